Source: an optimization exercise on an open RTL-to-GDS flow (aim: small area and a short achievable clock period). Production flows keep margins and buffers that such runs may drop. Function was checked by simulation only, so behaviour that the tests miss may differ from the original. The runs stand in the order in which they began. Some may have run side by side, so a run need not build on the results above it, and the first need not be the original design. The series may have gaps, and a smaller design here may also do less where the tests do not look. Power is estimated from default activity; no workload was simulated.

File: design/flow/run.sh
#!/bin/bash
# synth_recipe.tcl (not shown) runs the flow's synth.tcl, then flattens the netlist and writes it again
# the make line also repeats each setting of config.mk as NAME=value (left out here)
make -C /OpenROAD-flow-scripts/flow DESIGN_CONFIG=/design/flow/config.mk WORK_HOME=/design/flow/orfs CLKGATE_MAP_FILE= SYNTH_SCRIPT=/design/flow/synth_recipe.tcl finish
File: design/flow/config.mk
export PLATFORM = sky130hd
export DESIGN_NAME = cpu
export DESIGN_NICKNAME = cpu
export VERILOG_FILES = /design/flow/design.v
export SDC_FILE = /design/flow/constraint.sdc
export NUM_CORES = 4
export LEC_CHECK = 0
export CAP_MARGIN = 20
export CORE_MARGIN = 2
export CORE_UTILIZATION = 25
export SLEW_MARGIN = 20
File: design/flow/constraint.sdc
create_clock -name core_clock -period 14.0 [get_ports {clk}]
set_input_delay 2.8000 -clock core_clock [delete_from_list [all_inputs] [get_ports {clk}]]
set_output_delay 2.8000 -clock core_clock [all_outputs]
set_load 0.01 [all_outputs]
File: design/flow/design.v
module pc #(
    parameter COUNTER_WIDTH = 32,
    parameter CMD_WIDTH     = 32'h4,
    parameter START_ADDRESS = 32'h0
) (
    input   bit clk,
    input   bit a_reset_n,
    input   bit [COUNTER_WIDTH -1 : 0] cmd_address_next,
    output  bit [COUNTER_WIDTH -1 : 0] cmd_address_current
);
    always_ff @(posedge clk, negedge a_reset_n) begin
        if (~a_reset_n) cmd_address_current <= START_ADDRESS;
        else            cmd_address_current <= cmd_address_next;
    end
endmodule
module id #(
    parameter INSTRUCTON_WIDTH = 32
) (
    input   bit [INSTRUCTON_WIDTH -1 : 0] input_instruction,
    output  bit [6 : 0]     opcode,
    output  bit [4 : 0]     rd,
    output  bit [4 : 0]     rs1,
    output  bit [4 : 0]     rs2,
    output  bit [2 : 0]     func3,
    output  bit [31 : 0]    imm,
    output  bit [6 : 0]     func7
);
    localparam R_TYPE = 3'd0;
    localparam I_TYPE = 3'd1;
    localparam S_TYPE = 3'd2;
    localparam B_TYPE = 3'd3;
    localparam U_TYPE = 3'd4;
    localparam J_TYPE = 3'd5;
    bit [2 : 0] op_type;
    always_comb begin
        case (input_instruction[6:0])
            7'b0110011 : op_type = R_TYPE;
            7'b0010011 : op_type = I_TYPE;
            7'b0000011 : op_type = I_TYPE;
            7'b0100011 : op_type = S_TYPE;
            7'b1100011 : op_type = B_TYPE;
            7'b1101111 : op_type = J_TYPE;
            7'b1100111 : op_type = I_TYPE;
            7'b0010111 : op_type = U_TYPE;
            7'b0110111 : op_type = U_TYPE;
            7'b1110011 : op_type = I_TYPE;
            7'b0101111 : op_type = R_TYPE;
            default    : op_type = R_TYPE;
        endcase
    end
    assign  opcode   = input_instruction[6:0];
    always_comb begin
        rd      = input_instruction[11 : 7];
        func3   = input_instruction[14 : 12];
        rs1     = input_instruction[19 : 15];
        rs2     = input_instruction[24 : 20];
        imm     = '0;
        func7   = input_instruction[31 : 25];
        case (op_type)
            R_TYPE : begin    
                  rd      = input_instruction[11 : 7];
                  func3   = input_instruction[14 : 12];
                  rs1     = input_instruction[19 : 15];
                  rs2     = input_instruction[24 : 20];
                  imm     = '0;
                  func7   = input_instruction[31 : 25];
            end
            I_TYPE : begin    
                  rd      = input_instruction[11 : 7];
                  func3   = input_instruction[14 : 12];
                  rs1     = input_instruction[19 : 15];
                  rs2     = '0;
                  imm     = {{20{input_instruction[31]}}, input_instruction[31 : 20]};
                  func7   = (opcode == 7'b0010011 & (func3 == 3'h1 | func3 == 3'h5)) ? imm [11:5] : '0;
            end
            S_TYPE : begin    
                  rd      = '0;
                  func3   = input_instruction[14 : 12];
                  rs1     = input_instruction[19 : 15];
                  rs2     = input_instruction[24 : 20];
                  imm     = {{20{input_instruction[31]}}, input_instruction[31 : 25], input_instruction[11 : 7]};
                  func7   = '0;
            end
            B_TYPE : begin    
                  rd      = '0;
                  func3   = input_instruction[14 : 12];
                  rs1     = input_instruction[19 : 15];
                  rs2     = input_instruction[24 : 20];
                  imm     = { {19{input_instruction[31]}},
                                input_instruction[31], 
                                input_instruction[7],
                                input_instruction[30 : 25], 
                                input_instruction[11 : 8], 
                                1'b0};
                  func7   = '0;
            end
            U_TYPE : begin    
                  rd      = input_instruction[11 : 7];
                  func3   = '0;
                  rs1     = '0;
                  rs2     = '0;
                  imm     = {input_instruction[31 : 12], 12'b0};
                  func7   = '0;
            end
            J_TYPE : begin    
                  rd      = input_instruction[11 : 7];
                  func3   = '0;
                  rs1     = '0;
                  rs2     = '0;
                  imm     = { {11{input_instruction[31]}},
                                input_instruction[31], 
                                input_instruction[19 : 12], 
                                input_instruction[20], 
                                input_instruction[30 : 21], 
                                1'b0};
                  func7   = '0;
            end
            default : ;
        endcase
    end
endmodule
module rf #(
    parameter REGISTER_ADDRESS_WIDTH    = 5,
    parameter REGISTER_ADDRESS_DEPTH    = 32,
    parameter DATA_WIDTH                = 32
) (
    input   bit clk,
    input   bit a_reset_n,
    input   bit we,
    input   bit [REGISTER_ADDRESS_WIDTH - 1 : 0] address1,
    input   bit [REGISTER_ADDRESS_WIDTH - 1 : 0] address2,
    input   bit [REGISTER_ADDRESS_WIDTH - 1 : 0] address3,
    output  bit [DATA_WIDTH - 1 : 0] read_data_1,
    output  bit [DATA_WIDTH - 1 : 0] read_data_2,
    input   bit [DATA_WIDTH - 1 : 0] write_data
);
    bit [REGISTER_ADDRESS_DEPTH - 1 : 0] [DATA_WIDTH - 1: 0] RF_DATA ;    
    always_comb begin
        read_data_1 = RF_DATA[address1];
        read_data_2 = RF_DATA[address2];
    end
    always_ff @(posedge clk, negedge a_reset_n) begin
        if (~a_reset_n)  begin
            RF_DATA <= 'b0;
        end
        else begin
            if (we & address3 != 0 ) RF_DATA[address3] <= write_data;
        end 
    end
endmodule
module alu #(
    parameter DATA_WIDTH = 32,
    parameter RAM_WIDTH = 31,
    parameter FW_LENGTH = 8,
    parameter COUNTER_WIDTH = 12
) (
    input bit [2:0] func3,
    input bit [6:0] func7,
    input bit [6:0] opcode,
    input bit [DATA_WIDTH - 1:0]    rs1_data,
    input bit [DATA_WIDTH - 1:0]    rs2_data,
    output bit [DATA_WIDTH - 1:0]   rd_data,
    output bit                      rf_we,
    input bit [DATA_WIDTH - 1:0]    imm,
    input  bit clk,
    input  bit [DATA_WIDTH - 1:0]   ram_rdata,
    output bit [DATA_WIDTH - 1:0]   ram_wdata,
    output bit                      ram_we,
    output bit [RAM_WIDTH-1:0]      ram_address,
    input bit [COUNTER_WIDTH - 1:0]    pc_current_address,
    output bit [COUNTER_WIDTH - 1:0]   pc_next_address
);
    localparam FW_VOLUME = FW_LENGTH << 2;
    bit [DATA_WIDTH - 1:0] slt_calc_data;
    bit [DATA_WIDTH - 1:0] sltu_calc_data;
    bit [DATA_WIDTH - 1:0] slti_calc_data;
    bit [DATA_WIDTH - 1:0] sltiu_calc_data;
    bit [DATA_WIDTH - 1:0] jalr_target;
    assign slt_calc_data   = slt_calc(rs1_data, rs2_data);
    assign sltu_calc_data  = sltu_calc(rs1_data, rs2_data);
    assign slti_calc_data  = slt_calc(rs1_data, imm);
    assign sltiu_calc_data = sltu_calc(rs1_data, imm);
    assign jalr_target     = rs1_data + imm;
    function bit [DATA_WIDTH - 1:0] slt_calc (  input bit [DATA_WIDTH - 1:0] rs1_data,
                                                input bit [DATA_WIDTH - 1:0] rs2_data) ;
        case ({rs1_data[DATA_WIDTH - 1], rs2_data[DATA_WIDTH - 1]})
            2'b00:      slt_calc = rs1_data[DATA_WIDTH - 2:0] < rs2_data[DATA_WIDTH - 2:0] ? 1 : 0;
            2'b01:    slt_calc = 0;
            2'b10:    slt_calc = 1;
            2'b11:      slt_calc = rs1_data[DATA_WIDTH - 2:0] < rs2_data[DATA_WIDTH - 2:0] ? 1 : 0;
        endcase
    endfunction   
    function bit [DATA_WIDTH - 1:0] sltu_calc ( input bit [DATA_WIDTH - 1:0] rs1_data,
                                                input bit [DATA_WIDTH - 1:0] rs2_data) ;
        sltu_calc = rs1_data < rs2_data ? 1 : 0;
    endfunction   
    function bit [DATA_WIDTH - 1:0] sra_calc (  input bit [DATA_WIDTH - 1:0] rs1_data,
                                                input bit [4:0] shamt) ;
        reg [DATA_WIDTH - 1:0] output_data;
        output_data = rs1_data;
        for (int i = 0; i < DATA_WIDTH; i = i + 1) begin
            if (i < shamt) begin
                output_data = output_data >> 1;
                output_data[DATA_WIDTH - 1] = rs1_data[DATA_WIDTH - 1];
            end
        end
        sra_calc = output_data;
    endfunction  
    always_comb begin
        rd_data             = '0;
        ram_wdata           = 'b0;
        ram_we              = 1'b0;
        ram_address         = 'b0;
        pc_next_address     = (pc_current_address >= FW_VOLUME) ? 0 : pc_current_address + 4;
        rf_we               = 1'b1;
        case (opcode)
            7'b0110011 : begin
                case ({func7, func3})
                    10'b0000000000     :   rd_data = rs1_data + rs2_data;
                    10'b0100000000     :   rd_data = rs1_data - rs2_data;
                    10'b0000000100     :   rd_data = rs1_data ^ rs2_data;
                    10'b0000000110      :   rd_data = rs1_data | rs2_data;
                    10'b0000000111     :   rd_data = rs1_data & rs2_data;
                    10'b0000000001     :   rd_data = rs1_data << rs2_data[4:0];
                    10'b0000000101     :   rd_data = rs1_data >> rs2_data[4:0];
                    10'b0100000101     :   rd_data = sra_calc (rs1_data, rs2_data[4:0]);
                    10'b0000000010     :   rd_data = slt_calc_data;
                    10'b0000000011    :   rd_data = sltu_calc_data;
                    default  :   rd_data = '0;
                endcase
            end
            7'b0010011 : begin
                case ({func7, func3})
                    10'b0000000000     :   rd_data = rs1_data + imm;
                    10'b0000000100     :   rd_data = rs1_data ^ imm;
                    10'b0000000110      :   rd_data = rs1_data | imm;
                    10'b0000000111     :   rd_data = rs1_data & imm;
                    10'b0000000001     :   rd_data = rs1_data << imm[4:0];
                    10'b0000000101     :   rd_data = rs1_data >> imm[4:0];
                    10'b0100000101     :   rd_data = sra_calc (rs1_data, imm[4:0]);
                    10'b0000000010     :   rd_data = slti_calc_data;
                    10'b0000000011    :   rd_data = sltiu_calc_data;
                    default  :   rd_data = '0;  
                endcase          
            end
            7'b1100011 : begin    
                rf_we       = 1'b0;
                case ({func7, func3})
                    10'b0000000000     :   if (rs1_data == rs2_data)   pc_next_address = pc_current_address + imm;
                    10'b0000000001     :   if (rs1_data != rs2_data)   pc_next_address = pc_current_address + imm;
                    10'b0000000100     :   if (slt_calc_data[0])       pc_next_address = pc_current_address + imm;
                    10'b0000000101    :   if (sltu_calc_data[0])      pc_next_address = pc_current_address + imm;
                    10'b0000000110     :   if (~slt_calc_data[0])      pc_next_address = pc_current_address + imm;
                    10'b0000000111    :   if (~sltu_calc_data[0])     pc_next_address = pc_current_address + imm;
                    default  :   pc_next_address = (pc_current_address >= FW_VOLUME) ? 0 : pc_current_address + 4;
                endcase
            end
            7'b0000011 : begin
                ram_address = rs1_data + imm;      
                case ({func7, func3})
                    10'b0000000000     : rd_data = {{24{ram_rdata[7]}},  ram_rdata[7:0]};
                    10'b0000000001     : rd_data = {{16{ram_rdata[15]}}, ram_rdata[15:0]};
                    10'b0000000010     : rd_data = ram_rdata;
                    10'b0000000100    : rd_data = {24'b0, ram_rdata[7:0]};
                    10'b0000000101    : rd_data = {16'b0, ram_rdata[15:0]};
                endcase
            end
            7'b0100011 : begin
                ram_we      = 1'b1;        
                rf_we       = 1'b0;
                ram_address = rs1_data + imm;
                case ({func7, func3})
                    10'b0000000000 : ram_wdata = {24'b0, rs2_data[7:0]};
                    10'b0000000001 : ram_wdata = {16'b0, rs2_data[15:0]};
                    10'b0000000010 : ram_wdata = rs2_data;
                endcase         
            end
            7'b0110111 : begin  
                case ({func7, func3})
                    10'b0000000000 : rd_data = imm;
                endcase
            end
            7'b0010111  : begin                
                case ({func7, func3})
                    10'b0000000000  : rd_data = pc_current_address + imm;
                endcase
            end
            7'b1101111 : begin
                case ({func7, func3})
                    10'b0000000000    : begin
                        rd_data = pc_current_address + 4;
                        pc_next_address = pc_current_address + imm;
                    end
                endcase
            end
            7'b1100111 : begin                
                case ({func7, func3})
                    10'b0000000000   : begin
                        rd_data = pc_current_address + 4;
                        pc_next_address = {jalr_target[COUNTER_WIDTH - 1:1], 1'b0};
                    end
                endcase
            end
        endcase
    end
endmodule
module cpu #(   parameter CPU_WIDTH = 32, 
                parameter RAM_WIDTH = 31,
                parameter FW_LENGTH = 1024,
                parameter COUNTER_WIDTH = 12) (   
    input bit clk, 
    input bit a_reset_n,
    output bit [COUNTER_WIDTH - 1 : 0]  imem_addr,
    input  bit [CPU_WIDTH - 1 : 0]      imem_rdata,
    output bit [RAM_WIDTH - 1 : 0]      dmem_addr,
    output bit                          dmem_we,
    output bit [CPU_WIDTH - 1 : 0]      dmem_wdata,
    input  bit [CPU_WIDTH - 1 : 0]      dmem_rdata);
    localparam CMD_WIDTH        = 32'h4;
    localparam START_ADDRESS    = 32'h0;
    localparam DATA_WIDTH       = CPU_WIDTH;
    localparam INSTRUCTON_WIDTH = CPU_WIDTH;
    localparam REGISTER_ADDRESS_WIDTH = 5;
    localparam REGISTER_ADDRESS_DEPTH = 32;
    bit [COUNTER_WIDTH -1 : 0] cmd_address_next;
    bit [COUNTER_WIDTH -1 : 0] cmd_address_current;
    bit [CPU_WIDTH - 1:0] current_instruction; 
    bit [RAM_WIDTH - 1 :0]          ram_address;
    bit                             ram_we;
    bit [DATA_WIDTH - 1:0]          ram_wdata;
    bit [6 : 0]     id_opcode;
    bit [4 : 0]     id_rd;
    bit [4 : 0]     id_rs1;
    bit [4 : 0]     id_rs2;
    bit [2 : 0]     id_func3;
    bit [31 : 0]    id_imm;
    bit [6 : 0]     id_func7;
    bit[DATA_WIDTH - 1 : 0] rf_rd_data;
    bit[DATA_WIDTH - 1 : 0] rf_rs1_data;
    bit[DATA_WIDTH - 1 : 0] rf_rs2_data;
    bit                     rf_we;
    pc #(.COUNTER_WIDTH(COUNTER_WIDTH), 
         .CMD_WIDTH(CMD_WIDTH),
         .START_ADDRESS(START_ADDRESS)) 
        program_counter (
            .cmd_address_next(cmd_address_next),
            .cmd_address_current(cmd_address_current),
            .clk(clk),
            .a_reset_n(a_reset_n));
    assign imem_addr           = cmd_address_current;
    assign current_instruction = imem_rdata;
    id #( .INSTRUCTON_WIDTH(INSTRUCTON_WIDTH)
        ) instruction_decoder(
            .input_instruction(current_instruction),
            .opcode(id_opcode),
            .rd(id_rd),
            .rs1(id_rs1),
            .rs2(id_rs2),
            .func3(id_func3),
            .imm(id_imm),
            .func7(id_func7)
            );
    rf #(
        .REGISTER_ADDRESS_WIDTH(REGISTER_ADDRESS_WIDTH),
        .REGISTER_ADDRESS_DEPTH(REGISTER_ADDRESS_DEPTH),
        .DATA_WIDTH(DATA_WIDTH)
    ) register_file (
        .clk(clk),
        .a_reset_n(a_reset_n),
        .we(rf_we),
        .address1(id_rs1),
        .address2(id_rs2),
        .address3(id_rd),
        .read_data_1(rf_rs1_data),
        .read_data_2(rf_rs2_data),
        .write_data(rf_rd_data)
    );
    assign dmem_addr  = ram_address;
    assign dmem_we    = ram_we;
    assign dmem_wdata = ram_wdata;
    alu #(
        .RAM_WIDTH(RAM_WIDTH),
        .DATA_WIDTH(DATA_WIDTH),
        .FW_LENGTH(FW_LENGTH),
        .COUNTER_WIDTH(COUNTER_WIDTH)
        ) alu (
        .clk(clk),
        .func3(id_func3),
        .func7(id_func7),
        .opcode(id_opcode),
        .imm(id_imm),
        .rs1_data(rf_rs1_data),
        .rs2_data(rf_rs2_data),
        .rd_data(rf_rd_data),
        .rf_we(rf_we),
        .ram_rdata(dmem_rdata),
        .ram_wdata(ram_wdata),
        .ram_address(ram_address),
        .ram_we(ram_we),
        .pc_current_address(cmd_address_current),
        .pc_next_address(cmd_address_next)
        );
endmodule
==> results of run 1 <==
## logic make-up (layout without fill, tap and decap cells)
group | Yosys count | in the layout | share of synthesized area, %
mux | 738 | 738 | 10.1
other cells | 0 | 23 | 0
fa+ha+maj | 215 | 215 | 3.19
buf+inv | 1317 | 1233 | 6.24
simple gates | 3569 | 3570 | 18.6
flops | 1036 | 1036 | 30.4
compound gates | 3932 | 3932 | 30.6
xor+xnor | 82 | 82 | 0.850
## critical path, delay by kind of cell
kind | cells | cell delay [ns]
AOI/OAI and AO/OA | 15 | 3.16
buffers and inverters | 10 | 2.69
and+or+nand+nor | 7 | 1.71
adders and majority gates | 1 | 0.31
xor gates and xnor gates | 1 | 0.30
## metrics by stage
stage	cells	hold slack (ns)	setup slack [ns]	total power, mW
floorplan	10900	0.429	1.28	7.02
global placement	15100	0.365	-0.119	9.27
detailed placement	15100	0.366	-0.210	9.27
CTS	15300	0.381	0.0250	12.7
global route	15300	0.391	0.00990	13.4
finish	15400	0.378	0.209	12.9
## area by class of cell
class | count | area, um2 | area share, %
multi-input combinational | 8537 | 55100 | 56.0
clock buffer | 164 | 3380 | 3.44
clock inverter | 48 | 774 | 0.786
antenna | 23 | 57.6 | 0.0584
tap | 4536 | 5680 | 5.76
inverter | 231 | 872 | 0.885
timing repair buffer | 790 | 6710 | 6.81
sequential | 1036 | 25900 | 26.3
## cells in the final DEF (no fill, tap or decap), types with 48 or more instances in the layout
master           count
a211oi_1           227
a21o_1              55
a21oi_1           1161
a221o_1             55
a221oi_1           338
a22oi_1             83
a31oi_1            250
and3_1              88
buf_4              617
clkbuf_16          117
clkdlybuf4s50_1    132
dfrtp_1           1036
ha_1               210
inv_1              210
mux2_2             458
mux2i_1            226
mux4_2              53
nand2_1           1211
nand2b_1            65
nand3_1            248
nand4_1             57
nor2_1            1162
nor3_1             357
nor4_1              68
o211ai_1           145
o21ai_0            630
o21ai_1             55
o221ai_1           101
o22ai_1            146
o31ai_1             48
xnor2_1             68
## how the worst max path moves through the flow
stage	endpoint	slack [ns]	cells past startpoint
after floorplan	dmem_addr[29]	1.28	34
after global placement	dmem_addr[27]	-0.12	28
after detailed placement	register_file.RF_DATA[288]	-0.21	43
after CTS	dmem_addr[27]	0.02	29
after global routing	dmem_addr[29]	0.01	34
final	dmem_addr[29]	0.21	34
## sequential cells by signal, summed over array words and instances (netlist names), named ones only
register,cells
program_counter.cmd_address_current,10
register_file.RF_DATA,1024
## power by group through the flow
stage / registers (mW) / clock network, mW / logic, mW
floorplan: 3.90 / 0 / 3.12
global placement: 4.07 / 0 / 5.20
detailed placement: 4.07 / 0 / 5.20
CTS: 4.02 / 3.42 / 5.22
global route: 4.10 / 3.55 / 5.72
finish: 4.05 / 3.41 / 5.47
## routing by layer
| layer | wire (um) | share of wire [%] |
|---|---|---|
| met1 | 197000 | 37 |
| met2 | 216000 | 41 |
| met3 | 67100 | 13 |
| met4 | 47800 | 9.1 |
| met5 | 109 | 0.021 |
## what timing repair did
item	CTS	global route
gates resized for setup	1	6
endpoints found under the setup margin	1	5
pin swaps	2	2
gates cloned	0	1
setup buffers	1	1
==> results.yml, run 1 <==
cells_and_area:
  final_cell_area_um2: 98500
  final_nets: 11000
  nFillCells: 36700
  fin_util_pct: 29.0
  area_growth_pct: 15.4
  layout-drive-gt1-share_pct: 15.4
floorplan:
  num_rows: 214
  core_area_um2: 340000
  fp.dieArea_um2: 346000
  ios: 142
  die_x_um: 588
  initial_utilization_pct: 25.1
  fp.dieH_um: 588
yosys:
  yosysSeqAreaShare_pct: 30.4
  avgSynthCellArea_um2: 7.84
  synth_area_leader_cell: "dfrtp_1"
  synthCells: 10900
  ys.flop_type: "dfrtp_1"
  synth_top_area_share_pct: 30.4
  synth_cell_types: 127
  async_flop_share_pct: 100
  synth_common_cells: "nand2_1, nor2_1, a21oi_1, dfrtp_1, clkbuf_1"
  synth-seq-cells: 1036
  yosysMostFrequentCell: "nand2_1"
  synth_nets: 11200
  synth.area.top_cells: "dfrtp_1, a21oi_1, mux2_2"
  ys_warn_count: 4
  synth_area_um2: 85400
  synth_edf_count: 0
pwr:
  p_sw_mw: 5.66
  internal-power_mw: 7.27
  cellLeakagePower_nw: 39.4
  switching_share_pct: 43.8
  combPwrFrac_pct: 42.3
  p_clk_share_pct: 26.4
  powerDensity_nw_per_um2: 131
  pwr-share-seq_pct: 31.3
  ir_worst_vdd_uv: 119
grt:
  grt_pass1_vias: 90500
  track_usage_pct: 29.1
  grt_antenna_before_repair: 36
  grt.overflow.total: 0
  use_met1_pct: 36.4
  use_met2_pct: 41.8
  grt_pass1_wl_um: 729000
  busiest_layer: "met2"
  grt_max_degree: 148
  use_met3_pct: 9.06
worst_setup_path:
  critPathSlowestCell: "clkdlybuf4s50_1"
  crit_fanout: 25
  crit_arrival_ns: 10.99
  startpoint_type: "input pin"
  reg2reg_slack_ns: 4.62
  cp-startpoint: "imem_rdata[6]"
  reg2reg_to: "register_file.RF_DATA[303]"
  cp_common_cell: "buf_4"
  max_stage_delay_ns: 0.60
  cp-end-kind: "primary output"
  path_class: "in2out"
  ff2ff_path_depth: 23
  cp.required_ns: 11.20
  reg2reg_from: "register_file.RF_DATA[834]"
min_path:
  hold_path_depth: 0
  hold_end: "register_file.RF_DATA[14]"
  min_from: "register_file.RF_DATA[14]"
  hold_path.class: "reg2reg"
sta:
  slew_headroom_pct: 15.0
  finalClockSkew_ns: 0.0818
  fin_crit_sh_pct: 98.5
  slew_violations: 0
  rsz0062_at_grt: "no"
  final-hold-violation-count: 0
  tightest_slew_ns: 1.26
  period_minus_slack_ns: 13.79
  setup_tns_ns: 0
  setup_viol: 0
  fmax_mhz: 72.5
clocking:
  clkSinkCount: 1036
  cts_tree: "built"
  clkLatencyLatePin_ns: 0.81
  cts_root_buffer: "clkbuf_16"
  cts_buffers: 116
  h-tree-depth: 3
  clk_path_buf_depth: 3
  clk_pin_slew_ns: 0.06
  hold_buffers: 0
placed_design:
  port_buffers: 141
  place_congestion: 1.07
  place_area_um2: 94200
  hpwlAfterDp_um: 372000
detailed_routing:
  ant_nets: 0
  drtIter0Drc: 16300
  firstDrtPassIters: 10
  drc: 0
  routed_wl_um: 528000
  num_vias: 98000
  wire_per_inst_um: 34.3
  via_per_inst: 6.38
run:
  max_cap_violations: 0
status:
  status: "complete, no violations"
==> run 2: changes to the inputs <==
==> design/flow/design.v (replaced) <==
module cpu (
    input  logic        clk,
    input  logic        a_reset_n,
    output logic [11:0] imem_addr,
    input  logic [31:0] imem_rdata,
    output logic [30:0] dmem_addr,
    output logic        dmem_we,
    output logic [31:0] dmem_wdata,
    input  logic [31:0] dmem_rdata
);
    logic [31:0] ins;
    assign ins = imem_rdata;
    logic [6:0] opc;
    logic [2:0] f3;
    logic [4:0] rd, rs1, rs2;
    assign opc = ins[6:0];
    assign f3  = ins[14:12];
    assign rd  = ins[11:7];
    assign rs1 = ins[19:15];
    assign rs2 = ins[24:20];
    logic is_lui, is_auipc, is_jal, is_jalr, is_br, is_load, is_store, is_opimm, is_op;
    assign is_lui   = (opc == 7'b0110111);
    assign is_auipc = (opc == 7'b0010111);
    assign is_jal   = (opc == 7'b1101111);
    assign is_jalr  = (opc == 7'b1100111);
    assign is_br    = (opc == 7'b1100011);
    assign is_load  = (opc == 7'b0000011);
    assign is_store = (opc == 7'b0100011);
    assign is_opimm = (opc == 7'b0010011);
    assign is_op    = (opc == 7'b0110011);
    logic [31:0] imm_i, imm_s, imm_u;
    logic [11:0] imm_b, imm_j;           
    assign imm_i = {{20{ins[31]}}, ins[31:20]};
    assign imm_s = {{20{ins[31]}}, ins[31:25], ins[11:7]};
    assign imm_u = {ins[31:12], 12'b0};
    assign imm_b = {ins[7],  ins[30:25], ins[11:8], 1'b0};
    assign imm_j = {ins[20], ins[30:21], 1'b0};
    logic [31:0] regs [1:31];
    logic [31:1] valid;
    logic [31:1] wsel;
    logic [31:0] wdata;
    logic        rf_we;
    assign rf_we = ~(is_br | is_store);
    always_comb begin
        for (int k = 1; k < 32; k++)
            wsel[k] = rf_we & (rd == k[4:0]);
    end
    always_ff @(posedge clk, negedge a_reset_n) begin
        if (~a_reset_n) valid <= '0;
        else            valid <= valid | wsel;
    end
    for (genvar k = 1; k < 32; k++) begin : g_reg
        always_ff @(posedge clk) begin
            if (wsel[k]) regs[k] <= wdata;
        end
    end
    logic [31:0] a, b;
    always_comb begin
        a = '0;
        b = '0;
        for (int k = 1; k < 32; k++) begin
            a = a | ({32{valid[k] & (rs1 == k[4:0])}} & regs[k]);
            b = b | ({32{valid[k] & (rs2 == k[4:0])}} & regs[k]);
        end
    end
    logic [11:0] pc, pc_next;
    logic [12:0] pc4;
    logic [11:0] pc_tgt;
    always_ff @(posedge clk, negedge a_reset_n) begin
        if (~a_reset_n) pc <= '0;
        else            pc <= pc_next;
    end
    assign imem_addr = pc;
    assign pc4    = {1'b0, pc} + 13'd4;
    assign pc_tgt = pc + (is_jal ? imm_j : imm_b);
    logic [31:0] asum;
    assign asum = a + (is_store ? imm_s : imm_i);
    assign dmem_addr  = asum[30:0];
    assign dmem_we    = is_store;
    assign dmem_wdata = {f3[1] ? b[31:16] : 16'b0,
                         (f3[1] | f3[0]) ? b[15:8] : 8'b0,
                         b[7:0]};
    logic [31:0] opb;
    assign opb = ins[5] ? b : imm_i;           
    logic        sub;
    assign sub = ~(is_op & (f3 == 3'b000) & ~ins[30]);
    logic [32:0] dsum;
    assign dsum = {1'b0, a} + {1'b0, opb ^ {32{sub}}} + {32'b0, sub};
    logic ltu, lt, eq;
    assign ltu = ~dsum[32];
    assign lt  = (a[31] ^ opb[31]) ? a[31] : dsum[31];
    assign eq  = (a == b);
    logic taken;
    assign taken = f3[2] ? ((f3[0] ? ltu : lt) ^ f3[1]) : (eq ^ f3[0]);
    logic [4:0]  shamt;
    logic [31:0] sh_in, sh_out, sh_rev;
    logic [31:0] sh_ext;
    logic        sh_fill;
    logic        sh_left;
    assign shamt   = ins[5] ? b[4:0] : ins[24:20];
    assign sh_left = ~f3[2];
    for (genvar k = 0; k < 32; k++) begin : g_rev
        assign sh_rev[k] = a[31 - k];
        assign sh_out[k] = sh_left ? sh_ext[31 - k] : sh_ext[k];
    end
    assign sh_in  = sh_left ? sh_rev : a;
    assign sh_fill = ins[30] & ~sh_left & a[31];
    logic [31:0] sh1, sh2, sh4, sh8;
    assign sh1    = shamt[0] ? {{1{sh_fill}},  sh_in[31:1]}  : sh_in;
    assign sh2    = shamt[1] ? {{2{sh_fill}},  sh1[31:2]}    : sh1;
    assign sh4    = shamt[2] ? {{4{sh_fill}},  sh2[31:4]}    : sh2;
    assign sh8    = shamt[3] ? {{8{sh_fill}},  sh4[31:8]}    : sh4;
    assign sh_ext = shamt[4] ? {{16{sh_fill}}, sh8[31:16]}   : sh8;
    logic [31:0] alu;
    always_comb begin
        case (f3)
            3'b000:  alu = is_opimm ? asum : dsum[31:0];
            3'b001:  alu = sh_out;
            3'b010:  alu = {31'b0, lt};
            3'b011:  alu = {31'b0, ltu};
            3'b100:  alu = a ^ opb;
            3'b101:  alu = sh_out;
            3'b110:  alu = a | opb;
            default: alu = a & opb;
        endcase
    end
    logic [31:0] ld;
    always_comb begin
        case (f3[1:0])
            2'b00:   ld = {{24{~f3[2] & dmem_rdata[7]}},  dmem_rdata[7:0]};
            2'b01:   ld = {{16{~f3[2] & dmem_rdata[15]}}, dmem_rdata[15:0]};
            default: ld = dmem_rdata;
        endcase
    end
    always_comb begin
        if (is_load)                wdata = ld;
        else if (is_lui)            wdata = imm_u;
        else if (is_auipc)          wdata = {ins[31:12], pc};
        else if (is_jal | is_jalr)  wdata = {19'b0, pc4};
        else                        wdata = alu;
    end
    always_comb begin
        if (is_jalr)                          pc_next = {asum[11:1], 1'b0};
        else if (is_jal | (is_br & taken))    pc_next = pc_tgt;
        else                                  pc_next = pc4[11:0];
    end
endmodule
==> run 2 against run 1 <==
Synthesized cell count down 46%. Still clean. Fmax up 3.5%. Combinational power down about 40%. Clock skew up 0.034 ns. Non-clock buffer count down 182. First-iteration DRC count down 22%. Sequential power down 6.9%. Die area down 31%. Critical path type unchanged. Worst setup slack better by 0.47 ns. Sequential share of layout area up 18 points.
==> results.yml, run 2 <==
yosys:
  synth_area_um2: 58600
  synthCells: 5858
  yosysSeqAreaShare_pct: 52.6
  synth_area_leader_cell: "edfxtp_1"
  ys_warn_count: 2
  synth_common_cells: "nand2_1, edfxtp_1, o22ai_1, nor2_1, clkbuf_1"
  synth_nets: 6064
  yosysMostFrequentCell: "nand2_1"
  avgSynthCellArea_um2: 10.0
  synth_edf_count: 992
  ys.flop_type: "edfxtp_1"
  synth-seq-cells: 1034
  async_flop_share_pct: 4.06
  synth_cell_types: 94
  synth.area.top_cells: "edfxtp_1, nand2_1, o22ai_1"
  synth_top_area_share_pct: 50.8
grt:
  grt_antenna_before_repair: 47
  grt_max_degree: 46
  grt_pass1_wl_um: 576000
  grt_pass1_vias: 58600
  track_usage_pct: 36.3
  grt.overflow.total: 0
clocking:
  clk_path_buf_depth: 3
  cts_buffers: 116
  cts_resized: 0
  post-cts-setup-buffer-count: 0
  cts_tree: "built"
  h-tree-depth: 3
  clkLatencyLatePin_ns: 0.87
  clkSinkCount: 1034
  hold_buffers: 0
  cts_root_buffer: "clkbuf_16"
  clk_pin_slew_ns: 0.06
worst_setup_path:
  cp.required_ns: 11.20
  crit_arrival_ns: 10.52
  crit_fanout: 16
  startpoint_type: "input pin"
  reg2reg_from: "valid[10]"
  path_class: "in2out"
  critPathSlowestCell: "a211oi_1"
  cp_common_cell: "buf_4"
  cp-startpoint: "imem_rdata[17]"
  max_stage_delay_ns: 0.89
  path_cells: "clkdlybuf4s50_1 -> buf_4 -> and3b_2 -> nand2_1 -> buf_4 -> o22ai_1 -> nor4_1 -> and4_1 -> inv_1 -> ha_1 -> o21ai_0 -> a21oi_1 -> nor2_1 -> a211oi_1 -> buf_4 -> a31o_2 -> o21ai_0 -> nand2b_1 -> a21o_1 -> a21oi_1 -> xnor2_1 -> clkdlybuf4s50_1"
  cp-end-kind: "primary output"
detailed_routing:
  drtIter0Drc: 12700
  wire_per_inst_um: 47.9
  firstDrtPassIters: 7
  drc: 0
  via_per_inst: 6.82
  ant_nets: 0
  routed_wl_um: 448000
  num_vias: 63900
placed_design:
  place_congestion: 1.10
  dp_slack_ns: 0.780
  dp_cells: 9115
  hpwlAfterDp_um: 308000
  port_buffers: 140
cells_and_area:
  nFillCells: 24300
  largest_reg_flops: 992
  final_cell_mix: "nand2_1, edfxtp_1, o22ai_1"
  final_nets: 6308
  layout-drive-gt1-share_pct: 14.2
  regMostFlops: "regs"
  area_growth_pct: 20.2
  layout_commonest_cell: "nand2_1"
  largest_registers: "regs: 992 flops, valid: 31 flops, pc: 11 flops"
  layout.cells.non_filler: 9366
  multiInputGateArea_um2: 25900
  seq_area_um2: 30900
sta:
  fin_crit_sh_pct: 95.2
  period_minus_slack_ns: 13.32
  slew_headroom_pct: 7.17
  setup_tns_ns: 0
  rsz0062_at_grt: "no"
  fmax_mhz: 75.1
  slew_violations: 0
  setup_viol: 0
  finalClockSkew_ns: 0.116
  tightest_slew_ns: 1.39
  finalWorstSetupSlack_ns: 0.677
  final-hold-violation-count: 0
floorplan:
  fp.dieArea_um2: 238000
  initial_utilization_pct: 25.2
  num_rows: 177
  core_area_um2: 233000
  die_x_um: 488
  ios: 142
  fp.dieH_um: 488
pwr:
  p_sw_mw: 4.03
  internal-power_mw: 6.38
  powerDensity_nw_per_um2: 148
  fin_total_pwr_mw: 10.4
  cellLeakagePower_nw: 24.7
  pwr-share-seq_pct: 36.2
  p_clk_share_pct: 32.5
  switching_share_pct: 38.7
  combPwrFrac_pct: 31.3
  ir_worst_vdd_uv: 115
min_path:
  hold_path.class: "reg2reg"
  min_from: "valid[14]"
status:
  status: "complete, no violations"
run:
  max_cap_violations: 0
## run 2: cell types whose count changed after synthesis, moves of 444 or more
| cell | delta |
|---|---|
| a21oi_1 | -985 |
| nor2_1 | -875 |
| o21ai_0 | -497 |
| o22ai_1 | +444 |
| dfrtp_1 | -994 |
| clkbuf_1 | -485 |
| edfxtp_1 | +992 |
## run 2: final timing paths
path	depth (start not counted)	slack, ns	to
max	22	0.68	dmem_addr[16]
min	1	0.48	valid[14]
max reg2reg	23	5.88	regs[31][30]
min reg2reg	1	0.48	valid[14]
max in group asynchronous	2	11.11	valid[2]
min in group asynchronous	2	2.18	valid[23]
## run 2: final cells by class
type | instances | share of cell area (%)
flip-flops and latches | 1034 | 43.8
multi-input cells | 4234 | 36.8
repair buffers | 608 | 7.29
well taps | 3132 | 5.56
clock buffers | 146 | 4.34
clock inverters | 74 | 1.52
inverters | 108 | 0.575
diodes | 30 | 0.107
## run 2: routing by layer
metal / global-route usage (%) / wire (um) / vias to the layer above
met5: 0 / 281 / -
met3: 15.8 / 68200 / 2119
met4: 26.7 / 42400 / 32
met2: 51.0 / 178000 / 6844
li1: - / - / 23100
met1: 43.7 / 159000 / 31700
## run 2: critical path, delay by kind of cell
kind | cells | cell delay (ns)
AOI/OAI and AO/OA | 8 | 1.75
and+or+nand+nor | 6 | 2.42
xor gates and xnor gates | 1 | 0.68
adders and majority gates | 1 | 0.33
buffers and inverters | 6 | 2.50
## run 2: stage by stage
| step | instance area (um2) | utilization (%) | hold slack (ns) |
|---|---|---|---|
| 2_1_floorplan | 58600 | - | 0.636 |
| 3_3_place_gp | 66200 | 28.4 | 0.459 |
| 3_5_place_dp | 66200 | 28.4 | 0.462 |
| 4_1_cts | 70400 | 30.2 | 0.477 |
| 5_1_grt | 70400 | 30.2 | 0.488 |
| 6_report | 70500 | 30.2 | 0.476 |
## run 2: kinds of logic (layout without fill, tap and decap cells)
logic type      after synthesis  after routing  share of synthesized area [%]
other cells                   1             31                        0.00640
fa+ha+maj                   140            140                           3.03
mux                          80             80                           1.62
simple gates               2473           2473                           20.5
xor+xnor                    136            136                           2.03
flops                      1034           1034                           52.6
buf+inv                     590            936                           4.19
compound gates             1404           1404                           16.0
## run 2: power by group through the flow
stage,sequential (mW),combinational (mW),clock [mW]
after global placement,3.81,3.08,0
after detailed placement,3.81,3.06,0
final,3.77,3.26,3.39
after global routing,3.76,3.25,3.49
after floorplan,3.73,1.40,0
after CTS,3.75,3.07,3.38
==> run 3: changes to the inputs <==
--- a/design/flow/design.v
+++ b/design/flow/design.v
@@ -1,2 +1,52 @@
+module rf_dec (
+    input  logic [4:0]  rs,
+    input  logic [31:1] valid,
+    output logic [31:1] sel
+);
+    always_comb
+        for (int k = 1; k < 32; k++) sel[k] = valid[k] & (rs == k[4:0]);
+endmodule
+module rf_ao3n (
+    input  logic [2:0] s,
+    input  logic [2:0] d,
+    output logic       y
+);
+    assign y = ~((s[0] & d[0]) | (s[1] & d[1]) | (s[2] & d[2]));
+endmodule
+module rf_mux (
+    input  logic [31:1] sel,
+    input  logic [31:1] d,
+    output logic        y
+);
+    logic [10:0] t;
+    for (genvar g = 0; g < 10; g++) begin : g_ao
+        rf_ao3n u (.s(sel[3*g+3:3*g+1]), .d(d[3*g+3:3*g+1]), .y(t[g]));
+    end
+    assign t[10] = ~(sel[31] & d[31]);
+    assign y = ~&t;
+endmodule
+module add_ks #(parameter N = 32) (
+    input  logic [N-1:0] x,
+    input  logic [N-1:0] y,
+    output logic [N-1:0] s
+);
+    localparam L = 5;    
+    logic [N-1:0] g [0:L];
+    logic [N-1:0] p [0:L];
+    assign g[0] = x & y;
+    assign p[0] = x ^ y;
+    for (genvar l = 0; l < L; l++) begin : g_lvl
+        for (genvar i = 0; i < N; i++) begin : g_bit
+            if (i >= (1 << l)) begin : g_op
+                assign g[l+1][i] = g[l][i] | (p[l][i] & g[l][i - (1 << l)]);
+                assign p[l+1][i] = p[l][i] & p[l][i - (1 << l)];
+            end else begin : g_pass
+                assign g[l+1][i] = g[l][i];
+                assign p[l+1][i] = p[l][i];
+            end
+        end
+    end
+    assign s = p[0] ^ {g[L][N-2:0], 1'b0};
+endmodule
 module cpu (
     input  logic        clk,
@@ -56,11 +106,14 @@
     end
     logic [31:0] a, b;
-    always_comb begin
-        a = '0;
-        b = '0;
-        for (int k = 1; k < 32; k++) begin
-            a = a | ({32{valid[k] & (rs1 == k[4:0])}} & regs[k]);
-            b = b | ({32{valid[k] & (rs2 == k[4:0])}} & regs[k]);
+    logic [31:1] sel_a, sel_b;
+    rf_dec dec_a (.rs(rs1), .valid(valid), .sel(sel_a));
+    rf_dec dec_b (.rs(rs2), .valid(valid), .sel(sel_b));
+    for (genvar i = 0; i < 32; i++) begin : g_bit
+        logic [31:1] col;
+        for (genvar k = 1; k < 32; k++) begin : g_col
+            assign col[k] = regs[k][i];
         end
+        rf_mux mux_a (.sel(sel_a), .d(col), .y(a[i]));
+        rf_mux mux_b (.sel(sel_b), .d(col), .y(b[i]));
     end
     logic [11:0] pc, pc_next;
@@ -75,5 +128,5 @@
     assign pc_tgt = pc + (is_jal ? imm_j : imm_b);
     logic [31:0] asum;
-    assign asum = a + (is_store ? imm_s : imm_i);
+    add_ks #(.N(32)) addr_add (.x(a), .y(is_store ? imm_s : imm_i), .s(asum));
     assign dmem_addr  = asum[30:0];
     assign dmem_we    = is_store;
--- a/design/flow/config.mk
+++ b/design/flow/config.mk
@@ -8,4 +8,7 @@
 export CAP_MARGIN = 20
 export CORE_MARGIN = 2
-export CORE_UTILIZATION = 25
+export CORE_UTILIZATION = 45
+export SETUP_SLACK_MARGIN = 5
 export SLEW_MARGIN = 20
+export SYNTH_HIERARCHICAL = 1
+export SYNTH_MINIMUM_KEEP_SIZE = 0
==> run 3 against run 2 <==
Largest power group unchanged. Sequential power is 1% lower. Worst setup slack better by 3.4 ns. Highest routed layer unchanged. Largest cell class unchanged. Total power is 11% lower. Register-to-register slack better by 1.5 ns. Synthesized cell count is 35% lower. Critical path type unchanged. Global-route usage is 4.8 points higher.
==> results.yml, run 3 <==
status:
  status: "complete, no violations"
floorplan:
  fp.dieH_um: 343
  num_rows: 124
  fp.dieArea_um2: 118000
  die_x_um: 343
  initial_utilization_pct: 45.3
  core_area_um2: 114000
  ios: 142
yosys:
  synth_cell_types: 104
  synth_area_leader_cell: "edfxtp_1"
  synth_edf_count: 992
  avgSynthCellArea_um2: 13.6
  synth.area.top_cells: "edfxtp_1, a222oi_1, ha_1"
  ys_warn_count: 12
  ys.flop_type: "edfxtp_1"
  async_flop_share_pct: 4.06
  synth_top_area_share_pct: 57.6
  synth_area_um2: 51700
  yosysSeqAreaShare_pct: 59.7
  synthCells: 3800
  synth_nets: 4008
  yosysMostFrequentCell: "edfxtp_1"
  synth-seq-cells: 1034
  synth_common_cells: "edfxtp_1, a222oi_1, a21oi_1, nand2_1, nor2_1"
sta:
  rsz0062_at_grt: "yes"
  setup_tns_ns: 0
  slew_violations: 0
  slew_headroom_pct: 4.89
  finalClockSkew_ns: 0.0566
  fin_crit_sh_pct: 71.0
  finalWorstSetupSlack_ns: 4.06
  setup_viol: 0
  final-hold-violation-count: 0
  tightest_slew_ns: 1.43
  period_minus_slack_ns: 9.94
  fmax_mhz: 101
cells_and_area:
  layout-drive-gt1-share_pct: 24.3
  largest_reg_flops: 992
  final_nets: 4580
  final_cell_area_um2: 64400
  area_growth_pct: 24.5
  regMostFlops: "regs"
  nFillCells: 9345
  largest_registers: "regs: 992 flops, valid: 31 flops, pc: 11 flops"
  final_cell_mix: "edfxtp_1, a222oi_1, buf_4"
  layout_commonest_cell: "edfxtp_1"
  fin_util_pct: 56.4
worst_setup_path:
  path_class: "in2out"
  path_cells: "buf_12 -> and3b_2 -> and3_4 -> buf_12 -> a222oi_1 -> nand4_1 -> a2111o_1 -> ha_4 -> fa_2 -> a21oi_2 -> nand4b_1 -> a21oi_4 -> buf_4 -> nor3_4 -> o21ai_2 -> a21oi_2 -> xnor2_2 -> buf_2"
  cp.required_ns: 11.20
  cp-end-kind: "primary output"
  crit_fanout: 8
  ff2ff_path_depth: 21
  reg2reg_from: "valid[1]"
  cp_num_buf_inv: 4
  crit_family: "compound AO/OA/AOI/OAI gates"
  max_stage_delay_ns: 0.66
  cp_num_cells: 18
  crit_arrival_ns: 7.14
  critPathSlowestCell: "a2111o_1"
  reg2reg_to: "pc[11]"
  reg2reg_slack_ns: 7.36
  startpoint_type: "input pin"
detailed_routing:
  firstDrtPassIters: 15
  num_vias: 46500
  drtIter0Drc: 11300
  wire_per_inst_um: 42.2
  via_per_inst: 7.77
  routed_wl_um: 253000
  drc: 0
  ant_nets: 0
clocking:
  cts_buffers: 106
  h-tree-depth: 3
  clkSinkCount: 1034
  cts_tree: "built"
  hold_buffers: 0
  clkLatencyLatePin_ns: 0.74
  clk_pin_slew_ns: 0.06
  clk_path_buf_depth: 3
  cts_root_buffer: "clkbuf_16"
grt:
  grt_antenna_before_repair: 17
  track_usage_pct: 41.0
  grt_pass1_vias: 42900
  grt_max_degree: 60
  grt.overflow.total: 0
  grt_pass1_wl_um: 337000
pwr:
  cellLeakagePower_nw: 22.6
  powerDensity_nw_per_um2: 143
  fin_total_pwr_mw: 9.22
  ir_worst_vdd_uv: 140
min_path:
  hold_path.class: "reg2reg"
  hold_end: "valid[24]"
  min_from: "valid[24]"
  hold_path_depth: 1
placed_design:
  dp_slack_ns: 2.49
  place_area_um2: 56000
  hpwlAfterDp_um: 144000
  place_congestion: 1.03
  port_buffers: 140
run:
  max_cap_violations: 0
[run 3: cell count changes in the layout (fill, tap and decap cells not counted), sizes merged, moves of 86 or more]
cell / delta
a222oi: +640
and3: +86
nand2: -858
nand4: -99
nor2: -156
nor3: -158
nor4: -102
o2111ai: -114
o22ai: -581
or3: -188
[run 3: layer usage]
layer,track usage [%],vias up,wire length [um]
met2,60.3,4655,105000
met5,2.36,-,696
met4,27.3,28,23400
li1,-,18100,-
met3,17.5,1156,41500
met1,48.9,22500,81600
[run 3: stage by stage]
stage	instances	hold WS, ns
after floorplan	3800	0.445
after global placement	5462	0.468
after detailed placement	5462	0.467
after CTS	5895	0.501
after global routing	5971	0.538
final	5979	0.516
[run 3: area by class of cell]
type	count	area, um2	area share, %
Antenna cell	9	22.5	0.0350
Clock buffer	132	2790	4.34
Clock inverter	62	498	0.774
Inverter	83	319	0.496
Multi-Input combinational cell	2601	22800	35.4
Sequential cell	1034	30800	47.9
Tap cell	1512	1890	2.94
Timing Repair Buffer	546	5210	8.10
[run 3: cells by family after synthesis]
family | after synthesis | share of synthesized area [%]
mux | 101 | 2.90
simple gates | 830 | 8.25
other cells | 1 | 0.00726
buf+inv | 209 | 1.72
flops | 1034 | 59.7
fa+ha+maj | 142 | 3.48
xor+xnor | 138 | 2.34
compound gates | 1345 | 21.6
[run 3: worst max-delay path by stage]
stage,startpoint,endpoint
finish,imem_rdata[17],dmem_addr[18]
global route,imem_rdata[17],dmem_addr[18]
CTS,imem_rdata[18],dmem_addr[28]
detailed placement,imem_rdata[15],dmem_addr[26]
global placement,imem_rdata[15],dmem_addr[28]
floorplan,imem_rdata[19],dmem_addr[10]
[run 3: report_power, final]
| part | switching [mW] | internal [mW] |
|---|---|---|
| clock network | 1.22 | 1.52 |
| registers | 0.104 | 3.63 |
| logic | 1.74 | 1.02 |
| total | 3.06 | 6.17 |
[run 3: per-module statistics from Yosys, one instance, submodules excluded, a selection]
| module | cells inside | area (um2) |
|---|---|---|
| rf_mux | 4 | 27.5 |
| cpu | 2565 | 41100 |
| rf_dec | 47 | 318 |
| rf_ao3n | 1 | 10.0 |
[run 3: timing repair]
item | 4_1_cts | 5_1_grt
gates cloned | 39 | 13
setup endpoints to repair | 849 | 861
setup buffers | 200 | 62
gates resized for setup | 538 | 138
pin swaps | 252 | 173
==> run 4: changes to the inputs <==
==> design/flow/design.v (replaced) <==
module rf_dec (
    input  logic [4:0]  rs,
    input  logic [31:1] valid,
    output logic [31:1] sel
);
    always_comb
        for (int k = 1; k < 32; k++) sel[k] = valid[k] & (rs == k[4:0]);
endmodule
module rf_ao3n (
    input  logic [2:0] s,
    input  logic [2:0] d,
    output logic       y
);
    assign y = ~((s[0] & d[0]) | (s[1] & d[1]) | (s[2] & d[2]));
endmodule
module rf_nand4 (input logic [3:0] x, output logic y);  assign y = ~&x;  endmodule
module rf_and3  (input logic [2:0] x, output logic y);  assign y = &x;   endmodule
module rf_nor2  (input logic [1:0] x, output logic y);  assign y = ~|x;  endmodule
module rf_nand2 (input logic [1:0] x, output logic y);  assign y = ~&x;  endmodule
module rf_mux (
    input  logic [31:1] sel,
    input  logic [31:1] d,
    output logic        y
);
    logic [11:0] t;                  
    logic        u0, u1, u2, v0;
    for (genvar g = 0; g < 10; g++) begin : g_ao
        rf_ao3n u (.s(sel[3*g+3:3*g+1]), .d(d[3*g+3:3*g+1]), .y(t[g]));
    end
    rf_nand2 u_t10 (.x({sel[31], d[31]}), .y(t[10]));
    assign t[11] = 1'b1;
    rf_nand4 u_u0 (.x(t[3:0]), .y(u0));
    rf_nand4 u_u1 (.x(t[7:4]), .y(u1));
    rf_and3  u_u2 (.x(t[10:8]), .y(u2));           
    rf_nor2  u_v0 (.x({u1, u0}), .y(v0));          
    rf_nand2 u_y  (.x({u2, v0}), .y(y));
endmodule
module ks_g (input logic x, y, output logic g);  assign g = x & y;  endmodule
module ks_p (input logic x, y, output logic p);  assign p = x ^ y;  endmodule
module ks_inv (input logic x, output logic y);  assign y = ~x;  endmodule
module ks_node_n (
    input  logic gh, ph, gl, pl,
    output logic gn, pn
);
    assign gn = ~(gh | (ph & gl));
    assign pn = ~(ph & pl);
endmodule
module ks_node_p (
    input  logic gnh, pnh, gnl, pnl,
    output logic g, p
);
    assign g = ~(gnh & (pnh | gnl));
    assign p = ~(pnh | pnl);
endmodule
module ks_sum (input logic p, gn, output logic s);  assign s = ~(p ^ gn);  endmodule
module add_ks (
    input  logic [31:0] x,
    input  logic [31:0] y,
    output logic [31:0] s
);
    logic [31:0] g [0:5];
    logic [31:0] p [0:5];
    for (genvar i = 0; i < 32; i++) begin : g_in
        ks_g ug (.x(x[i]), .y(y[i]), .g(g[0][i]));
        ks_p up (.x(x[i]), .y(y[i]), .p(p[0][i]));
    end
    for (genvar l = 0; l < 5; l++) begin : g_lvl
        for (genvar i = 0; i < 32; i++) begin : g_bit
            if (i >= (1 << l)) begin : g_op
                if (l % 2 == 0) begin : g_n
                    ks_node_n u (.gh(g[l][i]), .ph(p[l][i]), .gl(g[l][i - (1 << l)]), .pl(p[l][i - (1 << l)]),
                                 .gn(g[l+1][i]), .pn(p[l+1][i]));
                end else begin : g_p
                    ks_node_p u (.gnh(g[l][i]), .pnh(p[l][i]), .gnl(g[l][i - (1 << l)]), .pnl(p[l][i - (1 << l)]),
                                 .g(g[l+1][i]), .p(p[l+1][i]));
                end
            end else begin : g_pass
                ks_inv ug (.x(g[l][i]), .y(g[l+1][i]));
                assign p[l+1][i] = 1'b0;     
            end
        end
    end
    assign s[0] = p[0][0];
    for (genvar i = 1; i < 32; i++) begin : g_sum
        ks_sum us (.p(p[0][i]), .gn(g[5][i - 1]), .s(s[i]));
    end
endmodule
module add_bk (
    input  logic [31:0] x,
    input  logic [31:0] y,
    input  logic        ci,
    output logic [31:0] s,
    output logic        co,
    output logic [31:0] p,
    output logic [31:0] g0
);
    logic [32:0] c;
    logic [31:0] gu [0:5];
    logic [31:0] pu [0:5];
    assign p  = x ^ y;
    assign g0 = x & y;
    assign gu[0] = {g0[31:1], g0[0] | (p[0] & ci)};
    assign pu[0] = p;
    for (genvar l = 0; l < 5; l++) begin : g_up
        for (genvar i = 0; i < 32; i++) begin : g_bit
            if ((i % (2 << l)) == (2 << l) - 1) begin : g_op
                assign gu[l+1][i] = gu[l][i] | (pu[l][i] & gu[l][i - (1 << l)]);
                assign pu[l+1][i] = pu[l][i] & pu[l][i - (1 << l)];
            end else begin : g_pass
                assign gu[l+1][i] = gu[l][i];
                assign pu[l+1][i] = pu[l][i];
            end
        end
    end
    logic [31:0] gd [0:5];
    assign gd[5] = gu[5];
    for (genvar l = 4; l >= 0; l--) begin : g_dn
        for (genvar i = 0; i < 32; i++) begin : g_bit
            if (((i + 1) % (2 << l)) == (1 << l) && (i + 1) >= (3 << l)) begin : g_op
                assign gd[l][i] = gd[l+1][i] | (pu[l][i] & gd[l+1][i - (1 << l)]);
            end else begin : g_pass
                assign gd[l][i] = gd[l+1][i];
            end
        end
    end
    assign c  = {gd[0], ci};
    assign s  = p ^ c[31:0];
    assign co = c[32];
endmodule
module sh_ao4 (
    input  logic [3:0] s,
    input  logic [3:0] d,
    output logic       y
);
    assign y = |(s & d);
endmodule
module sh_mux2i (
    input  logic s,
    input  logic d0,
    input  logic d1,
    output logic y
);
    assign y = ~(s ? d1 : d0);
endmodule
module shifter (
    input  logic [31:0] a,
    input  logic [4:0]  shamt,
    input  logic        left,
    input  logic        fill_in,
    output logic [31:0] y
);
    logic [31:0] x, s1, s2;
    logic [3:0]  d1, d2;
    logic        fill;
    assign fill = ~fill_in;
    assign d1 = 4'b0001 << shamt[1:0];
    assign d2 = 4'b0001 << shamt[3:2];
    for (genvar i = 0; i < 32; i++) begin : g_bit
        sh_mux2i u_in (.s(left), .d0(a[i]), .d1(a[31 - i]), .y(x[i]));
        sh_ao4 u_s1 (.s(d1), .y(s1[i]),
            .d({i + 3 < 32 ? x[(i + 3) % 32] : fill,
                i + 2 < 32 ? x[(i + 2) % 32] : fill,
                i + 1 < 32 ? x[(i + 1) % 32] : fill,
                x[i]}));
        sh_ao4 u_s2 (.s(d2), .y(s2[i]),
            .d({i + 12 < 32 ? s1[(i + 12) % 32] : fill,
                i + 8  < 32 ? s1[(i + 8) % 32]  : fill,
                i + 4  < 32 ? s1[(i + 4) % 32]  : fill,
                s1[i]}));
        sh_mux2i u_s3 (.s(shamt[4]), .d0(s2[i]), .d1(i + 16 < 32 ? s2[(i + 16) % 32] : fill), .y(y[i]));
    end
endmodule
module wb_bit (
    input  logic add, shr, shl, prop, gen, misc,
    input  logic v_add, v_shr, v_shl, v_prop, v_gen, v_misc,
    output logic y
);
    assign y = (add & v_add) | (shr & v_shr) | (shl & v_shl)
             | (prop & v_prop) | (gen & v_gen) | (misc & v_misc);
endmodule
module rf_wdec (
    input  logic        we,
    input  logic [4:0]  rd,
    output logic [31:1] wsel
);
    always_comb
        for (int k = 1; k < 32; k++) wsel[k] = we & (rd == k[4:0]);
endmodule
module cpu (
    input  logic        clk,
    input  logic        a_reset_n,
    output logic [11:0] imem_addr,
    input  logic [31:0] imem_rdata,
    output logic [30:0] dmem_addr,
    output logic        dmem_we,
    output logic [31:0] dmem_wdata,
    input  logic [31:0] dmem_rdata
);
    logic [31:0] ins;
    assign ins = imem_rdata;
    logic [6:0] opc;
    logic [2:0] f3;
    logic [4:0] rd, rs1, rs2;
    assign opc = ins[6:0];
    assign f3  = ins[14:12];
    assign rd  = ins[11:7];
    assign rs1 = ins[19:15];
    assign rs2 = ins[24:20];
    logic is_lui, is_auipc, is_jal, is_jalr, is_br, is_load, is_store, is_opimm, is_op;
    assign is_lui   = ins[5] & ins[4] & ins[2];
    assign is_auipc = ~ins[5] & ins[4] & ins[2];
    assign is_jal   = ins[6] & ins[3];
    assign is_jalr  = ins[6] & ~ins[3] & ins[2];
    assign is_br    = ins[6] & ~ins[2];
    assign is_load  = ~ins[6] & ~ins[5] & ~ins[4];
    assign is_store = ~ins[6] & ins[5] & ~ins[4];
    assign is_opimm = ~ins[5] & ins[4] & ~ins[2];
    assign is_op    = ins[5] & ins[4] & ~ins[2];
    logic [31:0] imm_i, imm_s, imm_u;
    logic [11:0] imm_b, imm_j;           
    assign imm_i = {{20{ins[31]}}, ins[31:20]};
    assign imm_s = {{20{ins[31]}}, ins[31:25], ins[11:7]};
    assign imm_u = {ins[31:12], 12'b0};
    assign imm_b = {ins[7],  ins[30:25], ins[11:8], 1'b0};
    assign imm_j = {ins[20], ins[30:21], 1'b0};
    logic [31:0] regs [1:31];
    logic [31:1] valid;
    logic [31:1] wsel;
    logic [31:0] wdata;
    logic        rf_we;
    assign rf_we = ~(is_br | is_store);        
    rf_wdec wdec (.we(rf_we), .rd(rd), .wsel(wsel));
    always_ff @(posedge clk, negedge a_reset_n) begin
        if (~a_reset_n) valid <= '0;
        else            valid <= valid | wsel;
    end
    for (genvar k = 1; k < 32; k++) begin : g_reg
        always_ff @(posedge clk) begin
            if (wsel[k]) regs[k] <= wdata;
        end
    end
    logic [31:0] a, b;
    logic [31:1] sel_a, sel_b;
    rf_dec dec_a (.rs(rs1), .valid(valid), .sel(sel_a));
    rf_dec dec_b (.rs(rs2), .valid(valid), .sel(sel_b));
    for (genvar i = 0; i < 32; i++) begin : g_bit
        logic [31:1] col;
        for (genvar k = 1; k < 32; k++) begin : g_col
            assign col[k] = regs[k][i];
        end
        rf_mux mux_a (.sel(sel_a), .d(col), .y(a[i]));
        rf_mux mux_b (.sel(sel_b), .d(col), .y(b[i]));
    end
    logic [11:0] pc, pc_next;
    logic [12:0] pc4;
    logic [11:0] pc_tgt;
    always_ff @(posedge clk, negedge a_reset_n) begin
        if (~a_reset_n) pc <= '0;
        else            pc <= pc_next;
    end
    assign imem_addr = pc;
    assign pc4    = {1'b0, pc} + 13'd4;
    assign pc_tgt = pc + (is_jal ? imm_j : imm_b);
    logic [31:0] asum;
    logic [31:0] imm_ls;
    assign imm_ls = {imm_i[31:5], (ins[5] & ~ins[6]) ? ins[11:7] : ins[24:20]};
    add_ks addr_add (.x(a), .y(imm_ls), .s(asum));
    assign dmem_addr  = asum[30:0];
    assign dmem_we    = is_store;
    assign dmem_wdata = {f3[1] ? b[31:16] : 16'b0,
                         (f3[1] | f3[0]) ? b[15:8] : 8'b0,
                         b[7:0]};
    logic [31:0] opb;
    assign opb = ins[5] ? b : imm_i;           
    logic        sub;
    assign sub = ins[6] | (f3[2:1] == 2'b01) | (ins[5] & (f3 == 3'b000) & ins[30]);
    logic [31:0] dsum, dprop, dgen;
    logic        dco;
    add_bk sub_add (.x(a), .y(opb ^ {32{sub}}), .ci(sub), .s(dsum), .co(dco), .p(dprop), .g0(dgen));
    logic ltu, lt, eq;
    assign ltu = ~dco;
    assign lt  = (a[31] ^ opb[31]) ? a[31] : dsum[31];
    assign eq  = &dprop;                       
    logic taken;
    assign taken = f3[2] ? ((f3[0] ? ltu : lt) ^ f3[1]) : (eq ^ f3[0]);
    logic [4:0]  shamt;
    logic [31:0] sh;
    logic        sh_left;
    assign shamt   = ins[5] ? b[4:0] : ins[24:20];
    assign sh_left = ~f3[2];
    shifter shf (.a(a), .shamt(shamt), .left(sh_left), .fill_in(ins[30] & f3[2] & a[31]), .y(sh));
    logic [31:0] ld, misc;
    always_comb begin
        case (f3[1:0])
            2'b00:   ld = {{24{~f3[2] & dmem_rdata[7]}},  dmem_rdata[7:0]};
            2'b01:   ld = {{16{~f3[2] & dmem_rdata[15]}}, dmem_rdata[15:0]};
            default: ld = dmem_rdata;
        endcase
    end
    always_comb begin
        if (is_load)        misc = ld;
        else if (is_lui)    misc = imm_u;
        else if (is_auipc)  misc = {ins[31:12], pc};
        else                misc = {19'b0, pc4};
    end
    logic is_alu, w_add, w_shr, w_shl, w_prop, w_gen, w_misc;
    assign is_alu = ins[4] & ~ins[2];
    assign w_add  = is_alu & (f3 == 3'b000);
    assign w_shr  = is_alu & (f3 == 3'b101);
    assign w_shl  = is_alu & (f3 == 3'b001);
    assign w_prop = is_alu & ((f3 == 3'b100) | (f3 == 3'b110));
    assign w_gen  = is_alu & ((f3 == 3'b111) | (f3 == 3'b110));
    assign w_misc = ~is_alu;
    logic [31:0] wb;
    for (genvar i = 0; i < 32; i++) begin : g_wb
        wb_bit u (.add(w_add), .shr(w_shr), .shl(w_shl), .prop(w_prop), .gen(w_gen), .misc(w_misc),
                  .v_add(dsum[i]), .v_shr(sh[i]), .v_shl(sh[31 - i]),
                  .v_prop(dprop[i]), .v_gen(dgen[i]), .v_misc(misc[i]), .y(wb[i]));
    end
    assign wdata = {wb[31:1], wb[0] | (is_alu & (f3 == 3'b010) & lt) | (is_alu & (f3 == 3'b011) & ltu)};
    always_comb begin
        if (is_jalr)                          pc_next = {asum[11:1], 1'b0};
        else if (is_jal | (is_br & taken))    pc_next = pc_tgt;
        else                                  pc_next = pc4[11:0];
    end
endmodule
--- a/design/flow/config.mk
+++ b/design/flow/config.mk
@@ -8,5 +8,6 @@
 export CAP_MARGIN = 20
 export CORE_MARGIN = 2
-export CORE_UTILIZATION = 45
+export CORE_UTILIZATION = 60
+export CTS_BUF_LIST = sky130_fd_sc_hd__clkbuf_8
 export SETUP_SLACK_MARGIN = 5
 export SLEW_MARGIN = 20
==> run 4 against run 3 <==
Still clean. Clock skew up 0.0073 ns. Clock power down 14%. Sequential power about the same. First-iteration DRC count up 1.3%. Utilization up 17 points. Cell count down 11%. Flip-flop and latch count unchanged. Highest routed layer unchanged.
==> results.yml, run 4 <==
detailed_routing:
  num_vias: 43200
  drc: 0
  wire_per_inst_um: 39.6
  via_per_inst: 8.14
  ant_nets: 0
  routed_wl_um: 210000
  drtIter0Drc: 11500
  firstDrtPassIters: 14
clocking:
  cts_tree: "built"
  h-tree-depth: 4
  hold_buffers: 0
  clk_pin_slew_ns: 0.06
  cts_root_buffer: "clkbuf_8"
  clkLatencyLatePin_ns: 0.88
  clkSinkCount: 1034
  cts_buffers: 160
  clk_path_buf_depth: 3
sta:
  setup_tns_ns: 0
  finalClockSkew_ns: 0.0638
  final-hold-violation-count: 0
  period_minus_slack_ns: 9.39
  slew_headroom_pct: 17.8
  setup_viol: 0
  fin_crit_sh_pct: 67.0
  tightest_slew_ns: 1.23
  slew_violations: 0
  fmax_mhz: 107
  rsz0062_at_grt: "yes"
placed_design:
  hpwlAfterDp_um: 123000
  place_congestion: 1.05
  port_buffers: 138
grt:
  track_usage_pct: 47.3
  grt_pass1_wl_um: 286000
  busiest_layer: "met2"
  use_met3_pct: 18.7
  grt_antenna_before_repair: 13
  use_met2_pct: 67.1
  grt_pass1_vias: 40800
  grt.overflow.total: 0
  use_met1_pct: 60.3
  grt_max_degree: 47
worst_setup_path:
  cp.required_ns: 11.20
  startpoint_type: "input pin"
  crit_fanout: 16
  path_class: "in2out"
  cp-end-kind: "primary output"
  crit_arrival_ns: 6.59
cells_and_area:
  nFillCells: 5165
  layout_commonest_cell: "edfxtp_1"
  final_cell_mix: "edfxtp_1, a222oi_1, nand2_1"
  largest_reg_flops: 992
  largest_registers: "regs: 992 flops, valid: 31 flops, pc: 11 flops"
  fin_util_pct: 73.6
  seq_area_um2: 30800
  regMostFlops: "regs"
  layout-drive-gt1-share_pct: 24.1
  multiInputGateArea_um2: 20100
  final_nets: 4249
  area_growth_pct: 21.8
pwr:
  cellLeakagePower_nw: 20.5
  p_sw_mw: 2.76
  powerDensity_nw_per_um2: 138
  pwr-share-seq_pct: 44.5
  switching_share_pct: 33.2
  internal-power_mw: 5.55
  p_clk_share_pct: 28.2
  combPwrFrac_pct: 27.2
  ir_worst_vdd_uv: 132
run:
  max_cap_violations: 0
yosys:
  avgSynthCellArea_um2: 13.9
  synth_area_um2: 49400
  synthCells: 3548
  ys_warn_count: 18
  synth_nets: 3675
floorplan:
  core_area_um2: 81700
  fp.dieH_um: 291
  fp.dieArea_um2: 84600
  initial_utilization_pct: 60.4
  num_rows: 105
  die_x_um: 291
  ios: 142
min_path:
  hold_path.class: "reg2reg"
status:
  status: "complete, no violations"
## run 4: final timing paths
kind | startpoint | to | slack (ns) | cells after the start
hold / removal | valid[28] | valid[28] | 0.49 | 1
min in group asynchronous | a_reset_n | pc[5] | 2.03 | 2
setup / recovery | imem_rdata[16] | dmem_addr[22] | 4.61 | 16
setup reg to reg | valid[12] | pc[2] | 7.24 | 25
hold reg to reg | valid[28] | valid[28] | 0.49 | 1
max in group asynchronous | a_reset_n | valid[10] | 11.47 | 2
## run 4: cell type report
| cell class | count | area share [%] |
|---|---|---|
| inverters | 63 | 0.402 |
| clock inverters | 112 | 1.02 |
| diodes | 7 | 0.0291 |
| well taps | 1070 | 2.23 |
| repair buffers | 457 | 7.92 |
| clock buffers | 163 | 3.73 |
| flip-flops and latches | 1034 | 51.3 |
| multi-input cells | 2406 | 33.4 |
## run 4: worst max-delay path: stages
cell and delay, ns:
clkbuf_16 0.14, and3b_2 0.25, and3_4 0.23, bufbuf_16 0.33
a222oi_1 0.26, nand4_1 0.50, nor2_1 0.31, nand2_2 0.20
xor2_2 0.37, nand2_2 0.20, nor2_4 0.20, nand2_1 0.13
nor2_1 0.15, a21oi_2 0.09, xnor2_1 0.21, buf_2 0.19
## run 4: per-layer routing
metal	wire length, um	up-vias
met2	87000	4691
met3	38900	1037
li1	-	16900
met5	70	-
met4	18500	12
met1	65700	20600
## run 4: metrics by stage
stage / instances / hold slack (ns) / area, um2 / setup slack, ns / power, mW
after floorplan: 3548 / 0.443 / 49400 / 5.71 / 4.85
after global placement: 4862 / 0.456 / 53300 / 2.64 / 5.60
after detailed placement: 4863 / 0.462 / 53300 / 2.64 / 5.65
after CTS: 5247 / 0.482 / 58700 / 4.91 / 8.07
after global routing: 5306 / 0.503 / 60100 / 4.65 / 8.52
final: 5312 / 0.488 / 60100 / 4.61 / 8.31
## run 4: timing repair
| action | in CTS | in global routing |
|---|---|---|
| gates cloned | 17 | 10 |
| buffers inserted | 92 | 47 |
| pin swaps | 182 | 163 |
| gates resized for setup | 474 | 203 |
| endpoints found under the setup margin | 434 | 174 |
## run 4: power groups by stage
| stage | sequential [mW] | clock, mW | combinational (mW) |
|---|---|---|---|
| after floorplan | 3.75 | 0 | 1.11 |
| after global placement | 3.75 | 0 | 1.85 |
| after detailed placement | 3.76 | 0 | 1.89 |
| after CTS | 3.69 | 2.33 | 2.05 |
| after global routing | 3.71 | 2.47 | 2.35 |
| final | 3.70 | 2.35 | 2.27 |
==> run 5: changes to the inputs <==
--- a/design/flow/config.mk
+++ b/design/flow/config.mk
@@ -8,8 +8,11 @@
 export CAP_MARGIN = 20
 export CORE_MARGIN = 2
-export CORE_UTILIZATION = 60
+export CORE_UTILIZATION = 70
 export CTS_BUF_LIST = sky130_fd_sc_hd__clkbuf_8
+export CTS_CLUSTER_DIAMETER = 60
+export CTS_CLUSTER_SIZE = 20
 export SETUP_SLACK_MARGIN = 5
 export SLEW_MARGIN = 20
 export SYNTH_HIERARCHICAL = 1
 export SYNTH_MINIMUM_KEEP_SIZE = 0
+export TNS_END_PERCENT = 20
==> run 5 against run 4 <==
The flow now stops in 5_1_grt. Synthesized cell count unchanged. Area after synthesis unchanged.
==> results.yml, run 5 <==
status:
  status: "aborted with a tool error"
  stop_stage: "5_1_grt"
  error_line: "[ERROR GRT-0232] Routing congestion too high. Check the congestion heatmap in the GUI."
placed_design:
  port_buffers: 138
  place_area_um2: 52900
  place_congestion: 1.05
  hpwlAfterDp_um: 121000
clocking:
  hold_buffers: 0
  h-tree-depth: 2
  cts_root_buffer: "clkbuf_8"
  clkSinkCount: 1034
  cts_buffers: 61
  clk_path_buf_depth: 3
floorplan:
  ios: 142
  die_x_um: 270
  initial_utilization_pct: 70.6
  num_rows: 97
  fp.dieH_um: 270
yosys:
  synth_nets: 3675
  synth_area_um2: 49400
  synthCells: 3548
  avgSynthCellArea_um2: 13.9
  ys_warn_count: 18
grt:
  grt.overflow.total: 16
  grt_max_degree: 47
  track_usage_pct: 82.7
[run 5: worst max path at each step]
stage,slack (ns),endpoint,start
floorplan,5.71,dmem_addr[17],imem_rdata[17]
global placement,2.88,dmem_addr[9],imem_rdata[17]
detailed placement,2.79,dmem_addr[9],imem_rdata[17]
CTS,4.88,regs[25][31],imem_rdata[24]
[run 5: per-layer routing]
metal,GRT usage [%],GRT overflow
met1,81.5,3
met2,93.6,8
met4,79.9,5
met5,59.8,0
met3,74.7,0
[run 5: per-stage QoR]
stage                     instances  setup WS (ns)  hold slack [ns]  util, %  total power [mW]
after floorplan                3548           5.71            0.443        -              4.85
after global placement         4701           2.88            0.457     75.6              5.60
after detailed placement       4703           2.79            0.465     75.7              5.67
after CTS                      4873           4.88            0.495     80.6              7.14
[run 5: power groups by stage]
stage	combinational, mW	sequential, mW	clock (mW)
3_5_place_dp	1.89	3.77	0
3_3_place_gp	1.84	3.76	0
2_1_floorplan	1.11	3.75	0
4_1_cts	2.08	3.71	1.36
[run 5: timing repair]
item | CTS
pin swaps | 146
endpoints found under the setup margin | 842
resized for setup | 471
setup buffers | 66
cloned | 11
==> run 6: changes to the inputs <==
--- a/design/flow/design.v
+++ b/design/flow/design.v
@@ -15,5 +15,8 @@
 endmodule
 module rf_nand4 (input logic [3:0] x, output logic y);  assign y = ~&x;  endmodule
-module rf_and3  (input logic [2:0] x, output logic y);  assign y = &x;   endmodule
+module rf_ao2n  (input logic [1:0] s, input logic [1:0] d, output logic y);
+    assign y = ~((s[0] & d[0]) | (s[1] & d[1]));
+endmodule
+module rf_inv   (input logic x, output logic y);  assign y = ~x;  endmodule
 module rf_nor2  (input logic [1:0] x, output logic y);  assign y = ~|x;  endmodule
 module rf_nand2 (input logic [1:0] x, output logic y);  assign y = ~&x;  endmodule
@@ -21,21 +24,56 @@
     input  logic [31:1] sel,
     input  logic [31:1] d,
+    input  logic        sel_x,       
+    input  logic        x,
     output logic        y
 );
     logic [11:0] t;                  
-    logic        u0, u1, u2, v0;
+    logic        u0, u1, u2, v0, v1;
     for (genvar g = 0; g < 10; g++) begin : g_ao
         rf_ao3n u (.s(sel[3*g+3:3*g+1]), .d(d[3*g+3:3*g+1]), .y(t[g]));
     end
     rf_nand2 u_t10 (.x({sel[31], d[31]}), .y(t[10]));
-    assign t[11] = 1'b1;
+    rf_nand2 u_t11 (.x({sel_x, x}), .y(t[11]));
     rf_nand4 u_u0 (.x(t[3:0]), .y(u0));
     rf_nand4 u_u1 (.x(t[7:4]), .y(u1));
-    rf_and3  u_u2 (.x(t[10:8]), .y(u2));           
+    rf_nand4 u_u2 (.x(t[11:8]), .y(u2));
     rf_nor2  u_v0 (.x({u1, u0}), .y(v0));          
-    rf_nand2 u_y  (.x({u2, v0}), .y(y));
+    rf_inv   u_v1 (.x(u2), .y(v1));                
+    rf_nand2 u_y  (.x({v1, v0}), .y(y));
+endmodule
+module rf_ao7 (
+    input  logic [6:0] s,
+    input  logic [6:0] d,
+    output logic       y
+);
+    assign y = |(s & d);
 endmodule
-module ks_g (input logic x, y, output logic g);  assign g = x & y;  endmodule
-module ks_p (input logic x, y, output logic p);  assign p = x ^ y;  endmodule
+module rf_ao8 (
+    input  logic [7:0] s,
+    input  logic [7:0] d,
+    output logic       y
+);
+    assign y = |(s & d);
+endmodule
+module rf_mux_fast (
+    input  logic [31:1] sel,
+    input  logic [31:1] d,
+    output logic        y,           
+    output logic        y2           
+);
+    logic [3:0]  u;
+    logic [1:0]  v;
+    rf_ao7 uu0 (.s(sel[7:1]), .d(d[7:1]), .y(u[0]));
+    for (genvar g = 1; g < 4; g++) begin : g_u
+        rf_ao8 uu (.s(sel[8*g+7:8*g]), .d(d[8*g+7:8*g]), .y(u[g]));
+    end
+    rf_nor2  u_v0 (.x(u[1:0]), .y(v[0]));          
+    rf_nor2  u_v1 (.x(u[3:2]), .y(v[1]));          
+    rf_nand2 u_y  (.x(v), .y(y));
+    rf_nand2 u_y2 (.x(v), .y(y2));
+endmodule
+module ks_gn (input logic x, y, output logic gn);  assign gn = ~(x & y);  endmodule
+module ks_tn (input logic x, y, output logic tn);  assign tn = ~(x | y);  endmodule
+module ks_p  (input logic x, y, output logic p);   assign p  = x ^ y;     endmodule
 module ks_inv (input logic x, output logic y);  assign y = ~x;  endmodule
 module ks_node_n (
@@ -53,5 +91,5 @@
     assign p = ~(pnh | pnl);
 endmodule
-module ks_sum (input logic p, gn, output logic s);  assign s = ~(p ^ gn);  endmodule
+module ks_sum (input logic p, c, output logic s);  assign s = p ^ c;  endmodule
 module add_ks (
     input  logic [31:0] x,
@@ -61,12 +99,14 @@
     logic [31:0] g [0:5];
     logic [31:0] p [0:5];
+    logic [31:0] pz;
     for (genvar i = 0; i < 32; i++) begin : g_in
-        ks_g ug (.x(x[i]), .y(y[i]), .g(g[0][i]));
-        ks_p up (.x(x[i]), .y(y[i]), .p(p[0][i]));
+        ks_gn ug (.x(x[i]), .y(y[i]), .gn(g[0][i]));
+        ks_tn ut (.x(x[i]), .y(y[i]), .tn(p[0][i]));
+        ks_p  up (.x(x[i]), .y(y[i]), .p(pz[i]));
     end
     for (genvar l = 0; l < 5; l++) begin : g_lvl
         for (genvar i = 0; i < 32; i++) begin : g_bit
             if (i >= (1 << l)) begin : g_op
-                if (l % 2 == 0) begin : g_n
+                if (l % 2 == 1) begin : g_n
                     ks_node_n u (.gh(g[l][i]), .ph(p[l][i]), .gl(g[l][i - (1 << l)]), .pl(p[l][i - (1 << l)]),
                                  .gn(g[l+1][i]), .pn(p[l+1][i]));
@@ -81,10 +121,13 @@
         end
     end
-    assign s[0] = p[0][0];
+    assign s[0] = pz[0];
     for (genvar i = 1; i < 32; i++) begin : g_sum
-        ks_sum us (.p(p[0][i]), .gn(g[5][i - 1]), .s(s[i]));
+        ks_sum us (.p(pz[i]), .c(g[5][i - 1]), .s(s[i]));
     end
 endmodule
-module add_bk (
+module ks_g0c (input logic x, y, ci, output logic gn);
+    assign gn = ~((x & y) | ((x | y) & ci));
+endmodule
+module add_ksc (
     input  logic [31:0] x,
     input  logic [31:0] y,
@@ -92,39 +135,41 @@
     output logic [31:0] s,
     output logic        co,
-    output logic [31:0] p,
-    output logic [31:0] g0
+    output logic [31:0] pz,
+    output logic [31:0] gz_n
 );
-    logic [32:0] c;
-    logic [31:0] gu [0:5];
-    logic [31:0] pu [0:5];
-    assign p  = x ^ y;
-    assign g0 = x & y;
-    assign gu[0] = {g0[31:1], g0[0] | (p[0] & ci)};
-    assign pu[0] = p;
-    for (genvar l = 0; l < 5; l++) begin : g_up
-        for (genvar i = 0; i < 32; i++) begin : g_bit
-            if ((i % (2 << l)) == (2 << l) - 1) begin : g_op
-                assign gu[l+1][i] = gu[l][i] | (pu[l][i] & gu[l][i - (1 << l)]);
-                assign pu[l+1][i] = pu[l][i] & pu[l][i - (1 << l)];
-            end else begin : g_pass
-                assign gu[l+1][i] = gu[l][i];
-                assign pu[l+1][i] = pu[l][i];
-            end
+    logic [31:0] g [0:5];
+    logic [31:0] p [0:5];
+    for (genvar i = 0; i < 32; i++) begin : g_in
+        ks_gn ug (.x(x[i]), .y(y[i]), .gn(gz_n[i]));
+        ks_p  up (.x(x[i]), .y(y[i]), .p(pz[i]));
+        if (i == 0) begin : g_c
+            ks_g0c uc (.x(x[0]), .y(y[0]), .ci(ci), .gn(g[0][0]));
+            assign p[0][0] = 1'b0;       
+        end else begin : g_t
+            ks_tn ut (.x(x[i]), .y(y[i]), .tn(p[0][i]));
+            assign g[0][i] = gz_n[i];
         end
     end
-    logic [31:0] gd [0:5];
-    assign gd[5] = gu[5];
-    for (genvar l = 4; l >= 0; l--) begin : g_dn
+    for (genvar l = 0; l < 5; l++) begin : g_lvl
         for (genvar i = 0; i < 32; i++) begin : g_bit
-            if (((i + 1) % (2 << l)) == (1 << l) && (i + 1) >= (3 << l)) begin : g_op
-                assign gd[l][i] = gd[l+1][i] | (pu[l][i] & gd[l+1][i - (1 << l)]);
+            if (i >= (1 << l)) begin : g_op
+                if (l % 2 == 1) begin : g_n
+                    ks_node_n u (.gh(g[l][i]), .ph(p[l][i]), .gl(g[l][i - (1 << l)]), .pl(p[l][i - (1 << l)]),
+                                 .gn(g[l+1][i]), .pn(p[l+1][i]));
+                end else begin : g_p
+                    ks_node_p u (.gnh(g[l][i]), .pnh(p[l][i]), .gnl(g[l][i - (1 << l)]), .pnl(p[l][i - (1 << l)]),
+                                 .g(g[l+1][i]), .p(p[l+1][i]));
+                end
             end else begin : g_pass
-                assign gd[l][i] = gd[l+1][i];
+                ks_inv ug (.x(g[l][i]), .y(g[l+1][i]));
+                assign p[l+1][i] = 1'b0;
             end
         end
     end
-    assign c  = {gd[0], ci};
-    assign s  = p ^ c[31:0];
-    assign co = c[32];
+    ks_sum us0 (.p(pz[0]), .c(ci), .s(s[0]));
+    for (genvar i = 1; i < 32; i++) begin : g_sum
+        ks_sum us (.p(pz[i]), .c(g[5][i - 1]), .s(s[i]));
+    end
+    assign co = g[5][31];
 endmodule
 module sh_ao4 (
@@ -173,9 +218,9 @@
 module wb_bit (
     input  logic add, shr, shl, prop, gen, misc,
-    input  logic v_add, v_shr, v_shl, v_prop, v_gen, v_misc,
+    input  logic v_add, v_shr, v_shl, v_prop, v_gen_n, v_misc,
     output logic y
 );
     assign y = (add & v_add) | (shr & v_shr) | (shl & v_shl)
-             | (prop & v_prop) | (gen & v_gen) | (misc & v_misc);
+             | (prop & v_prop) | (gen & ~v_gen_n) | (misc & v_misc);
 endmodule
 module rf_wdec (
@@ -240,8 +285,8 @@
         end
     end
-    logic [31:0] a, b;
+    logic [31:0] a, b, a_addr;
     logic [31:1] sel_a, sel_b;
     rf_dec dec_a (.rs(rs1), .valid(valid), .sel(sel_a));
-    rf_dec dec_b (.rs(rs2), .valid(valid), .sel(sel_b));
+    rf_dec dec_b (.rs(rs2), .valid(valid & {31{ins[5]}}), .sel(sel_b));
     for (genvar i = 0; i < 32; i++) begin : g_bit
         logic [31:1] col;
@@ -249,6 +294,6 @@
             assign col[k] = regs[k][i];
         end
-        rf_mux mux_a (.sel(sel_a), .d(col), .y(a[i]));
-        rf_mux mux_b (.sel(sel_b), .d(col), .y(b[i]));
+        rf_mux_fast mux_a (.sel(sel_a), .d(col), .y(a_addr[i]), .y2(a[i]));
+        rf_mux mux_b (.sel(sel_b), .d(col), .sel_x(~ins[5]), .x(imm_i[i]), .y(b[i]));
     end
     logic [11:0] pc, pc_next;
@@ -265,5 +310,5 @@
     logic [31:0] imm_ls;
     assign imm_ls = {imm_i[31:5], (ins[5] & ~ins[6]) ? ins[11:7] : ins[24:20]};
-    add_ks addr_add (.x(a), .y(imm_ls), .s(asum));
+    add_ks addr_add (.x(a_addr), .y(imm_ls), .s(asum));
     assign dmem_addr  = asum[30:0];
     assign dmem_we    = is_store;
@@ -272,10 +317,10 @@
                          b[7:0]};
     logic [31:0] opb;
-    assign opb = ins[5] ? b : imm_i;           
+    assign opb = b;                            
     logic        sub;
     assign sub = ins[6] | (f3[2:1] == 2'b01) | (ins[5] & (f3 == 3'b000) & ins[30]);
-    logic [31:0] dsum, dprop, dgen;
+    logic [31:0] dsum, dprop, dgen_n;
     logic        dco;
-    add_bk sub_add (.x(a), .y(opb ^ {32{sub}}), .ci(sub), .s(dsum), .co(dco), .p(dprop), .g0(dgen));
+    add_ksc sub_add (.x(a), .y(opb ^ {32{sub}}), .ci(sub), .s(dsum), .co(dco), .pz(dprop), .gz_n(dgen_n));
     logic ltu, lt, eq;
     assign ltu = ~dco;
@@ -287,5 +332,5 @@
     logic [31:0] sh;
     logic        sh_left;
-    assign shamt   = ins[5] ? b[4:0] : ins[24:20];
+    assign shamt   = opb[4:0];
     assign sh_left = ~f3[2];
     shifter shf (.a(a), .shamt(shamt), .left(sh_left), .fill_in(ins[30] & f3[2] & a[31]), .y(sh));
@@ -316,5 +361,5 @@
         wb_bit u (.add(w_add), .shr(w_shr), .shl(w_shl), .prop(w_prop), .gen(w_gen), .misc(w_misc),
                   .v_add(dsum[i]), .v_shr(sh[i]), .v_shl(sh[31 - i]),
-                  .v_prop(dprop[i]), .v_gen(dgen[i]), .v_misc(misc[i]), .y(wb[i]));
+                  .v_prop(dprop[i]), .v_gen_n(dgen_n[i]), .v_misc(misc[i]), .y(wb[i]));
     end
     assign wdata = {wb[31:1], wb[0] | (is_alu & (f3 == 3'b010) & lt) | (is_alu & (f3 == 3'b011) & ltu)};
==> design/flow/flow/run.sh (new file) <==
#!/bin/bash
# The standard layout, except that:
#  - the port buffers are plain buffers (buf_4) rather than the delay buffers
#    buffer_ports picks by default, so that timing repair can size them;
#  - clock tree synthesis adds no dummy loads.
set -euo pipefail
CTS="-sink_clustering_enable -repair_clock_nets -dont_use_dummy_load"
CTS="$CTS -sink_clustering_size 12 -sink_clustering_max_diameter 45"
CTS="$CTS -buf_list sky130_fd_sc_hd__clkbuf_8"
export BUFFER_PORTS_ARGS="-buffer_cell sky130_fd_sc_hd__buf_4"
export CTS_ARGS="$CTS"
bash standard.sh BUFFER_PORTS_ARGS="$BUFFER_PORTS_ARGS" CTS_ARGS="$CTS" SETUP_SLACK_MARGIN=6 finish > standard.log 2>&1
==> design/flow/standard.sh (new file) <==
#!/bin/bash
# synth_recipe.tcl (not shown) runs the flow's synth.tcl, then flattens the netlist and writes it again
# the make line also repeats each setting of config.mk as NAME=value (left out here)
make -C /OpenROAD-flow-scripts/flow DESIGN_CONFIG=/design/flow/config.mk WORK_HOME=/design/flow/orfs CLKGATE_MAP_FILE= SYNTH_SCRIPT=/design/flow/synth_recipe.tcl "${@:-finish}"
--- a/design/flow/config.mk
+++ b/design/flow/config.mk
@@ -8,9 +8,8 @@
 export CAP_MARGIN = 20
 export CORE_MARGIN = 2
-export CORE_UTILIZATION = 70
+export CORE_UTILIZATION = 50
 export CTS_BUF_LIST = sky130_fd_sc_hd__clkbuf_8
-export CTS_CLUSTER_DIAMETER = 60
-export CTS_CLUSTER_SIZE = 20
-export SETUP_SLACK_MARGIN = 5
+export CTS_CLUSTER_DIAMETER = 45
+export CTS_CLUSTER_SIZE = 12
 export SLEW_MARGIN = 20
 export SYNTH_HIERARCHICAL = 1
removed: design/flow/run.sh
==> run 6 against run 5 <==
Now clean on timing, DRC and antenna. Synthesized cell count is 16% higher. Area after synthesis is 4.9% higher.
==> results.yml, run 6 <==
yosys:
  synth_nets: 4206
  synth_area_um2: 51800
  synthCells: 4128
  avgSynthCellArea_um2: 12.5
  ys_warn_count: 19
sta:
  setup_viol: 0
  tightest_slew_ns: 1.10
  setup_tns_ns: 0
  slew_headroom_pct: 27.0
  finalClockSkew_ns: 0.113
  fin_crit_sh_pct: 61.6
  final-hold-violation-count: 0
  slew_violations: 0
  rsz0062_at_grt: "yes"
  period_minus_slack_ns: 8.63
  fmax_mhz: 116
min_path:
  hold_path.class: "reg2reg"
cells_and_area:
  final_nets: 4607
  largest_registers: "regs: 992 flops, valid: 31 flops, pc: 11 flops"
  layout-drive-gt1-share_pct: 26.9
  layout.cells.non_filler: 5915
  layout_commonest_cell: "edfxtp_1"
  area_growth_pct: 17.3
  nFillCells: 8305
  multiInputGateArea_um2: 22300
  seq_area_um2: 30800
  final_cell_mix: "edfxtp_1, a22oi_1, nand2_1"
  largest_reg_flops: 992
  regMostFlops: "regs"
grt:
  grt_pass1_vias: 40700
  grt_max_degree: 81
  grt.overflow.total: 0
  track_usage_pct: 40.4
  grt_antenna_before_repair: 5
  grt_pass1_wl_um: 304000
floorplan:
  fp.dieArea_um2: 106000
  ios: 142
  core_area_um2: 103000
  num_rows: 118
  fp.dieH_um: 326
  initial_utilization_pct: 50.2
  die_x_um: 326
worst_setup_path:
  crit_family: "simple AND/OR/NAND/NOR gates"
  path_cells: "buf_4 -> and3b_2 -> and3_1 -> buf_4 -> a222oi_1 -> nand4_1 -> nor2_1 -> nand2_1 -> and2_1 -> buf_4"
  max_stage_delay_ns: 0.89
  cp-end-kind: "primary output"
  critPathSlowestCell: "a222oi_1"
  cp.required_ns: 11.20
  cp_common_cell: "buf_4"
  path_class: "in2out"
  startpoint_type: "input pin"
  crit_fanout: 32
  crit_arrival_ns: 5.83
  cp_num_buf_inv: 3
detailed_routing:
  via_per_inst: 7.42
  routed_wl_um: 224000
  drc: 0
  drtIter0Drc: 8652
  wire_per_inst_um: 37.9
  firstDrtPassIters: 12
  ant_nets: 0
  num_vias: 43900
pwr:
  powerDensity_nw_per_um2: 127
  ir_worst_vdd_uv: 108
  cellLeakagePower_nw: 20.3
run:
  max_cap_violations: 0
placed_design:
  dp_cells: 5709
  place_congestion: 1.01
  hpwlAfterDp_um: 138000
  port_buffers: 138
clocking:
  cts_tree: "built"
  clk_pin_slew_ns: 0.06
  cts_buffers: 118
  clk_path_buf_depth: 3
  cts_root_buffer: "clkbuf_8"
  hold_buffers: 0
  h-tree-depth: 3
  clkLatencyLatePin_ns: 0.84
  clkSinkCount: 1034
status:
  status: "complete, no violations"
run 6: timing repair:
item | CTS | global route
buffers inserted | 33 | 20
pin swaps | 79 | 138
gates resized for setup | 380 | 203
gates cloned | 16 | 11
endpoints found under the setup margin | 105 | 123
run 6: power breakdown:
group	total, mW	internal [mW]	switching, mW
sequential	3.70	3.62	0.0768
combinational	2.25	0.721	1.53
clock	1.74	0.739	1.00
run 6: stage by stage:
stage	total power, mW	instance area, um2	worst slack [ns]	utilization (%)	hold WS, ns
finish	7.69	60800	5.37	58.9	0.483
global route	7.92	60700	5.36	58.9	0.497
CTS	7.56	59400	5.41	57.5	0.480
global placement	5.75	55600	4.21	53.9	0.461
floorplan	4.98	51800	5.99	-	0.446
detailed placement	5.76	55600	4.20	53.9	0.466
run 6: routing by layer:
layer | up-vias | wire length (um) | track usage (%)
met5 | - | 105 | 0
met4 | 4 | 14900 | 21.4
met3 | 639 | 33600 | 11.8
met2 | 3784 | 94200 | 57.7
met1 | 21500 | 81200 | 55.9
li1 | 17900 | - | -
run 6: cell type report:
type | instances | share of cell area (%)
sequential | 1034 | 50.8
multi-input combinational | 2889 | 36.7
timing repair buffer | 354 | 6.14
tap | 1380 | 2.84
clock buffer | 118 | 2.67
inverter | 132 | 0.824
antenna | 8 | 0.0330
run 6: path summary, 6_finish.rpt:
check / slack, ns / start / cells after the start / endpoint
worst max-delay path: 5.37 / imem_rdata[21] / 10 / dmem_wdata[23]
worst min-delay path: 0.48 / valid[29] / 1 / valid[29]
worst max register to register: 8.09 / valid[13] / 21 / pc[6]
worst min register to register: 0.48 / valid[29] / 1 / valid[29]
max in group asynchronous: 11.45 / a_reset_n / 1 / valid[16]
min in group asynchronous: 2.03 / a_reset_n / 1 / valid[19]
run 6: worst reg2reg max path, stage by stage (launching register included):
cell and delay [ns]:
dfrtp_1 0.38, and2_1 0.15, and3_1 0.13, buf_4 0.32, a222oi_1 1.03, nand4_1 0.20
nor2_1 0.21, nand2_2 0.21, xnor2_4 0.22, nand2_1 0.31, o21ai_2 0.18, a21oi_2 0.20
o21ai_2 0.11, a21oi_2 0.18, o21ai_2 0.11, xor2_2 0.20, a21boi_0 0.31, o22ai_2 0.20
xor2_1 0.18, and3_2 0.36, or2_4 0.35, a221o_1 0.30
==> run 7: changes to the inputs <==
==> design/flow/run.sh (new file) <==
#!/bin/bash
# synth_recipe.tcl (not shown) runs the flow's synth.tcl, then flattens the netlist and writes it again
# the make line also repeats each setting of config.mk as NAME=value (left out here)
make -C /OpenROAD-flow-scripts/flow DESIGN_CONFIG=/design/flow/config.mk WORK_HOME=/design/flow/orfs CLKGATE_MAP_FILE= SYNTH_SCRIPT=/design/flow/synth_recipe.tcl finish
--- a/design/flow/config.mk
+++ b/design/flow/config.mk
@@ -12,4 +12,5 @@
 export CTS_CLUSTER_DIAMETER = 45
 export CTS_CLUSTER_SIZE = 12
+export SETUP_SLACK_MARGIN = 5
 export SLEW_MARGIN = 20
 export SYNTH_HIERARCHICAL = 1
removed: design/flow/flow/run.sh
removed: design/flow/standard.sh
==> run 7 against run 6 <==
Via count is 1.5% lower. Clock power is 17% higher. Non-clock buffer count is 35 lower. Design area is 2.1% lower. Hold slack better by 0.0074 ns. Flip-flop and latch count stayed put. Global-route usage is 0.93 points lower. Highest routed layer unchanged.
==> results.yml, run 7 <==
clocking:
  cts_buffers: 117
  clk_pin_slew_ns: 0.08
  clkSinkCount: 1034
  clk_path_buf_depth: 3
  h-tree-depth: 3
  hold_buffers: 0
  cts_tree: "built"
  clkLatencyLatePin_ns: 0.84
  cts_root_buffer: "clkbuf_8"
worst_setup_path:
  reg2reg_slack_ns: 7.51
  crit_arrival_ns: 6.45
  cp-end-kind: "primary output"
  cp-startpoint: "imem_rdata[23]"
  startpoint_type: "input pin"
  reg2reg_from: "valid[10]"
  path_class: "in2out"
  reg2reg_to: "pc[6]"
  crit_end: "dmem_wdata[4]"
  ff2ff_path_depth: 21
  max_stage_delay_ns: 0.63
  cp.required_ns: 11.20
  crit_fanout: 34
  path_cells: "clkdlybuf4s50_1 -> buf_4 -> nor3b_2 -> and3_1 -> buf_4 -> a222oi_1 -> nand4_1 -> nor2_2 -> nand2_2 -> buf_6 -> clkdlybuf4s50_1"
  critPathSlowestCell: "clkdlybuf4s50_1"
cells_and_area:
  largest_reg_flops: 992
  final_cell_mix: "edfxtp_1, a22oi_1, nand2_1"
  layout-drive-gt1-share_pct: 19.8
  area_growth_pct: 14.8
  largest_registers: "regs: 992 flops, valid: 31 flops, pc: 11 flops"
  layout_commonest_cell: "edfxtp_1"
  regMostFlops: "regs"
  final_nets: 4571
  fin_util_pct: 57.6
  layout.cells.non_filler: 5954
sta:
  period_minus_slack_ns: 9.25
  rsz0062_at_grt: "yes"
  fin_crit_sh_pct: 66.1
  finalClockSkew_ns: 0.0568
  setup_tns_ns: 0
  setup_viol: 0
  final-hold-violation-count: 0
  finalWorstSetupSlack_ns: 4.75
  slew_headroom_pct: 27.2
  tightest_slew_ns: 1.09
  fmax_mhz: 108
  slew_violations: 0
placed_design:
  port_buffers: 138
  dp_cells: 5725
  place_congestion: 1.05
  hpwlAfterDp_um: 143000
  dp_slack_ns: 3.03
pwr:
  fin_total_pwr_mw: 7.89
  powerDensity_nw_per_um2: 133
  cellLeakagePower_nw: 19.9
  ir_worst_vdd_uv: 93.2
floorplan:
  ios: 142
  num_rows: 118
  fp.dieArea_um2: 106000
  initial_utilization_pct: 50.2
  fp.dieH_um: 326
  die_x_um: 326
  core_area_um2: 103000
detailed_routing:
  drc: 0
  num_vias: 43200
  ant_nets: 0
  wire_per_inst_um: 36.2
  firstDrtPassIters: 13
  drtIter0Drc: 8662
  via_per_inst: 7.26
  routed_wl_um: 216000
yosys:
  synth_area_um2: 51800
  synthCells: 4128
  synth_nets: 4206
  avgSynthCellArea_um2: 12.5
  ys_warn_count: 19
grt:
  grt.overflow.total: 0
  track_usage_pct: 39.5
  grt_pass1_vias: 40200
  grt_pass1_wl_um: 300000
  grt_max_degree: 66
  grt_antenna_before_repair: 5
run:
  max_cap_violations: 0
status:
  status: "complete, no violations"
min_path:
  hold_path.class: "reg2reg"
==> run 7: critical path, delay by kind of cell <==
| kind | cells | cell delay [ns] |
|---|---|---|
| buf+inv | 5 | 2.33 |
| simple gates | 5 | 1.03 |
| compound gates | 1 | 0.24 |
==> run 7: worst min-delay path by stage <==
stage | cells past startpoint | startpoint | endpoint
2_1_floorplan | 1 | valid[10] | valid[10]
3_3_place_gp | 1 | valid[15] | valid[15]
3_5_place_dp | 1 | valid[26] | valid[26]
4_1_cts | 1 | valid[13] | valid[13]
5_1_grt | 1 | valid[15] | valid[15]
6_report | 1 | valid[19] | valid[19]
==> run 7: final cells by class <==
type                            count  area, um2
Inverter                          132        495
Clock inverter                     76        568
Tap cell                         1380       1730
Timing Repair Buffer              319       3000
Multi-Input combinational cell   2889      21200
Clock buffer                      120       1650
Fill cell                        8523      43700
Sequential cell                  1034      30800
Antenna cell                        4       10.0
==> run 7: through the flow <==
stage	area [um2]	hold slack, ns
floorplan	51800	0.446
global placement	56100	0.462
detailed placement	56100	0.466
CTS	59300	0.485
global route	59500	0.493
finish	59500	0.490
==> run 7: timing repair <==
item	CTS	global route
cloned	0	0
gates resized for setup	286	35
pin swaps	47	18
setup endpoints to repair	105	65
setup buffers	29	0
==> run 7: report_power, final <==
part	internal [mW]	switching, mW	total [mW]
combinational	0.676	1.48	2.15
sequential	3.62	0.0765	3.70
clock	0.891	1.15	2.04
==> run 7: metal layers <==
| layer | vias up | share of wire (%) | track usage (%) |
|---|---|---|---|
| met5 | - | 0.013 | 0 |
| met4 | 4 | 5.8 | 18.7 |
| met3 | 555 | 14 | 10.1 |
| met2 | 3572 | 42 | 57.4 |
| met1 | 21200 | 37 | 55.6 |
| li1 | 17900 | - | - |
==> run 8: changes to the inputs <==
--- a/design/flow/design.v
+++ b/design/flow/design.v
@@ -42,11 +42,4 @@
     rf_nand2 u_y  (.x({v1, v0}), .y(y));
 endmodule
-module rf_ao7 (
-    input  logic [6:0] s,
-    input  logic [6:0] d,
-    output logic       y
-);
-    assign y = |(s & d);
-endmodule
 module rf_ao8 (
     input  logic [7:0] s,
@@ -64,5 +57,5 @@
     logic [3:0]  u;
     logic [1:0]  v;
-    rf_ao7 uu0 (.s(sel[7:1]), .d(d[7:1]), .y(u[0]));
+    rf_ao8 uu0 (.s({sel[7:1], 1'b0}), .d({d[7:1], d[1]}), .y(u[0]));
     for (genvar g = 1; g < 4; g++) begin : g_u
         rf_ao8 uu (.s(sel[8*g+7:8*g]), .d(d[8*g+7:8*g]), .y(u[g]));
==> design/flow/flow/run.sh (new file) <==
#!/bin/bash
# The standard layout, except that:
#  - the port buffers are plain buffers (buf_4) rather than the delay buffers
#    buffer_ports picks by default, so that timing repair can size them;
#  - clock tree synthesis adds no dummy loads.
set -euo pipefail
CTS="-sink_clustering_enable -repair_clock_nets -dont_use_dummy_load"
CTS="$CTS -sink_clustering_size 12 -sink_clustering_max_diameter 45"
CTS="$CTS -buf_list sky130_fd_sc_hd__clkbuf_8"
export BUFFER_PORTS_ARGS="-buffer_cell sky130_fd_sc_hd__buf_4"
export CTS_ARGS="$CTS"
bash standard.sh BUFFER_PORTS_ARGS="$BUFFER_PORTS_ARGS" CTS_ARGS="$CTS" SETUP_SLACK_MARGIN=6 finish > standard.log 2>&1
==> design/flow/standard.sh (new file) <==
#!/bin/bash
# synth_recipe.tcl (not shown) runs the flow's synth.tcl, then flattens the netlist and writes it again
# the make line also repeats each setting of config.mk as NAME=value (left out here)
make -C /OpenROAD-flow-scripts/flow DESIGN_CONFIG=/design/flow/config.mk WORK_HOME=/design/flow/orfs CLKGATE_MAP_FILE= SYNTH_SCRIPT=/design/flow/synth_recipe.tcl "${@:-finish}"
--- a/design/flow/config.mk
+++ b/design/flow/config.mk
@@ -12,5 +12,4 @@
 export CTS_CLUSTER_DIAMETER = 45
 export CTS_CLUSTER_SIZE = 12
-export SETUP_SLACK_MARGIN = 5
 export SLEW_MARGIN = 20
 export SYNTH_HIERARCHICAL = 1
removed: design/flow/run.sh
==> run 8 against run 7 <==
Design area rose by 3.2%. Routed wire length rose by 5.5%. Non-clock buffer count rose by 46. Via count rose by 2.9%. Clock skew rose by 0.074 ns. Fmax rose by 7.0%. Critical path depth rose by 6. Synthesized cell count rose by 1.6%. Sequential share of layout area fell by 1.6 points. Register-to-register slack improved by 0.46 ns. Count of clock-buffer cells in the layout fell by 2. Total power fell by 2.7%.
==> results.yml, run 8 <==
status:
  status: "complete, no violations"
worst_setup_path:
  path_cells: "buf_12 -> and3b_2 -> and3_4 -> buf_12 -> a22oi_1 -> nand4_1 -> nor2_2 -> nand2_4 -> nor2_4 -> buf_4 -> nor2_4 -> a21oi_2 -> o21ai_2 -> a21oi_2 -> o21ai_2 -> xor2_2 -> buf_4"
  cp_num_buf_inv: 4
  max_stage_delay_ns: 0.32
  crit_family: "simple AND/OR/NAND/NOR gates"
  reg2reg_from: "valid[15]"
  reg2reg_slack_ns: 7.97
  reg2reg_to: "pc[6]"
  critPathSlowestCell: "nand4_1"
  path_class: "in2out"
  startpoint_type: "input pin"
  crit_arrival_ns: 5.84
  ff2ff_path_depth: 22
  crit_fanout: 16
  cp.required_ns: 11.20
  cp-end-kind: "primary output"
detailed_routing:
  firstDrtPassIters: 11
  ant_nets: 0
  via_per_inst: 7.43
  drc: 0
  drtIter0Drc: 8588
  routed_wl_um: 227000
  num_vias: 44500
  wire_per_inst_um: 38.0
cells_and_area:
  largest_reg_flops: 992
  largest_registers: "regs: 992 flops, valid: 31 flops, pc: 11 flops"
  seq_area_um2: 30800
  fin_util_pct: 59.3
  layout-drive-gt1-share_pct: 26.9
  final_nets: 4683
  regMostFlops: "regs"
  final_cell_mix: "edfxtp_1, a22oi_1, nand2_1"
  nFillCells: 8467
  multiInputGateArea_um2: 22600
  area_growth_pct: 17.7
  layout_commonest_cell: "edfxtp_1"
pwr:
  ir_worst_vdd_uv: 84.3
  pwr-share-seq_pct: 48.3
  fin_total_pwr_mw: 7.67
  powerDensity_nw_per_um2: 125
  combPwrFrac_pct: 29.0
  switching_share_pct: 33.8
  p_clk_share_pct: 22.7
  p_sw_mw: 2.59
  cellLeakagePower_nw: 20.3
  internal-power_mw: 5.08
sta:
  fmax_mhz: 116
  period_minus_slack_ns: 8.64
  slew_violations: 0
  finalWorstSetupSlack_ns: 5.36
  setup_viol: 0
  fin_crit_sh_pct: 61.7
  setup_tns_ns: 0
  finalClockSkew_ns: 0.131
  tightest_slew_ns: 1.13
  rsz0062_at_grt: "yes"
  final-hold-violation-count: 0
  slew_headroom_pct: 24.9
floorplan:
  core_area_um2: 103000
  fp.dieH_um: 327
  ios: 142
  initial_utilization_pct: 50.4
  num_rows: 118
  die_x_um: 327
  fp.dieArea_um2: 107000
min_path:
  hold_path_depth: 1
  hold_end: "valid[24]"
  hold_path.class: "reg2reg"
  min_from: "valid[24]"
placed_design:
  port_buffers: 138
  hpwlAfterDp_um: 140000
  dp_slack_ns: 4.26
  place_congestion: 1.01
clocking:
  hold_buffers: 0
  cts_tree: "built"
  clkSinkCount: 1034
  clk_pin_slew_ns: 0.05
  clkLatencyLatePin_ns: 0.84
  cts_root_buffer: "clkbuf_8"
  cts_buffers: 118
  h-tree-depth: 3
  clk_path_buf_depth: 3
grt:
  grt_pass1_vias: 41700
  grt_pass1_wl_um: 312000
  grt_max_degree: 48
  grt.overflow.total: 0
  grt_antenna_before_repair: 7
  track_usage_pct: 41.2
yosys:
  ys_warn_count: 19
  avgSynthCellArea_um2: 12.4
  synthCells: 4192
  synth_area_um2: 52100
  synth_nets: 4270
run:
  max_cap_violations: 0
[run 8: layout make-up]
cell class | instances | share of cell area [%]
antenna | 4 | 0.0163
clock buffer | 118 | 2.65
inverter | 132 | 0.824
multi-input combinational | 2954 | 36.9
sequential | 1034 | 50.3
tap | 1380 | 2.81
timing repair buffer | 365 | 6.56
[run 8: power groups by stage]
| stage | Sequential, mW | Combinational (mW) | Clock, mW |
|---|---|---|---|
| 5_1_grt | 3.71 | 2.33 | 1.86 |
| 2_1_floorplan | 3.76 | 1.20 | 0 |
| 4_1_cts | 3.70 | 2.11 | 1.75 |
| 3_5_place_dp | 3.76 | 1.97 | 0 |
| 3_3_place_gp | 3.76 | 1.96 | 0 |
| 6_report | 3.70 | 2.23 | 1.74 |
[run 8: layer usage]
layer	track usage [%]	wire [um]	vias to the layer above
met5	0	55	-
met1	55.9	82600	22000
li1	-	-	18100
met3	10.7	32100	739
met4	23.5	16000	6
met2	60.2	96600	3640
[run 8: what timing repair did]
action,4_1_cts,5_1_grt
cloned,27,5
hold endpoints to repair,0,0
setup endpoints to repair,132,136
gates resized for setup,501,112
pin swaps,145,79
setup buffers,44,14
[run 8: worst max path at each step]
stage / from / endpoint / slack [ns] / depth (start not counted)
after floorplan: imem_rdata[5] / dmem_addr[9] / 5.99 / 11
after global placement: imem_rdata[17] / dmem_addr[18] / 4.29 / 16
after detailed placement: imem_rdata[17] / dmem_addr[18] / 4.26 / 16
after CTS: imem_rdata[17] / dmem_addr[30] / 5.50 / 18
after global routing: imem_rdata[17] / dmem_addr[18] / 5.34 / 17
final: imem_rdata[16] / dmem_addr[18] / 5.36 / 17
[run 8: per-stage QoR]
| stage | instances | cell area [um2] | hold slack [ns] |
|---|---|---|---|
| 6_report | 5987 | 61400 | 0.492 |
| 5_1_grt | 5985 | 61400 | 0.507 |
| 4_1_cts | 5963 | 60600 | 0.484 |
| 3_5_place_dp | 5774 | 56000 | 0.463 |
| 3_3_place_gp | 5774 | 55900 | 0.461 |
| 2_1_floorplan | 4192 | 52100 | 0.446 |
[run 8: worst reg2reg max path: stages, from the launching register on]
cell,delay (ns)
dfrtp_1,0.39
and2_1,0.15
and3_1,0.13
buf_4,0.31
a222oi_1,0.83
nand4_1,0.21
nor2_2,0.28
nand2_1,0.22
xnor2_1,0.36
nor2_1,0.19
nor2_2,0.33
nand2_1,0.18
nor2_1,0.20
nand2_1,0.09
o21ai_2,0.22
xor2_2,0.13
a21boi_0,0.27
o22ai_2,0.10
buf_4,0.17
xor2_1,0.13
and3_2,0.34
or2_4,0.33
a221o_1,0.31
==> run 9: changes to the inputs <==
--- a/design/flow/flow/run.sh
+++ b/design/flow/flow/run.sh
@@ -10,3 +10,3 @@
 export BUFFER_PORTS_ARGS="-buffer_cell sky130_fd_sc_hd__buf_4"
 export CTS_ARGS="$CTS"
-bash standard.sh BUFFER_PORTS_ARGS="$BUFFER_PORTS_ARGS" CTS_ARGS="$CTS" SETUP_SLACK_MARGIN=6 finish > standard.log 2>&1
+bash standard.sh BUFFER_PORTS_ARGS="$BUFFER_PORTS_ARGS" CTS_ARGS="$CTS" SETUP_SLACK_MARGIN=5.5 finish > standard.log 2>&1
==> run 9 against run 8 <==
Still clean on timing, DRC and antenna. Clock power about the same. Register-to-register slack got worse by 0.43 ns. Utilization decreased by 1.2 points. Largest cell class unchanged.
==> results.yml, run 9 <==
grt:
  grt_pass1_wl_um: 303000
  grt_pass1_vias: 40800
  grt_antenna_before_repair: 5
  track_usage_pct: 40.0
  grt.overflow.total: 0
  grt_max_degree: 62
yosys:
  synth_area_um2: 52100
  synth_nets: 4270
  ys_warn_count: 19
  avgSynthCellArea_um2: 12.4
  synthCells: 4192
sta:
  fmax_mhz: 116
  tightest_slew_ns: 1.18
  fin_crit_sh_pct: 61.5
  period_minus_slack_ns: 8.61
  setup_viol: 0
  final-hold-violation-count: 0
  finalClockSkew_ns: 0.0916
  slew_headroom_pct: 21.6
  finalWorstSetupSlack_ns: 5.39
  setup_tns_ns: 0
  slew_violations: 0
  rsz0062_at_grt: "yes"
pwr:
  pwr-share-seq_pct: 48.6
  switching_share_pct: 33.8
  fin_total_pwr_mw: 7.62
  ir_worst_vdd_uv: 83.5
  internal-power_mw: 5.04
  p_sw_mw: 2.57
  powerDensity_nw_per_um2: 127
  combPwrFrac_pct: 28.4
  p_clk_share_pct: 23.0
  cellLeakagePower_nw: 19.9
status:
  status: "complete, no violations"
worst_setup_path:
  cp_num_buf_inv: 4
  crit_arrival_ns: 5.81
  crit_fanout: 16
  reg2reg_from: "valid[10]"
  crit_family: "simple AND/OR/NAND/NOR gates"
  startpoint_type: "input pin"
  cp-end-kind: "primary output"
  path_class: "in2out"
  path_cells: "clkbuf_16 -> and3b_2 -> and3_4 -> buf_12 -> a22oi_1 -> nand4_1 -> nor2_4 -> nand2_8 -> buf_6 -> nand2_4 -> o21ai_4 -> a21oi_2 -> o21ai_2 -> a21oi_2 -> o21ai_2 -> xor2_2 -> buf_4"
  max_stage_delay_ns: 0.32
  cp.required_ns: 11.20
  critPathSlowestCell: "nand4_1"
  cp-startpoint: "imem_rdata[15]"
cells_and_area:
  area_growth_pct: 15.4
  final_cell_area_um2: 60200
  layout_commonest_cell: "edfxtp_1"
  final_nets: 4655
  largest_reg_flops: 992
  largest_registers: "regs: 992 flops, valid: 31 flops, pc: 11 flops"
  final_cell_mix: "edfxtp_1, a22oi_1, nand2_1"
  layout-drive-gt1-share_pct: 24.1
  regMostFlops: "regs"
placed_design:
  place_congestion: 0.994
  dp_slack_ns: 4.21
  place_area_um2: 56000
  hpwlAfterDp_um: 142000
  port_buffers: 138
clocking:
  clkSinkCount: 1034
  cts_root_buffer: "clkbuf_8"
  clk_path_buf_depth: 3
  clkLatencyLatePin_ns: 0.82
  h-tree-depth: 3
  cts_buffers: 119
  cts_tree: "built"
  clk_pin_slew_ns: 0.06
floorplan:
  fp.dieArea_um2: 107000
  fp.dieH_um: 327
  core_area_um2: 103000
  die_x_um: 327
  ios: 142
  num_rows: 118
  initial_utilization_pct: 50.4
detailed_routing:
  via_per_inst: 7.39
  num_vias: 44000
  routed_wl_um: 223000
  drc: 0
  firstDrtPassIters: 10
  ant_nets: 0
  wire_per_inst_um: 37.5
  drtIter0Drc: 8792
min_path:
  hold_path.class: "reg2reg"
  min_from: "valid[13]"
run:
  max_cap_violations: 0
[run 9: routing by layer]
| layer | part of all wire [%] | GRT usage (%) | wire length, um | vias up |
|---|---|---|---|---|
| met3 | 15 | 11.7 | 34400 | 620 |
| met4 | 6.1 | 20.3 | 13600 | 4 |
| met5 | 0.11 | 0.0887 | 235 | - |
| met1 | 37 | 56.2 | 82500 | 21500 |
| met2 | 41 | 56.4 | 92400 | 3778 |
| li1 | - | - | - | 18100 |
[run 9: cell type report]
| type | instances | area (um2) |
|---|---|---|
| clock buffers | 119 | 1640 |
| multi-input cells | 2953 | 22100 |
| inverters | 132 | 495 |
| flip-flops and latches | 1034 | 30800 |
| repair buffers | 337 | 3360 |
| diodes | 3 | 7.51 |
| well taps | 1380 | 1730 |
| fillers | 8566 | 43300 |
[run 9: worst paths after layout]
path                       cells after the start  slack [ns]            end
setup / recovery                              17        5.39  dmem_addr[18]
hold / removal                                 1        0.49      valid[13]
setup reg to reg                              21        7.54          pc[3]
hold reg to reg                                1        0.49      valid[13]
max in group asynchronous                      1       11.45          pc[1]
min in group asynchronous                      1        2.03      valid[29]
[run 9: power by group through the flow]
stage	registers, mW	clock network [mW]	logic (mW)
2_1_floorplan	3.76	0	1.21
3_3_place_gp	3.76	0	1.98
3_5_place_dp	3.76	0	1.98
4_1_cts	3.70	1.75	2.06
5_1_grt	3.71	1.86	2.27
6_report	3.70	1.75	2.16
[run 9: metrics by stage]
stage	hold slack [ns]	utilization, %	cells
2_1_floorplan	0.446	-	4192
3_3_place_gp	0.464	54.1	5775
3_5_place_dp	0.470	54.1	5776
4_1_cts	0.483	57.2	5933
5_1_grt	0.506	58.1	5956
6_report	0.494	58.1	5958
[run 9: repair_timing]
item / CTS / global route
pin swaps: 51 / 78
setup endpoints to repair: 88 / 93
buffers inserted: 29 / 10
cloned: 9 / 12
hold buffers: 0 / 0
resized for setup: 293 / 135
[run 9: worst reg2reg max path, stage by stage (launching register included)]
cell and delay, ns:
dfrtp_1 0.41, and2_1 0.16, and3_1 0.14, buf_4 0.32, a222oi_1 0.57, nand4_1 0.32, nor2_1 0.38, nand2_1 0.25
xnor2_1 0.35, nor2_1 0.18, nor2_1 0.42, nand2_1 0.19, nor2_1 0.25, nand2_1 0.10, o21ai_2 0.27, xor2_2 0.39
a21boi_0 0.16, o22ai_1 0.32, xor2_1 0.13, and3_2 0.35, or2_4 0.34, o311a_1 0.30
==> run 10: changes to the inputs <==
--- a/design/flow/flow/run.sh
+++ b/design/flow/flow/run.sh
@@ -10,3 +10,3 @@
 export BUFFER_PORTS_ARGS="-buffer_cell sky130_fd_sc_hd__buf_4"
 export CTS_ARGS="$CTS"
-bash standard.sh BUFFER_PORTS_ARGS="$BUFFER_PORTS_ARGS" CTS_ARGS="$CTS" SETUP_SLACK_MARGIN=5.5 finish > standard.log 2>&1
+bash standard.sh BUFFER_PORTS_ARGS="$BUFFER_PORTS_ARGS" CTS_ARGS="$CTS" SETUP_SLACK_MARGIN=6 finish > standard.log 2>&1
--- a/design/flow/config.mk
+++ b/design/flow/config.mk
@@ -15,3 +15,3 @@
 export SYNTH_HIERARCHICAL = 1
 export SYNTH_MINIMUM_KEEP_SIZE = 0
-export TNS_END_PERCENT = 20
+export TNS_END_PERCENT = 5
==> run 10 against run 9 <==
Critical path depth is 1 lower. Sequential power barely moved. Register-to-register slack better by 0.49 ns. Flip-flop and latch count stayed put. Clock power is essentially flat. Hold slack improved by 0.0016 ns. Synthesized cell count did not move. Count of clock-buffer cells in the layout shrank 1. Total power increased by 0.31%. Worst setup slack got worse by 0.0049 ns. First-iteration DRC count shrank 1.9%. Combinational power is 2% higher. Critical path type unchanged. Largest cell class unchanged. Largest power group unchanged.
==> results.yml, run 10 <==
status:
  status: "complete, no violations"
clocking:
  clk_pin_slew_ns: 0.07
  clkLatencyLatePin_ns: 0.84
  hold_buffers: 0
  cts_tree: "built"
  cts_root_buffer: "clkbuf_8"
  h-tree-depth: 3
  clkSinkCount: 1034
  cts_buffers: 118
  clk_path_buf_depth: 3
grt:
  grt_max_degree: 48
  track_usage_pct: 40.9
  grt_pass1_vias: 41600
  grt.overflow.total: 0
  grt_pass1_wl_um: 310000
  grt_antenna_before_repair: 2
detailed_routing:
  ant_nets: 0
  wire_per_inst_um: 37.7
  num_vias: 44200
  routed_wl_um: 225000
  firstDrtPassIters: 11
  drc: 0
  via_per_inst: 7.42
  drtIter0Drc: 8626
floorplan:
  core_area_um2: 103000
  die_x_um: 327
  initial_utilization_pct: 50.4
  ios: 142
  fp.dieArea_um2: 107000
  fp.dieH_um: 327
  num_rows: 118
worst_setup_path:
  startpoint_type: "input pin"
  cp.required_ns: 11.20
  cp-end-kind: "primary output"
  crit_arrival_ns: 5.82
  path_class: "in2out"
  crit_fanout: 16
placed_design:
  hpwlAfterDp_um: 140000
  port_buffers: 138
  place_congestion: 1.01
sta:
  final-hold-violation-count: 0
  period_minus_slack_ns: 8.62
  tightest_slew_ns: 1.11
  rsz0062_at_grt: "yes"
  setup_tns_ns: 0
  slew_headroom_pct: 26.1
  setup_viol: 0
  finalClockSkew_ns: 0.119
  fmax_mhz: 116
  slew_violations: 0
  fin_crit_sh_pct: 61.6
pwr:
  switching_share_pct: 33.7
  p_clk_share_pct: 22.8
  powerDensity_nw_per_um2: 125
  fin_total_pwr_mw: 7.64
  ir_worst_vdd_uv: 84.4
  cellLeakagePower_nw: 20.2
  internal-power_mw: 5.06
  p_sw_mw: 2.58
  pwr-share-seq_pct: 48.5
  combPwrFrac_pct: 28.7
yosys:
  synthCells: 4192
  synth_nets: 4270
  synth_area_um2: 52100
  ys_warn_count: 19
  avgSynthCellArea_um2: 12.4
cells_and_area:
  layout-drive-gt1-share_pct: 25.8
  area_growth_pct: 16.8
  nFillCells: 8514
  seq_area_um2: 30800
  multiInputGateArea_um2: 22500
  final_nets: 4662
  largest_reg_flops: 992
  regMostFlops: "regs"
  final_cell_mix: "edfxtp_1, a22oi_1, nand2_1"
  largest_registers: "regs: 992 flops, valid: 31 flops, pc: 11 flops"
  layout_commonest_cell: "edfxtp_1"
min_path:
  hold_path.class: "reg2reg"
run:
  max_cap_violations: 0
run 10: cell count changes in the layout (fill, tap and decap cells not counted), sizes merged:
cell	previous run	this run
buf	326	330
clkbuf	130	120
bufbuf	0	13
run 10: power by group through the flow:
stage / clock network (mW) / logic [mW] / registers [mW]
after floorplan: 0 / 1.20 / 3.76
after global placement: 0 / 1.96 / 3.76
after detailed placement: 0 / 1.97 / 3.76
after CTS: 1.75 / 2.08 / 3.70
after global routing: 1.86 / 2.30 / 3.71
final: 1.74 / 2.20 / 3.70
run 10: final timing paths:
kind / from / end / slack, ns / depth (start not counted)
worst max-delay path: imem_rdata[19] / dmem_addr[19] / 5.38 / 16
worst min-delay path: valid[30] / valid[30] / 0.50 / 1
worst max register to register: valid[15] / pc[3] / 8.03 / 22
worst min register to register: valid[30] / valid[30] / 0.50 / 1
max in group asynchronous: a_reset_n / pc[4] / 11.47 / 1
min in group asynchronous: a_reset_n / valid[29] / 2.01 / 1
run 10: worst max-delay path, stage by stage:
cell and delay [ns]:
buf_4 0.18, nor3b_4 0.19, and3_4 0.22, buf_12 0.16, a22oi_1 0.20, nand4_1 0.31, nor2_2 0.27, nand2_4 0.17
nor2_4 0.24, o21ai_4 0.13, a21oi_4 0.19, o21ai_2 0.10, a21oi_2 0.14, o21ai_2 0.07, xor2_1 0.20, buf_4 0.16
run 10: repair_timing:
action / 4_1_cts / 5_1_grt
setup endpoints to repair: 132 / 136
gates cloned: 23 / 2
resized for setup: 436 / 124
setup buffers: 29 / 15
pin swaps: 121 / 84
run 10: layer usage:
metal,wire [um],track usage (%)
met3,31300,10.2
met1,82200,55.9
met2,96300,59.7
met5,0,0
met4,15200,23.4
run 10: area by class of cell:
class	count	share of cell area [%]
clock buffer	118	2.67
multi-input combinational	2953	36.9
inverter	132	0.814
timing repair buffer	345	6.11
sequential	1034	50.7
tap	1380	2.84
antenna	3	0.0123
run 10: metrics by stage:
stage               utilization, %  setup slack, ns  std cells  instance area, um2  hold slack [ns]
floorplan                        -             5.99       4192               52100            0.446
global placement              54.0             4.29       5774               55900            0.461
detailed placement            54.1             4.26       5774               56000            0.463
CTS                           58.1             5.50       5944               60200            0.484
global route                  58.8             5.34       5964               60900            0.500
finish                        58.8             5.38       5965               60900            0.496
==> run 11: changes to the inputs <==
--- a/design/flow/flow/run.sh
+++ b/design/flow/flow/run.sh
@@ -10,3 +10,3 @@
 export BUFFER_PORTS_ARGS="-buffer_cell sky130_fd_sc_hd__buf_4"
 export CTS_ARGS="$CTS"
-bash standard.sh BUFFER_PORTS_ARGS="$BUFFER_PORTS_ARGS" CTS_ARGS="$CTS" SETUP_SLACK_MARGIN=6 finish > standard.log 2>&1
+bash standard.sh BUFFER_PORTS_ARGS="$BUFFER_PORTS_ARGS" CTS_ARGS="$CTS" SETUP_SLACK_MARGIN=5.5 finish > standard.log 2>&1
--- a/design/flow/config.mk
+++ b/design/flow/config.mk
@@ -8,5 +8,5 @@
 export CAP_MARGIN = 20
 export CORE_MARGIN = 2
-export CORE_UTILIZATION = 50
+export CORE_UTILIZATION = 55
 export CTS_BUF_LIST = sky130_fd_sc_hd__clkbuf_8
 export CTS_CLUSTER_DIAMETER = 45
@@ -15,3 +15,3 @@
 export SYNTH_HIERARCHICAL = 1
 export SYNTH_MINIMUM_KEEP_SIZE = 0
-export TNS_END_PERCENT = 5
+export TNS_END_PERCENT = 20
==> run 11 against run 10 <==
Still clean on timing, DRC and antenna. Count of clock-buffer cells in the layout fell by 5. First-iteration DRC count grew 15%. Register-to-register slack worse by 0.60 ns. Via count about the same. Fmax shrank 0.77%. Clock power is 3% lower. Hold slack worse by 0.016 ns. Critical path type unchanged. Largest power group unchanged.
==> results.yml, run 11 <==
placed_design:
  dp_cells: 5648
  port_buffers: 138
  dp_slack_ns: 3.92
  place_congestion: 1.02
  hpwlAfterDp_um: 137000
grt:
  grt_antenna_before_repair: 3
  grt_pass1_wl_um: 295000
  grt.overflow.total: 0
  grt_pass1_vias: 40900
  track_usage_pct: 42.6
  grt_max_degree: 81
floorplan:
  fp.dieArea_um2: 97200
  core_area_um2: 93600
  ios: 142
  fp.dieH_um: 312
  die_x_um: 312
  num_rows: 112
  initial_utilization_pct: 55.7
cells_and_area:
  layout.cells.non_filler: 5824
  layout_commonest_cell: "edfxtp_1"
  multiInputGateArea_um2: 22100
  seq_area_um2: 30800
  fin_util_pct: 64.1
  layout-drive-gt1-share_pct: 24.2
  area_growth_pct: 15.1
  final_cell_mix: "edfxtp_1, a22oi_1, nand2_1"
  regMostFlops: "regs"
  nFillCells: 7256
  largest_registers: "regs: 992 flops, valid: 31 flops, pc: 11 flops"
  final_nets: 4645
  largest_reg_flops: 992
sta:
  fin_crit_sh_pct: 62.0
  finalClockSkew_ns: 0.0671
  period_minus_slack_ns: 8.69
  fmax_mhz: 115
  rsz0062_at_grt: "yes"
  setup_tns_ns: 0
  setup_viol: 0
  final-hold-violation-count: 0
  tightest_slew_ns: 1.19
  slew_violations: 0
  finalWorstSetupSlack_ns: 5.31
  slew_headroom_pct: 19.5
status:
  status: "complete, no violations"
clocking:
  clk_pin_slew_ns: 0.05
  cts_tree: "built"
  clkSinkCount: 1034
  cts_buffers: 113
  h-tree-depth: 3
  clk_path_buf_depth: 3
  cts_root_buffer: "clkbuf_8"
  hold_buffers: 0
  clkLatencyLatePin_ns: 0.81
detailed_routing:
  routed_wl_um: 221000
  drc: 0
  num_vias: 44300
  firstDrtPassIters: 13
  wire_per_inst_um: 37.9
  drtIter0Drc: 9907
  ant_nets: 0
  via_per_inst: 7.60
worst_setup_path:
  reg2reg_to: "pc[11]"
  path_cells: "buf_4 -> and3_2 -> and3_1 -> buf_4 -> a222oi_1 -> nand4_1 -> nor2_1 -> nand2_2 -> and2_1 -> buf_4"
  reg2reg_slack_ns: 7.43
  startpoint_type: "input pin"
  cp_common_cell: "buf_4"
  crit_arrival_ns: 5.89
  critPathSlowestCell: "a222oi_1"
  cp-startpoint: "imem_rdata[22]"
  path_class: "in2out"
  ff2ff_path_depth: 21
  cp.required_ns: 11.20
  cp-end-kind: "primary output"
  max_stage_delay_ns: 0.87
  crit_fanout: 32
  reg2reg_from: "valid[19]"
pwr:
  ir_worst_vdd_uv: 91.6
  cellLeakagePower_nw: 19.9
  fin_total_pwr_mw: 7.55
  powerDensity_nw_per_um2: 126
yosys:
  synth_nets: 4270
  synth_area_um2: 52100
  synthCells: 4192
  avgSynthCellArea_um2: 12.4
  ys_warn_count: 19
min_path:
  hold_path.class: "reg2reg"
  hold_path_depth: 1
  hold_end: "valid[15]"
  min_from: "valid[15]"
run:
  max_cap_violations: 0
-- run 11: report_power, final --
group	internal, mW	leakage (nW)	switching (mW)
clock network	0.709	0.812	0.980
registers	3.63	9.57	0.0772
logic	0.669	9.52	1.49
total	5.00	19.9	2.55
-- run 11: per-layer routing --
metal | global-route usage (%) | wire length (um)
met5 | 0 | 23
met4 | 24.7 | 16100
met3 | 12.7 | 37500
met2 | 60.0 | 90100
met1 | 58.7 | 76900
-- run 11: worst max-delay path by stage --
stage / depth (start not counted) / slack [ns] / to
floorplan: 9 / 5.52 / dmem_wdata[4]
global placement: 16 / 3.95 / dmem_addr[18]
detailed placement: 16 / 3.92 / dmem_addr[18]
CTS: 10 / 5.42 / dmem_wdata[26]
global route: 16 / 5.37 / dmem_addr[25]
finish: 10 / 5.31 / dmem_wdata[27]
-- run 11: critical path: cells and delay by family --
| family | cells | cell delay (ns) |
|---|---|---|
| simple gates | 6 | 1.49 |
| buf+inv | 3 | 0.69 |
| compound gates | 1 | 0.87 |
-- run 11: cell type report --
class | count | share of cell area [%]
Sequential cell | 1034 | 51.4
Multi-Input combinational cell | 2953 | 36.9
Timing Repair Buffer | 333 | 5.70
Tap cell | 1254 | 2.61
Clock buffer | 113 | 2.59
Inverter | 132 | 0.826
Antenna cell | 5 | 0.0208
-- run 11: timing repair --
item,4_1_cts,5_1_grt
setup buffers,12,20
gates resized for setup,275,168
gates cloned,3,22
pin swaps,34,75
endpoints found under the setup margin,67,79
-- run 11: per-stage QoR --
step	cell area (um2)	hold slack, ns
floorplan	52100	0.446
global placement	55800	0.460
detailed placement	55800	0.463
CTS	58600	0.475
global route	60000	0.491
finish	60000	0.479
==> run 12: changes to the inputs <==
--- a/design/flow/flow/run.sh
+++ b/design/flow/flow/run.sh
@@ -6,5 +6,5 @@
 set -euo pipefail
 CTS="-sink_clustering_enable -repair_clock_nets -dont_use_dummy_load"
-CTS="$CTS -sink_clustering_size 12 -sink_clustering_max_diameter 45"
+CTS="$CTS -sink_clustering_size 16 -sink_clustering_max_diameter 50"
 CTS="$CTS -buf_list sky130_fd_sc_hd__clkbuf_8"
 export BUFFER_PORTS_ARGS="-buffer_cell sky130_fd_sc_hd__buf_4"
--- a/design/flow/config.mk
+++ b/design/flow/config.mk
@@ -8,8 +8,8 @@
 export CAP_MARGIN = 20
 export CORE_MARGIN = 2
-export CORE_UTILIZATION = 55
+export CORE_UTILIZATION = 50
 export CTS_BUF_LIST = sky130_fd_sc_hd__clkbuf_8
-export CTS_CLUSTER_DIAMETER = 45
-export CTS_CLUSTER_SIZE = 12
+export CTS_CLUSTER_DIAMETER = 50
+export CTS_CLUSTER_SIZE = 16
 export SLEW_MARGIN = 20
 export SYNTH_HIERARCHICAL = 1
==> run 12 against run 11 <==
Highest routed layer is now met4. Global-route usage shrank 2.5 points. Total power shrank 0.63%. Critical path type unchanged. Utilization shrank 6.3 points. Still clean on timing, DRC and antenna. Die area grew 9.9%. Flip-flop and latch count is the same.
==> results.yml, run 12 <==
status:
  status: "complete, no violations"
detailed_routing:
  routed.top_layer: "met4"
  m1WireLength_um: 82900
  num_vias: 44000
  via_per_inst: 7.40
  routed_wl_um: 221000
  wire_per_inst_um: 37.2
  drc: 0
  drtIter0Drc: 8983
  ant_nets: 0
  firstDrtPassIters: 13
  dr_wl_met3_um: 32800
  wl_met2_um: 91900
cells_and_area:
  fin_util_pct: 57.8
  area_growth_pct: 14.8
  final_nets: 4643
  largest_registers: "regs: 992 flops, valid: 31 flops, pc: 11 flops"
  final_cell_area_um2: 59900
  final_cell_mix: "edfxtp_1, a22oi_1, nand2_1"
  regMostFlops: "regs"
  layout.cells.non_filler: 5948
  largest_reg_flops: 992
  layout_commonest_cell: "edfxtp_1"
  layout-drive-gt1-share_pct: 23.8
clocking:
  h-tree-depth: 3
  cts_root_buffer: "clkbuf_8"
  cts_buffers: 107
  clkLatencyLatePin_ns: 0.81
  cts_tree: "built"
  hold_buffers: 0
  clkSinkCount: 1034
  clk_pin_slew_ns: 0.05
  clk_path_buf_depth: 3
yosys:
  ys_warn_count: 19
  avgSynthCellArea_um2: 12.4
  synthCells: 4192
  synth_nets: 4270
  synth_area_um2: 52100
worst_setup_path:
  cp-end-kind: "primary output"
  cp_num_buf_inv: 5
  cp.required_ns: 11.20
  path_class: "in2out"
  critPathSlowestCell: "nor2_4"
  startpoint_type: "input pin"
  reg2reg_to: "pc[11]"
  crit_family: "simple AND/OR/NAND/NOR gates"
  ff2ff_path_depth: 21
  max_stage_delay_ns: 0.28
  reg2reg_slack_ns: 7.51
  path_cells: "buf_12 -> and3b_2 -> and3_4 -> buf_12 -> buf_6 -> a22oi_1 -> nand4_1 -> nor2_4 -> nand2_4 -> nor2_4 -> nor2_2 -> a21oi_2 -> o21ai_2 -> a21oi_2 -> inv_1 -> xor2_2 -> buf_4"
  crit_fanout: 9
  reg2reg_from: "valid[10]"
  crit_arrival_ns: 5.83
grt:
  grt_pass1_vias: 40700
  track_usage_pct: 40.1
  grt_antenna_before_repair: 4
  grt.overflow.total: 0
  grt_pass1_wl_um: 304000
  grt_max_degree: 62
floorplan:
  fp.dieH_um: 327
  die_x_um: 327
  core_area_um2: 103000
  ios: 142
  initial_utilization_pct: 50.4
  fp.dieArea_um2: 107000
  num_rows: 118
sta:
  finalWorstSetupSlack_ns: 5.37
  finalClockSkew_ns: 0.0863
  fmax_mhz: 116
  tightest_slew_ns: 1.13
  final-hold-violation-count: 0
  setup_tns_ns: 0
  slew_headroom_pct: 23.9
  rsz0062_at_grt: "yes"
  fin_crit_sh_pct: 61.6
  whs_ns: 0.496
  period_minus_slack_ns: 8.63
  setup_viol: 0
  slew_violations: 0
pwr:
  switching_share_pct: 33.9
  ir_worst_vdd_uv: 88.6
  combPwrFrac_pct: 28.7
  p_sw_mw: 2.54
  internal-power_mw: 4.96
  p_clk_share_pct: 22.0
  cellLeakagePower_nw: 19.8
  pwr-share-seq_pct: 49.3
  powerDensity_nw_per_um2: 125
  fin_total_pwr_mw: 7.51
placed_design:
  hpwlAfterDp_um: 142000
  dp_cells: 5776
  port_buffers: 138
  place_congestion: 0.994
  dp_slack_ns: 4.21
  place_area_um2: 56000
min_path:
  hold_path_depth: 1
  hold_path.class: "reg2reg"
  hold_end: "valid[26]"
  min_from: "valid[26]"
run:
  max_cap_violations: 0
## run 12: worst max path at each step
stage	from	depth (start not counted)	to
floorplan	imem_rdata[5]	9	dmem_wdata[4]
global placement	imem_rdata[17]	16	dmem_addr[18]
detailed placement	imem_rdata[17]	16	dmem_addr[18]
CTS	imem_rdata[20]	9	dmem_wdata[31]
global route	imem_rdata[18]	17	dmem_addr[18]
finish	imem_rdata[17]	17	dmem_addr[11]
## run 12: worst register-to-register path: cells and delay by family (launching register included)
| kind | cells | cell delay [ns] |
|---|---|---|
| DFF | 1 | 0.40 |
| and+or+nand+nor | 12 | 3.34 |
| xor gates and xnor gates | 3 | 0.87 |
| buffers and inverters | 1 | 0.35 |
| AOI/OAI and AO/OA | 5 | 1.42 |
## run 12: power groups by stage
stage	clock network [mW]	logic [mW]	registers (mW)
floorplan	0	1.21	3.76
global placement	0	1.98	3.76
detailed placement	0	1.98	3.76
CTS	1.66	2.06	3.70
global route	1.77	2.26	3.71
finish	1.65	2.15	3.70
## run 12: layout make-up
type | count | area (um2)
fillers | 8608 | 43600
repair buffers | 337 | 3300
inverters | 132 | 495
diodes | 5 | 12.5
flip-flops and latches | 1034 | 30800
well taps | 1380 | 1730
clock buffers | 107 | 1470
multi-input cells | 2953 | 22000
## run 12: layer usage
metal,GRT usage [%],vias up
met2,56.5,3780
met5,0.177,-
met3,11.5,659
met1,56.7,21600
li1,-,18000
met4,20.1,0
## run 12: timing repair
action	4_1_cts	5_1_grt
setup buffers	28	19
hold endpoints to repair	0	0
pin swaps	65	68
gates resized for setup	315	89
endpoints found under the setup margin	88	96
gates cloned	11	2

==> static timing again, ports no longer ideal <==
The flow's constraints put no driver on any port. The routed layouts listed below were extracted and timed again, unchanged, in two steps.
Step 1 assumes that a clkbuf_16 drives the clock port and a buf_2 every other input.
Step 2 moves the port delays by t, midway between the first and last clock arrival at a register: inputs arrive t later, outputs are due t later. That takes back most of the time a late clock gives input paths.
a / b / c = ideal ports / drivers / drivers and shift; a / b = the first two.
| run | t (ns) | slack for setup (ns) | worst hold slack (ns) | latest minus earliest clock arrival (ns) |
|---|---|---|---|---|
| run 1 | 0.880 | 0.209 / 0.115 / -0.430 | 0.378 / 0.378 / 0.378 | 0.082 / 0.082 |
| run 2 | 0.904 | 0.677 / 0.654 / 0.654 | 0.476 / 0.476 / 0.476 | 0.116 / 0.117 |
| run 3 | 0.781 | 4.060 / 3.867 / 3.867 | 0.516 / 0.516 / 0.516 | 0.056 / 0.056 |
| run 4 | 0.916 | 4.614 / 4.399 / 3.970 | 0.488 / 0.488 / 0.488 | 0.063 / 0.063 |
| run 6 | 0.854 | 5.369 / 5.260 / 5.179 | 0.483 / 0.483 / 0.483 | 0.114 / 0.113 |
| run 7 | 0.883 | 4.750 / 4.724 / 4.291 | 0.490 / 0.490 / 0.490 | 0.057 / 0.057 |
| run 8 | 0.849 | 5.358 / 5.175 / 5.124 | 0.492 / 0.492 / 0.492 | 0.131 / 0.131 |
| run 9 | 0.846 | 5.386 / 5.218 / 4.797 | 0.494 / 0.494 / 0.494 | 0.092 / 0.092 |
| run 10 | 0.848 | 5.382 / 5.317 / 5.193 | 0.496 / 0.496 / 0.496 | 0.119 / 0.120 |
| run 11 | 0.844 | 5.315 / 5.294 / 4.600 | 0.479 / 0.479 / 0.479 | 0.067 / 0.067 |
| run 12 | 0.838 | 5.370 / 5.321 / 4.702 | 0.496 / 0.496 / 0.496 | 0.086 / 0.087 |
With both steps, setup timing fails in run 1, where it was met with ideal ports. The setup slack of run 11, which loses most, moves by -0.021 ns with the drivers and by -0.715 ns with both steps.
